Context: an optimization exercise on an open-source flow, tuned for small area and a short achievable clock period. The choices shown serve that exercise and are no tape-out recipe. The RTL was checked by simulation tests, not by an equivalence proof against the original design. Order is by start time. A run may have started before the one above it ended, and the first run may already hold edits. Some runs may be left out. An edit can pass the tests and still lose a function that they never use. No activity file was given, so power comes from the tool's default toggle rates.

<file path="flow/design.v">
`default_nettype none
module alu_op_cell(
	input i_clk,
	input i_rst,
	input i_data_valid,
	input [31:0] i_data,
	input i_result_empty,
	output o_result_valid,
	output [31:0] o_result,
	output [31:0] o_op_a,
	output [31:0] o_op_b,
	input [31:0] i_op_result
);
	reg [32:0] op_cell;
	wire op_cell_empty = !op_cell[32];
	wire [31:0] op_cell_value = op_cell[31:0];
	assign o_result_valid = !op_cell_empty;
	assign o_result = op_cell_value;
	assign o_op_a = i_data;
	assign o_op_b = op_cell_value;
	always @(posedge i_clk) begin
		if (i_rst) begin
			op_cell <= {1'b0, 32'b0};
		end else if (i_data_valid) begin
			if (op_cell_empty) begin
				op_cell <= {1'b1, i_data};
			end else begin
				op_cell <= {1'b1, i_op_result};
			end
		end else if (i_result_empty && o_result_valid) begin
			op_cell <= {1'b0, 32'b0};
		end
	end
endmodule
module alu_op_cell_plus(
	input i_clk,
	input i_rst,
	input i_data_valid,
	input [31:0] i_data,
	input i_result_empty,
	output o_result_valid,
	output [31:0] o_result
);
	wire [31:0] op_a;
	wire [31:0] op_b;
	wire [31:0] op_result = op_a + op_b;
	alu_op_cell op_cell (
		.i_clk(i_clk),
		.i_rst(i_rst),
		.i_data_valid(i_data_valid),
		.i_data(i_data),
		.i_result_empty(i_result_empty),
		.o_result_valid(o_result_valid),
		.o_result(o_result),
		.o_op_a(op_a),
		.o_op_b(op_b),
		.i_op_result(op_result)
	);
endmodule
module alu_op_cell_and(
	input i_clk,
	input i_rst,
	input i_data_valid,
	input [31:0] i_data,
	input i_result_empty,
	output o_result_valid,
	output [31:0] o_result
);
	wire [31:0] op_a;
	wire [31:0] op_b;
	wire [31:0] op_result = op_a & op_b;
	alu_op_cell op_cell (
		.i_clk(i_clk),
		.i_rst(i_rst),
		.i_data_valid(i_data_valid),
		.i_data(i_data),
		.i_result_empty(i_result_empty),
		.o_result_valid(o_result_valid),
		.o_result(o_result),
		.o_op_a(op_a),
		.o_op_b(op_b),
		.i_op_result(op_result)
	);
endmodule
module alu_op_cell_or(
	input i_clk,
	input i_rst,
	input i_data_valid,
	input [31:0] i_data,
	input i_result_empty,
	output o_result_valid,
	output [31:0] o_result
);
	wire [31:0] op_a;
	wire [31:0] op_b;
	wire [31:0] op_result = op_a | op_b;
	alu_op_cell op_cell (
		.i_clk(i_clk),
		.i_rst(i_rst),
		.i_data_valid(i_data_valid),
		.i_data(i_data),
		.i_result_empty(i_result_empty),
		.o_result_valid(o_result_valid),
		.o_result(o_result),
		.o_op_a(op_a),
		.o_op_b(op_b),
		.i_op_result(op_result)
	);
endmodule
module alu_op_cell_xor(
	input i_clk,
	input i_rst,
	input i_data_valid,
	input [31:0] i_data,
	input i_result_empty,
	output o_result_valid,
	output [31:0] o_result
);
	wire [31:0] op_a;
	wire [31:0] op_b;
	wire [31:0] op_result = op_a ^ op_b;
	alu_op_cell op_cell (
		.i_clk(i_clk),
		.i_rst(i_rst),
		.i_data_valid(i_data_valid),
		.i_data(i_data),
		.i_result_empty(i_result_empty),
		.o_result_valid(o_result_valid),
		.o_result(o_result),
		.o_op_a(op_a),
		.o_op_b(op_b),
		.i_op_result(op_result)
	);
endmodule
module alu(
	input i_clk,
	input i_rst,
	input [1:0] i_input_op,
	input i_data_valid,
	input [31:0] i_data,
	input [1:0] i_output_op,
	input i_result_empty,
	output reg o_result_valid,
	output reg [31:0] o_result,
	output [4:0] o_result_flags
);
	parameter OP_PLUS = 2'b00;
	parameter OP_AND = 2'b01;
	parameter OP_OR = 2'b10;
	parameter OP_XOR = 2'b11;
	reg data_valid_plus;
	reg result_empty_plus;
	wire result_valid_plus;
	wire [31:0] result_plus;
	alu_op_cell_plus op_cell_plus (
		.i_clk(i_clk),
		.i_rst(i_rst),
		.i_data_valid(data_valid_plus),
		.i_data(i_data),
		.i_result_empty(result_empty_plus),
		.o_result_valid(result_valid_plus),
		.o_result(result_plus)
	);
	reg data_valid_and;
	reg result_empty_and;
	wire result_valid_and;
	wire [31:0] result_and;
	alu_op_cell_and op_cell_and (
		.i_clk(i_clk),
		.i_rst(i_rst),
		.i_data_valid(data_valid_and),
		.i_data(i_data),
		.i_result_empty(result_empty_and),
		.o_result_valid(result_valid_and),
		.o_result(result_and)
	);
	reg data_valid_or;
	reg result_empty_or;
	wire result_valid_or;
	wire [31:0] result_or;
	alu_op_cell_or op_cell_or (
		.i_clk(i_clk),
		.i_rst(i_rst),
		.i_data_valid(data_valid_or),
		.i_data(i_data),
		.i_result_empty(result_empty_or),
		.o_result_valid(result_valid_or),
		.o_result(result_or)
	);
	reg data_valid_xor;
	reg result_empty_xor;
	wire result_valid_xor;
	wire [31:0] result_xor;
	alu_op_cell_xor op_cell_xor (
		.i_clk(i_clk),
		.i_rst(i_rst),
		.i_data_valid(data_valid_xor),
		.i_data(i_data),
		.i_result_empty(result_empty_xor),
		.o_result_valid(result_valid_xor),
		.o_result(result_xor)
	);
	always @(*) begin
		data_valid_plus = i_data_valid && i_input_op == OP_PLUS;
		data_valid_and = i_data_valid && i_input_op == OP_AND;
		data_valid_or = i_data_valid && i_input_op == OP_OR;
		data_valid_xor = i_data_valid && i_input_op == OP_XOR;
	end
	always @(*) begin
		result_empty_plus = i_result_empty && i_output_op == OP_PLUS;
		result_empty_and = i_result_empty && i_output_op == OP_AND;
		result_empty_or = i_result_empty && i_output_op == OP_OR;
		result_empty_xor = i_result_empty && i_output_op == OP_XOR;
		case (i_output_op)
			OP_PLUS: begin
				o_result_valid = result_valid_plus;
				o_result = result_plus;
			end
			OP_AND: begin
				o_result_valid = result_valid_and;
				o_result = result_and;
			end
			OP_OR: begin
				o_result_valid = result_valid_or;
				o_result = result_or;
			end
			OP_XOR: begin
				o_result_valid = result_valid_xor;
				o_result = result_xor;
			end
		endcase
	end
	assign o_result_flags = {
		^o_result,  
		~|o_result,  
		1'b0,  
		o_result[31],  
		1'b0  
	};
endmodule
`default_nettype none
module cpu(
	input i_clk,
	input i_rst,
	output [31:0] o_pc,
	input [39:0] i_instr,
	output [7:0] o_gpio
);
	reg [31:0] datamem [0:(2**6-1)];
	reg [1:0] alu_input_op;
	reg alu_data_valid;
	reg [31:0] alu_data;
	reg [1:0] alu_output_op;
	reg alu_result_empty;
	wire alu_result_valid;
	wire [31:0] alu_result;
	wire [4:0] alu_result_flags;
	alu ALU (
		.i_clk(i_clk),
		.i_rst(i_rst),
		.i_input_op(alu_input_op),
		.i_data_valid(alu_data_valid),
		.i_data(alu_data),
		.i_output_op(alu_output_op),
		.i_result_empty(alu_result_empty),
		.o_result_valid(alu_result_valid),
		.o_result(alu_result),
		.o_result_flags(alu_result_flags)
	);
	parameter SPR_PC = 0;
	parameter SPR_STATUS = 1;
	parameter SPR_RNG = 3;
	parameter SPR_ALU_OPS_XMASK = 4'b1xx;
	parameter SPR_SIZ = 8;
	parameter SPR_SINZ = 9;
	parameter SPR_REF = 10;
	parameter SPR_DEF = 11;
	parameter SPR_NULL = 12;
	parameter SPR_GPIO = 13;
	reg [31:0] reg_pc;
	reg [4:0] reg_status;
	reg [31:0] reg_rng;
	reg [5:0] reg_ref;
	wire [31:0] reg_def = datamem[reg_ref];
	reg [7:0] reg_gpio;
	assign o_gpio = reg_gpio;
	assign o_pc = reg_pc;
	reg [31:0] reg_gprs [0:31];
	wire [39:0] instr = i_instr;
	wire instr_transfer = instr[39];
	wire [31:0] instr_source = instr[37:6];
	wire [5:0] instr_dest = instr[5:0];
	wire instr_dest_reg_is_spr = !instr_dest[5];
	wire [4:0] instr_dest_reg = instr_dest[4:0];
	wire [31:0] instr_source_literal = instr_source;
	wire instr_source_reg_is_spr = !instr_source[5];
	wire [4:0] instr_source_reg = instr_source[4:0];
	reg rng_next;
	reg [31:0] source_value;
	always @(*) begin
		rng_next = 1'b0;
		alu_output_op = 2'b0;
		alu_result_empty = 1'b0;
		if (!instr_transfer) begin
			source_value = instr_source_literal;
		end else begin
			if (instr_source_reg_is_spr) begin
				casex (instr_source_reg)
					SPR_PC: source_value = reg_pc;
					SPR_STATUS: source_value = reg_status;
					SPR_RNG: begin
						source_value = reg_rng;
						rng_next = 1'b1;
					end
					SPR_ALU_OPS_XMASK: begin
						alu_output_op = instr_source_reg[1:0];
						alu_result_empty = 1'b1;
						source_value = alu_result;
					end
					SPR_REF: source_value = reg_ref;
					SPR_DEF: source_value = reg_def;
					SPR_NULL: source_value = 0;
					SPR_GPIO: source_value = reg_gpio;
					default: source_value = 0;
				endcase
			end else begin
				source_value = reg_gprs[instr_source_reg];
			end
		end
	end
	wire [31:0] next_pc_no_skip = reg_pc + 1;
	wire [31:0] next_pc_skip = reg_pc + 2;
	reg [31:0] next_pc;
	always @(*) begin
		alu_input_op = 2'b0;
		alu_data_valid = 1'b0;
		alu_data = 32'b0;
		next_pc = reg_pc + 1;
		if (instr_dest_reg_is_spr) begin
			casex (instr_dest_reg)
				SPR_PC: next_pc = source_value;
				SPR_ALU_OPS_XMASK: begin
					alu_input_op = instr_dest_reg[1:0];
					alu_data_valid = 1'b1;
					alu_data = source_value;
				end
				SPR_SIZ: next_pc = source_value == 32'b0
					? next_pc_skip : next_pc_no_skip;
				SPR_SINZ: next_pc = source_value != 32'b0
					? next_pc_skip : next_pc_no_skip;
			endcase
		end
	end
	wire rng_next_bit = ^(reg_rng & 32'h800007D8);
	always @(posedge i_clk) begin
		if (!i_rst) begin
			if (instr_dest_reg_is_spr) begin
				if (instr_dest_reg == SPR_DEF)
					datamem[reg_ref] <= source_value;
			end else begin
				reg_gprs[instr_dest_reg] <= source_value;
			end
		end
	end
	always @(posedge i_clk) begin
		if (i_rst) begin
			reg_pc <= 32'b0;
			reg_status <= 5'b0;
			reg_rng <= 32'b0;
			reg_ref <= 6'b0;
			reg_gpio <= 8'b0;
		end else begin
			if (instr_dest_reg_is_spr) begin
				case (instr_dest_reg)
					SPR_RNG: reg_rng <= source_value;
					SPR_REF: reg_ref <= source_value;
					SPR_GPIO: reg_gpio <= source_value;
				endcase
			end
			reg_pc <= next_pc;
			if (alu_result_valid) begin
				reg_status <= {27'b0, alu_result_flags};
			end
			if (rng_next) begin
				reg_rng <= {rng_next_bit, reg_rng[31:1]};
			end
		end
	end
endmodule
</file>
<file path="flow/run.sh">
#!/bin/bash
# synth_recipe.tcl (not shown) runs the flow's synth.tcl, then flattens the netlist and writes it again
# the make line also repeats each setting of config.mk as NAME=value (left out here)
make -C /OpenROAD-flow-scripts/flow DESIGN_CONFIG=/design/flow/config.mk WORK_HOME=/design/flow/orfs CLKGATE_MAP_FILE= SYNTH_SCRIPT=/design/flow/synth_recipe.tcl finish
</file>
<file path="flow/config.mk">
export PLATFORM = sky130hd
export DESIGN_NAME = cpu
export DESIGN_NICKNAME = cpu
export VERILOG_FILES = /design/flow/design.v
export SDC_FILE = /design/flow/constraint.sdc
export NUM_CORES = 4
export LEC_CHECK = 0
export CAP_MARGIN = 20
export CORE_MARGIN = 2
export CORE_UTILIZATION = 40
export SETUP_SLACK_MARGIN = 0.2
export SLEW_MARGIN = 20
</file>
<file path="flow/constraint.sdc">
create_clock -name core_clock -period 7.5 [get_ports {i_clk}]
set_input_delay 1.5000 -clock core_clock [delete_from_list [all_inputs] [get_ports {i_clk}]]
set_output_delay 1.5000 -clock core_clock [all_outputs]
set_load 0.01 [all_outputs]
</file>
==> results_dict.tcl, run 1 <==
set metrics [dict create \
    max_stage_delay_ns 0.83 \
    postRouteAntennaNets 0 \
    layout_commonest_cell "edfxtp_1" \
    finalSetupTns_ns 0 \
    p_leak_nw 48.4 \
    setup_slack_ns 0.454 \
    hold_path_class "reg2reg" \
    outcome "no timing/DRC/antenna violations" \
    ys.flop_type "edfxtp_1" \
    cts.clk_slew.worst_paths_ns 0.06 \
    yosys_register_bits 3291 \
    die_h_um 581 \
    max_freq_ghz 0.142 \
    clock_latency_ns 0.91 \
    synth-edff-count 3072 \
    drive_above_1_share_pct 26.0 \
    core_mm2 0.331 \
    peakVddDrop_mv 0.210 \
    ios 82 \
    synth_area_mm2 0.133 \
    finalSetupViolCount 0 \
    cts_hold_buffers 0 \
    fin_nets 7937 \
    seq_area_frac_synth_pct 72.7 \
    yosysWarnings 3 \
    cts_sinks 3291 \
    final-hold-violation-count 0 \
    cts_tree "built" \
    cts_buffers 334 \
    wirelength_um 456000 \
    synthCells 7216 \
    rows 211 \
    gr-total-overflow 0 \
    syn_avg_cell_area_um2 18.4 \
    drt_first_pass_iters 8 \
    grt.total_usage_pct 26.5 \
    syn2layout_area_growth_pct 16.0 \
    grt_pass1_vias 75300 \
    synthArstFlopShare_pct 0 \
    grt_pass1_wl_um 622000 \
    whs_ns 0.484 \
    initial_core_util_pct 40.2 \
    cp_top_family "compound AO/OA/AOI/OAI gates" \
    grt_max_degree 101 \
    die_width_um 581 \
    cpMaxStageDelayCell "a2111oi_1" \
    dieArea_mm2 0.337 \
    endpoint_kind "flip-flop" \
    hpwl_um 292000 \
    startpoint_type "primary input" \
    cts-root-buf "clkbuf_16" \
    clk_path_buf_depth 4 \
    fin_crit_ns 7.05 \
    tightest_slew_ns 1.21 \
    required_ns 8.28 \
    path_common_cell "buf_4" \
    antenna_found_initial 32 \
    maxSlewViolCount 0 \
    fin_worst_skew_ns 0.0536 \
    ys_types 103 \
    critPathKind "in2reg" \
    rsz0062_at_grt "no" \
    port_buffers 80 \
    fin_area_mm2 0.154 \
    place_congestion 0.984 \
    vias 78500 \
    via_per_inst 6.29 \
    total_power_mw 38.6 \
    slew_headroom_pct 19.6 \
    dpl_worst_slack_ns -0.257 \
    drc 0 \
    final.period_utilization_pct 93.9 \
    post_drt_wl_per_cell_um 36.6 \
    path_buf_inv 6 \
    cp_data_arrival_time_ns 7.82 \
    final_cell_mix "3072 x edfxtp_1, 707 x mux4_2, 579 x buf_4, 349 x nor2_1, 341 x clkbuf_16" \
    drt_iter0_drc 12000 \
    fill_cells 27700 \
    htree_levels 5 \
    syn-num-nets 7310 \
    p_per_area_mw_per_mm2 250 \
    cp_max_fo 12 \
    maxCapViolCount 0 \
    dpl_cell_area_mm2 0.144 \
]
## layer usage
layer,track usage (%),routed length (um),vias up
met5,0,77,-
met1,35.4,172000,41600
li1,-,-,30900
met2,41.2,209000,4979
met4,12.1,24400,14
met3,6.17,50400,934
## cells in the mapped netlist, drive strengths merged, types with 37 or more instances
cell type / count / area (um2)
nand3: 104 / 526
nor2: 457 / 1730
clkbuf: 212 / 797
o21ai: 102 / 514
o22ai: 103 / 644
ha: 51 / 638
mux4: 707 / 15900
a211oi: 53 / 398
a22oi: 211 / 1580
nand2: 264 / 993
nor2b: 37 / 231
and2: 48 / 300
edfxtp: 3072 / 92200
dfxtp: 219 / 4380
nand2b: 37 / 231
mux2i: 240 / 2400
nor4: 42 / 293
nor3: 100 / 510
a221oi: 43 / 377
xnor2: 45 / 394
mux2: 67 / 754
a21oi: 196 / 988
buf: 239 / 1660
## worst register-to-register path, cell delays in order, from the launching register on
cell,delay (ns)
dfxtp_4,0.97
buf_4,0.64
mux4_2,0.65
a2111oi_1,0.74
buf_4,0.29
nor4_1,0.09
buf_4,0.20
or3_4,0.38
and2_1,0.19
ha_1,0.29
a21oi_1,0.18
nor2b_1,0.07
o21ai_0,0.18
nand2b_1,0.11
a21o_1,0.18
a21o_1,0.19
o211ai_1,0.29
a311oi_2,0.18
a211oi_2,0.27
nor4_1,0.07
or4_1,0.53
o211a_1,0.14
## metrics by stage
step / cells / util (%)
after global routing: 12500 / 46.7
final: 12500 / 46.7
after floorplan: 7216 / -
after detailed placement: 11900 / 43.6
after global placement: 11900 / 43.6
after CTS: 12500 / 46.7
## area by class of cell
class | instances | area, um2 | area share, %
well taps | 4366 | 5460 | 3.54
inverters | 36 | 141 | 0.0916
multi-input cells | 3438 | 35000 | 22.7
flip-flops and latches | 3291 | 96700 | 62.6
clock inverters | 141 | 1270 | 0.821
diodes | 14 | 35.0 | 0.0227
clock buffers | 442 | 8970 | 5.81
repair buffers | 742 | 6810 | 4.41
## kinds of logic (layout without fill, tap and decap cells)
kind of cell	after synthesis	in the layout	synth area share, %
mux	1014	1014	14.3
flops	3291	3291	72.7
buf+inv	487	1361	1.95
other cells	0	14	0
fa+ha+maj	52	52	0.495
xor+xnor	70	70	0.461
simple gates	1256	1256	4.54
compound gates	1046	1046	5.56
## registers in the layout, summed over array words and instances, names as in the netlist, named ones only
name,cells
datamem,2048
reg_status,3
reg_gpio,8
reg_pc,32
ALU.op_cell_xor.op_cell.op_cell,33
ALU.op_cell_and.op_cell.op_cell,33
ALU.op_cell_or.op_cell.op_cell,33
reg_gprs,1024
reg_rng,32
ALU.op_cell_plus.op_cell.op_cell,33
reg_ref,6
## final timing paths
kind                                                          start                                   end  slack (ns)  cells past startpoint
worst max-delay path                                     i_instr[8]  ALU.op_cell_plus.op_cell.op_cell[31]        0.45                     26
worst max register to register                            flip-flop  ALU.op_cell_plus.op_cell.op_cell[31]        0.59                     21
worst min register to register  ALU.op_cell_and.op_cell.op_cell[11]   ALU.op_cell_and.op_cell.op_cell[11]        0.48                      2
worst min-delay path            ALU.op_cell_and.op_cell.op_cell[11]   ALU.op_cell_and.op_cell.op_cell[11]        0.48                      2
## power breakdown
part	switching, mW	internal (mW)
combinational	1.53	0.512
sequential	0.0263	20.4
clock	7.03	9.07
## repair_timing
| item | in CTS | in global routing |
|---|---|---|
| setup endpoints to repair | 0 | 1 |
| hold endpoints to repair | 0 | 0 |
| gates resized for setup | 0 | 1 |
| setup buffers | 0 | 0 |
==> run 2: changes to the inputs <==
==> flow/design.v (replaced) <==
`default_nettype none
module alu(
	input i_clk,
	input i_rst,
	input [1:0] i_input_op,
	input i_data_valid,
	input [31:0] i_data,
	input [1:0] i_output_op,
	input i_result_empty,
	output o_result_valid,
	output [31:0] o_result,
	output [4:0] o_result_flags
);
	reg [31:0] plus_s;
	reg [31:1] plus_c;
	reg [31:0] and_m;
	reg [31:0] or_v;
	reg [31:0] xor_v;
	reg [3:0] full;
	wire [31:0] plus_c32 = {plus_c, 1'b0};
	wire [31:0] plus_val = plus_s + plus_c32;
	wire [31:0] and_val = full[1] ? and_m : 32'b0;
	wire [3:0] wr = {4{i_data_valid}} & (4'b0001 << i_input_op);
	wire [3:0] rd = {4{i_result_empty}} & (4'b0001 << i_output_op);
	wire [31:0] csa_s = plus_s ^ plus_c32 ^ i_data;
	wire [31:0] csa_c = (plus_s & plus_c32) | (plus_s & i_data) | (plus_c32 & i_data);
	always @(posedge i_clk) begin
		if (i_rst) begin
			plus_s <= 32'b0;
			plus_c <= 31'b0;
			and_m <= 32'hFFFFFFFF;
			or_v <= 32'b0;
			xor_v <= 32'b0;
			full <= 4'b0;
		end else begin
			if (wr[0]) begin
				plus_s <= csa_s;
				plus_c <= csa_c[30:0];
			end else if (rd[0]) begin
				plus_s <= 32'b0;
				plus_c <= 31'b0;
			end
			if (wr[1])
				and_m <= and_m & i_data;
			else if (rd[1])
				and_m <= 32'hFFFFFFFF;
			if (wr[2])
				or_v <= or_v | i_data;
			else if (rd[2])
				or_v <= 32'b0;
			if (wr[3])
				xor_v <= xor_v ^ i_data;
			else if (rd[3])
				xor_v <= 32'b0;
			full <= (full | wr) & ~(rd & ~wr);
		end
	end
	reg [31:0] result;
	always @(*) begin
		case (i_output_op)
			2'd0: result = plus_val;
			2'd1: result = and_val;
			2'd2: result = or_v;
			default: result = xor_v;
		endcase
	end
	assign o_result = result;
	assign o_result_valid = full[i_output_op];
	assign o_result_flags = {^result, ~|result, 1'b0, result[31], 1'b0};
endmodule
`default_nettype none
module cpu(
	input i_clk,
	input i_rst,
	output [31:0] o_pc,
	input [39:0] i_instr,
	output [7:0] o_gpio
);
	reg [31:0] datamem [0:63];
	reg [31:0] gprs [0:31];
	reg [31:0] reg_pc;
	reg [2:0] reg_status;  
	reg [31:0] reg_rng;
	reg [5:0] reg_ref;
	reg [7:0] reg_gpio;
	assign o_pc = reg_pc;
	assign o_gpio = reg_gpio;
	wire t = i_instr[39];
	wire [31:0] lit = i_instr[37:6];
	wire [5:0] src = i_instr[11:6];
	wire [5:0] dst = i_instr[5:0];
	wire src_alu = t && src[5:2] == 4'b0001;
	wire src_rng = t && src == 6'd3;
	wire alu_valid;
	wire [31:0] alu_result;
	wire [4:0] alu_flags;
	wire [31:0] def_val = datamem[reg_ref];
	wire [31:0] status_val = {27'b0, reg_status[2:1], 1'b0, reg_status[0], 1'b0};
	reg [31:0] spr_val;
	always @(*) begin
		case (src[4:0])
			5'd0: spr_val = reg_pc;
			5'd1: spr_val = status_val;
			5'd3: spr_val = reg_rng;
			5'd4, 5'd5, 5'd6, 5'd7: spr_val = alu_result;
			5'd10: spr_val = {26'b0, reg_ref};
			5'd11: spr_val = def_val;
			5'd13: spr_val = {24'b0, reg_gpio};
			default: spr_val = 32'b0;
		endcase
	end
	wire [31:0] reg_val = src[5] ? gprs[src[4:0]] : spr_val;
	wire [31:0] source_value = t ? reg_val : lit;
	alu ALU (
		.i_clk(i_clk),
		.i_rst(i_rst),
		.i_input_op(dst[1:0]),
		.i_data_valid(dst[5:2] == 4'b0001),
		.i_data(source_value),
		.i_output_op(src_alu ? src[1:0] : 2'b00),
		.i_result_empty(src_alu),
		.o_result_valid(alu_valid),
		.o_result(alu_result),
		.o_result_flags(alu_flags)
	);
	wire zero = source_value == 32'b0;
	wire [31:0] pc1 = reg_pc + 32'd1;
	wire [31:0] pc2 = reg_pc + 32'd2;
	reg [31:0] next_pc;
	always @(*) begin
		case (dst)
			6'd0: next_pc = source_value;
			6'd8: next_pc = zero ? pc2 : pc1;
			6'd9: next_pc = zero ? pc1 : pc2;
			default: next_pc = pc1;
		endcase
	end
	wire rng_bit = ^(reg_rng & 32'h800007D8);
	always @(posedge i_clk) begin
		if (!i_rst) begin
			if (dst == 6'd11)
				datamem[reg_ref] <= source_value;
			if (dst[5])
				gprs[dst[4:0]] <= source_value;
		end
	end
	always @(posedge i_clk) begin
		if (i_rst) begin
			reg_pc <= 32'b0;
			reg_status <= 3'b0;
			reg_rng <= 32'b0;
			reg_ref <= 6'b0;
			reg_gpio <= 8'b0;
		end else begin
			reg_pc <= next_pc;
			if (alu_valid)
				reg_status <= {alu_flags[4:3], alu_flags[1]};
			if (src_rng)
				reg_rng <= {rng_bit, reg_rng[31:1]};
			else if (dst == 6'd3)
				reg_rng <= source_value;
			if (dst == 6'd10)
				reg_ref <= source_value[5:0];
			if (dst == 6'd13)
				reg_gpio <= source_value[7:0];
		end
	end
endmodule
==> results_dict.tcl, run 2 <==
set metrics [dict create \
    finalSetupTns_ns 0 \
    synth-xor-area-share_pct 0.647 \
    synth-edff-count 3072 \
    clock_latency_ns 0.96 \
    fin_nets 7921 \
    syn2layout_area_growth_pct 15.5 \
    dp_cells 11800 \
    synth_top_family_by_area "multiplexers" \
    cts_tree "built" \
    rows 212 \
    largest_register "datamem" \
    endpoint_kind "flip-flop" \
    fin_crit_ns 6.60 \
    cp_data_arrival_time_ns 7.44 \
    synth_compound_gate_area_share_pct 4.98 \
    drt_first_pass_iters 9 \
    cts-root-buf "clkbuf_16" \
    yosys.area_share.simple_pct 4.39 \
    seq_area_frac_synth_pct 72.6 \
    syn_avg_cell_area_um2 18.3 \
    setup_slack_ns 0.903 \
    grt_max_degree 103 \
    total_power_mw 39.8 \
    yosys_register_bits 3322 \
    dpl_worst_slack_ns 0.309 \
    die_h_um 583 \
    maxCapViolCount 0 \
    cts.clk_slew.worst_paths_ns 0.06 \
    antenna_found_initial 30 \
    largest_register_ffs 2048 \
    clk_path_buf_depth 4 \
    ys.flop_type "edfxtp_1" \
    grt_pass1_vias 74900 \
    synthMuxAreaShare_pct 14.4 \
    ff_latch_area_mm2 0.0973 \
    via_per_inst 6.11 \
    required_ns 8.34 \
    postRouteAntennaNets 0 \
    startpoint_type "flip-flop" \
    core_mm2 0.333 \
    synth_largest_area_cell "edfxtp_1" \
    synth_most_common_cell "edfxtp_1" \
    hpwl_um 275000 \
    cts_setup_buffers 0 \
    cts.repair.resized 0 \
    wirelength_um 433000 \
    maxSlewViolCount 0 \
    tightest_slew_ns 1.20 \
    synthArstFlopShare_pct 0 \
    cts_hold_buffers 0 \
    outcome "no timing/DRC/antenna violations" \
    dieArea_mm2 0.340 \
    p_leak_nw 48.3 \
    slew_headroom_pct 19.2 \
    fill_cells 27900 \
    synth_commonest_cells "3072 x edfxtp_1, 717 x mux4_2, 490 x nor2_1" \
    ios 82 \
    final-hold-violation-count 0 \
    peakVddDrop_mv 0.197 \
    drive_above_1_share_pct 23.9 \
    drt_iter0_drc 11500 \
    hold_path_class "reg2reg" \
    fin_worst_skew_ns 0.0991 \
    critPathKind "reg2reg" \
    htree_levels 5 \
    max_freq_ghz 0.152 \
    synth_area_mm2 0.134 \
    yosysWarnings 2 \
    yosys.area_share.adder_pct 0.920 \
    netlist.area_leader.share_pct 68.8 \
    initial_core_util_pct 40.2 \
    grt_pass1_wl_um 597000 \
    port_buffers 80 \
    cts_sinks 3322 \
    p_per_area_mw_per_mm2 257 \
    drc 0 \
    vias 76400 \
    ys_types 99 \
    final.period_utilization_pct 88.0 \
    die_width_um 583 \
    multi_input_area_mm2 0.0351 \
    rsz0062_at_grt "no" \
    grt.total_usage_pct 25.1 \
    gr-total-overflow 0 \
    syn-num-nets 7435 \
    cts_buffers 348 \
    finalSetupViolCount 0 \
    fin_cells 12500 \
    cp_max_fo 46 \
    place_congestion 0.977 \
    final_cell_mix "3072 x edfxtp_1, 717 x mux4_2, 427 x buf_4, 389 x nor2_1, 351 x clkbuf_16" \
    post_drt_wl_per_cell_um 34.6 \
    synth_area_leaders "edfxtp_1 69%, mux4_2 12%, dfxtp_1 3.7%" \
    synthCells 7313 \
    layout_commonest_cell "edfxtp_1" \
]
[run 2: changes by cell type after synthesis, sizes merged, moves of 22 or more]
cell	previous run	this run
nor3	100	73
a22oi	211	150
inv	28	106
fa	1	31
dfxtp	219	250
nand2	264	351
a21oi	196	241
nor2	457	493
and2	48	26
xor2	25	49
o22ai	103	80
[run 2: power by group]
group	leakage [nW]	total (mW)	internal [mW]	switching, mW
sequential	29.7	20.6	20.5	0.0348
combinational	13.0	1.83	0.461	1.37
clock	5.56	17.4	10.0	7.36
[run 2: routing by layer]
metal	vias to the layer above	track usage (%)	part of all wire [%]
met5	-	0	0.0095
met4	6	11.7	5.3
met3	803	4.95	10
met2	4214	38.2	45
met1	40600	34.8	39
li1	30700	-	-
[run 2: worst max-delay path, cell delays in order (launching register included)]
cell and delay [ns]:
dfxtp_4 0.89, buf_12 0.34, buf_12 0.31, mux4_2 0.35, mux2i_1 0.71, o221ai_1 0.25, o21ai_0 0.24, a21o_1 0.43
nor3b_1 0.37, a31oi_1 0.15, a2111o_1 0.32, or4_1 0.54, nor3_4 0.24, mux2i_1 0.26, nor2_1 0.12, buf_4 0.17
or4_1 0.47, a31oi_1 0.19
[run 2: per-stage QoR]
| stage | cell area, um2 | util (%) | hold slack, ns |
|---|---|---|---|
| 2_1_floorplan | 134000 | - | 0.439 |
| 6_report | 155000 | 46.4 | 0.462 |
| 4_1_cts | 155000 | 46.4 | 0.464 |
| 5_1_grt | 155000 | 46.4 | 0.488 |
| 3_3_place_gp | 143000 | 43.0 | 0.448 |
| 3_5_place_dp | 143000 | 43.0 | 0.453 |
[run 2: cells by family after synthesis]
logic type / Yosys count
fa+ha+maj: 80
simple gates: 1284
flops: 3322
mux: 1016
xor+xnor: 99
buf+inv: 536
compound gates: 976
[run 2: final cells by class]
cell class,instances,share of cell area (%)
clock buffer,418,5.88
multi-input combinational,3455,22.7
sequential,3322,62.8
clock inverter,225,1.48
tap,4387,3.54
inverter,110,0.273
antenna,9,0.0145
timing repair buffer,562,3.33
[run 2: worst paths after layout]
kind / from / to / slack, ns / depth (start not counted)
min reg2reg: ALU.and_m[5] / ALU.and_m[5] / 0.46 / 2
max: flip-flop / reg_pc[29] / 0.90 / 17
max reg2reg: flip-flop / reg_pc[29] / 0.90 / 17
min: ALU.and_m[5] / ALU.and_m[5] / 0.46 / 2
==> run 3: changes to the inputs <==
--- a/flow/design.v
+++ b/flow/design.v
@@ -1,2 +1,27 @@
 `default_nettype none
+module add32(
+	input [31:0] i_a,
+	input [31:0] i_b,
+	output [31:0] o_sum
+);
+	wire [31:0] g [0:5];
+	wire [31:0] p [0:5];
+	assign g[0] = i_a & i_b;
+	assign p[0] = i_a ^ i_b;
+	genvar l, i;
+	generate
+		for (l = 0; l < 5; l = l + 1) begin : lvl
+			for (i = 0; i < 32; i = i + 1) begin : bt
+				if (i >= (1 << l)) begin : comb
+					assign g[l + 1][i] = g[l][i] | (p[l][i] & g[l][i - (1 << l)]);
+					assign p[l + 1][i] = p[l][i] & p[l][i - (1 << l)];
+				end else begin : pass
+					assign g[l + 1][i] = g[l][i];
+					assign p[l + 1][i] = p[l][i];
+				end
+			end
+		end
+	endgenerate
+	assign o_sum = p[0] ^ {g[5][30:0], 1'b0};
+endmodule
 module alu(
@@ -11,3 +36,4 @@
 	output [31:0] o_result,
-	output [4:0] o_result_flags
+	output [4:0] o_result_flags,
+	output [3:0] o_zero
 );
@@ -20,3 +46,4 @@
 	wire [31:0] plus_c32 = {plus_c, 1'b0};
-	wire [31:0] plus_val = plus_s + plus_c32;
+	wire [31:0] plus_val;
+	add32 plus_add (.i_a(plus_s), .i_b(plus_c32), .o_sum(plus_val));
 	wire [31:0] and_val = full[1] ? and_m : 32'b0;
@@ -69,2 +96,6 @@
 	assign o_result_flags = {^result, ~|result, 1'b0, result[31], 1'b0};
+	wire [31:0] plus_p = plus_s ^ plus_c32;
+	wire [31:0] plus_o = plus_s | plus_c32;
+	wire plus_zero = ~|(plus_p ^ {plus_o[30:0], 1'b0});
+	assign o_zero = {~|xor_v, ~|or_v, ~|and_val, plus_zero};
 endmodule
@@ -78,4 +109,2 @@
 );
-	reg [31:0] datamem [0:63];
-	reg [31:0] gprs [0:31];
 	reg [31:0] reg_pc;
@@ -84,2 +113,3 @@
 	reg [5:0] reg_ref;
+	reg [63:0] ref_sel;  
 	reg [7:0] reg_gpio;
@@ -93,2 +123,46 @@
 	wire src_rng = t && src == 6'd3;
+	wire [31:0] source_value;
+	wire [31:0] gpr_sel = {32{src[5]}} & (32'd1 << src[4:0]);
+	wire [31:0] gpr_we = {32{!i_rst && dst[5]}} & (32'd1 << dst[4:0]);
+	wire [63:0] dm_we = {64{!i_rst && dst == 6'd11}} & ref_sel;
+	wire [32*32-1:0] gpr_q;
+	wire [31:0] gpr_z;  
+	wire [32*64-1:0] dm_q;
+	genvar w;
+	generate
+		for (w = 0; w < 32; w = w + 1) begin : gpr
+			reg [31:0] q;
+			reg z;
+			always @(posedge i_clk)
+				if (gpr_we[w]) begin
+					q <= source_value;
+					z <= zero;
+				end
+			assign gpr_q[32*w +: 32] = q;
+			assign gpr_z[w] = z;
+		end
+		for (w = 0; w < 64; w = w + 1) begin : dm
+			reg [31:0] q;
+			always @(posedge i_clk)
+				if (dm_we[w])
+					q <= source_value;
+			assign dm_q[32*w +: 32] = q;
+		end
+	endgenerate
+	wire zero;
+	reg [31:0] gpr_val;
+	reg gpr_zero;
+	reg [31:0] def_val;
+	integer i;
+	always @(*) begin
+		gpr_val = 32'b0;
+		gpr_zero = 1'b0;
+		for (i = 0; i < 32; i = i + 1) begin
+			gpr_val = gpr_val | ({32{gpr_sel[i]}} & gpr_q[32*i +: 32]);
+			gpr_zero = gpr_zero | (gpr_sel[i] & gpr_z[i]);
+		end
+		def_val = 32'b0;
+		for (i = 0; i < 64; i = i + 1)
+			def_val = def_val | ({32{ref_sel[i]}} & dm_q[32*i +: 32]);
+	end
 	wire alu_valid;
@@ -96,19 +170,3 @@
 	wire [4:0] alu_flags;
-	wire [31:0] def_val = datamem[reg_ref];
-	wire [31:0] status_val = {27'b0, reg_status[2:1], 1'b0, reg_status[0], 1'b0};
-	reg [31:0] spr_val;
-	always @(*) begin
-		case (src[4:0])
-			5'd0: spr_val = reg_pc;
-			5'd1: spr_val = status_val;
-			5'd3: spr_val = reg_rng;
-			5'd4, 5'd5, 5'd6, 5'd7: spr_val = alu_result;
-			5'd10: spr_val = {26'b0, reg_ref};
-			5'd11: spr_val = def_val;
-			5'd13: spr_val = {24'b0, reg_gpio};
-			default: spr_val = 32'b0;
-		endcase
-	end
-	wire [31:0] reg_val = src[5] ? gprs[src[4:0]] : spr_val;
-	wire [31:0] source_value = t ? reg_val : lit;
+	wire [3:0] alu_zero;
 	alu ALU (
@@ -123,25 +181,49 @@
 		.o_result(alu_result),
-		.o_result_flags(alu_flags)
+		.o_result_flags(alu_flags),
+		.o_zero(alu_zero)
 	);
-	wire zero = source_value == 32'b0;
-	wire [31:0] pc1 = reg_pc + 32'd1;
-	wire [31:0] pc2 = reg_pc + 32'd2;
-	reg [31:0] next_pc;
+	wire [31:0] status_val = {27'b0, reg_status[2:1], 1'b0, reg_status[0], 1'b0};
+	reg [31:0] spr_val;
+	reg spr_zero;
 	always @(*) begin
-		case (dst)
-			6'd0: next_pc = source_value;
-			6'd8: next_pc = zero ? pc2 : pc1;
-			6'd9: next_pc = zero ? pc1 : pc2;
-			default: next_pc = pc1;
+		case (src[4:0])
+			5'd0: begin spr_val = reg_pc; spr_zero = ~|reg_pc; end
+			5'd1: begin spr_val = status_val; spr_zero = ~|reg_status; end
+			5'd3: begin spr_val = reg_rng; spr_zero = ~|reg_rng; end
+			5'd4: begin spr_val = alu_result; spr_zero = alu_zero[0]; end
+			5'd5: begin spr_val = alu_result; spr_zero = alu_zero[1]; end
+			5'd6: begin spr_val = alu_result; spr_zero = alu_zero[2]; end
+			5'd7: begin spr_val = alu_result; spr_zero = alu_zero[3]; end
+			5'd10: begin spr_val = {26'b0, reg_ref}; spr_zero = ~|reg_ref; end
+			5'd11: begin spr_val = def_val; spr_zero = ~|def_val; end
+			5'd13: begin spr_val = {24'b0, reg_gpio}; spr_zero = ~|reg_gpio; end
+			default: begin spr_val = 32'b0; spr_zero = 1'b1; end
 		endcase
 	end
+	wire [31:0] reg_val = gpr_val | (src[5] ? 32'b0 : spr_val);
+	wire reg_zero = src[5] ? gpr_zero : spr_zero;
+	assign source_value = t ? reg_val : lit;
+	assign zero = t ? reg_zero : ~|lit;
+	wire [31:0] pc_carry;
+	assign pc_carry[0] = 1'b1;
+	genvar b;
+	generate
+		for (b = 1; b < 32; b = b + 1) begin : inc
+			assign pc_carry[b] = &reg_pc[b-1:0];
+		end
+	endgenerate
+	wire [31:0] pc1 = reg_pc ^ pc_carry;
+	wire [31:1] hi_carry;
+	assign hi_carry[1] = 1'b1;
+	generate
+		for (b = 2; b < 32; b = b + 1) begin : inc2
+			assign hi_carry[b] = &reg_pc[b-1:1];
+		end
+	endgenerate
+	wire [31:0] pc2 = {reg_pc[31:1] ^ hi_carry[31:1], reg_pc[0]};
+	wire jmp = dst == 6'd0;
+	wire [31:0] next_pc_z = jmp ? source_value : dst == 6'd8 ? pc2 : pc1;
+	wire [31:0] next_pc_nz = jmp ? source_value : dst == 6'd9 ? pc2 : pc1;
+	wire [31:0] next_pc = zero ? next_pc_z : next_pc_nz;
 	wire rng_bit = ^(reg_rng & 32'h800007D8);
-	always @(posedge i_clk) begin
-		if (!i_rst) begin
-			if (dst == 6'd11)
-				datamem[reg_ref] <= source_value;
-			if (dst[5])
-				gprs[dst[4:0]] <= source_value;
-		end
-	end
 	always @(posedge i_clk) begin
@@ -152,2 +234,3 @@
 			reg_ref <= 6'b0;
+			ref_sel <= 64'd1;
 			reg_gpio <= 8'b0;
@@ -161,4 +244,6 @@
 				reg_rng <= source_value;
-			if (dst == 6'd10)
+			if (dst == 6'd10) begin
 				reg_ref <= source_value[5:0];
+				ref_sel <= 64'd1 << source_value[5:0];
+			end
 			if (dst == 6'd13)
--- a/flow/config.mk
+++ b/flow/config.mk
@@ -7,6 +7,8 @@
 export LEC_CHECK = 0
+export ABC_CLOCK_PERIOD_IN_PS = 3500
 export CAP_MARGIN = 20
 export CORE_MARGIN = 2
-export CORE_UTILIZATION = 40
-export SETUP_SLACK_MARGIN = 0.2
+export CORE_UTILIZATION = 55
+export SETUP_SLACK_MARGIN = 3.6
 export SLEW_MARGIN = 20
+export TNS_END_PERCENT = 5
==> results_dict.tcl, run 3 <==
set metrics [dict create \
    postRouteAntennaNets 0 \
    total_power_mw 40.4 \
    grt_pass1_vias 83500 \
    synth_top_family_by_area "compound AO/OA/AOI/OAI gates" \
    cts_buffers 362 \
    clock_latency_ns 0.99 \
    maxSlewViolCount 0 \
    min_from "ALU.and_m[23]" \
    drt_iter0_drc 19500 \
    netlist.area_leader.share_pct 72.0 \
    synth-xor-area-share_pct 0.609 \
    peakVddDrop_mv 0.209 \
    maxCapViolCount 0 \
    rows 178 \
    cts.clk_slew.worst_paths_ns 0.06 \
    p_leak_nw 52.1 \
    antenna_found_initial 49 \
    grt.total_usage_pct 47.1 \
    largest_register_ffs 2048 \
    post_drt_wl_per_cell_um 47.4 \
    die_h_um 489 \
    yosysWarnings 3 \
    tightest_slew_ns 1.33 \
    synthMuxAreaShare_pct 0.260 \
    syn-num-nets 8072 \
    finalSetupTns_ns 0 \
    fin_crit_ns 4.89 \
    fin_worst_skew_ns 0.0775 \
    synth_commonest_cells "3104 x edfxtp_1, 522 x a221oi_1, 516 x a22o_1" \
    via_per_inst 7.65 \
    required_ns 8.40 \
    port_buffers 80 \
    startpoint_type "flip-flop" \
    syn_avg_cell_area_um2 16.4 \
    synth_largest_area_cell "edfxtp_1" \
    die_width_um 489 \
    endpoint_kind "flip-flop" \
    synth_most_common_cell "edfxtp_1" \
    gr-total-overflow 0 \
    fin_cells 12200 \
    clk_path_buf_depth 4 \
    cp_max_fo 12 \
    grt_pass1_wl_um 748000 \
    initial_core_util_pct 55.2 \
    ys.flop_type "edfxtp_1" \
    yosys_register_bits 3412 \
    finish.utilization_pct 67.6 \
    cp_data_arrival_time_ns 5.79 \
    synth_area_leaders "edfxtp_1 72%, dfxtp_1 4.8%, a221oi_1 3.5%" \
    hold_path_class "reg2reg" \
    synth-edff-count 3104 \
    routed-wl-met2_um 244000 \
    place_congestion 0.977 \
    synth_area_mm2 0.129 \
    drc 0 \
    seq_area_frac_synth_pct 76.8 \
    min_to "ALU.and_m[23]" \
    ys_types 93 \
    top_layer "met5" \
    met1_length_um 186000 \
    synthArstFlopShare_pct 0 \
    hpwl_um 306000 \
    final.period_utilization_pct 65.1 \
    cts_sinks 3412 \
    cts_tree "built" \
    r2r-end "ALU.plus_s[8]" \
    ios 82 \
    grt_max_degree 102 \
    cts_hold_buffers 0 \
    r2r_slack_ns 2.61 \
    rsz0062_at_grt "yes" \
    hold_path_depth 2 \
    max_freq_ghz 0.205 \
    timing.rr.start "ref_sel[54]" \
    cts-root-buf "clkbuf_16" \
    wirelength_um 579000 \
    synth_compound_gate_area_share_pct 13.4 \
    slew_headroom_pct 11.1 \
    largest_register "dm.q" \
    synthCells 7909 \
    htree_levels 5 \
    final-hold-violation-count 0 \
    fin_nets 8931 \
    wl_met3_um 95300 \
    drt_first_pass_iters 10 \
    dieArea_mm2 0.239 \
    yosys.area_share.simple_pct 5.44 \
    final_cell_mix "3104 x edfxtp_1, 528 x buf_4, 515 x a22o_1, 510 x a22oi_1, 395 x a221oi_1" \
    outcome "no timing/DRC/antenna violations" \
    yosys.area_share.adder_pct 1.35 \
    critPathKind "reg2reg" \
    core_mm2 0.235 \
    layout_commonest_cell "edfxtp_1" \
    reg2regPathDepth 15 \
    dp_cells 11000 \
    finalSetupViolCount 0 \
    p_per_area_mw_per_mm2 255 \
    drive_above_1_share_pct 22.8 \
    syn2layout_area_growth_pct 22.6 \
    vias 93500 \
]
==> run 3: cell types whose count changed in the layout (fill, tap and decap cells not counted), sizes merged, moves of 65 or more <==
cell,delta
a21oi,-91
a221oi,+475
a22o,+497
a22oi,+361
buf,+432
clkbuf,+65
mux2i,-217
mux4,-727
nand4,+204
nor2,-76
nor4,+75
o22ai,-65
==> run 3: where the power goes <==
group	leakage, nW	switching [mW]	internal, mW
sequential	30.5	0.0390	21.1
clock	5.43	7.43	9.89
combinational	16.1	1.42	0.599
total	52.1	8.89	31.5
==> run 3: metrics by stage <==
stage | worst slack (ns) | cell area [um2] | hold slack (ns)
finish | 2.61 | 159000 | 0.485
global route | 2.64 | 158000 | 0.500
CTS | 2.97 | 156000 | 0.480
detailed placement | 0.682 | 137000 | 0.469
global placement | 0.746 | 137000 | 0.457
floorplan | 1.45 | 130000 | 0.440
==> run 3: worst max path at each step <==
stage / startpoint / end / depth (start not counted)
floorplan: i_instr[8] / ALU.plus_s[18] / 16
global placement: i_instr[9] / reg_pc[31] / 15
detailed placement: i_instr[9] / reg_pc[31] / 15
CTS: ref_sel[52] / reg_pc[29] / 16
global route: ref_sel[47] / reg_pc[29] / 17
finish: ref_sel[54] / ALU.plus_s[8] / 15
==> run 3: cell families (layout without fill, tap and decap cells) <==
logic type                 after synthesis  after routing
and+or+nand+nor                       1403           1405
other                                    0             42
adders and majority gates              121            121
buffers and inverters                  681           1798
muxes                                   31             32
AOI/OAI and AO/OA                     2171           2173
DFF                                   3412           3412
xor gates and xnor gates                90             90
==> run 3: area by class of cell <==
| cell class | instances | area, um2 |
|---|---|---|
| multi-input combinational | 3821 | 30200 |
| antenna | 42 | 105 |
| tap | 3150 | 3940 |
| timing repair buffer | 1034 | 13000 |
| fill | 15800 | 76000 |
| timing repair inverter | 2 | 28.8 |
| clock inverter | 161 | 1400 |
| clock buffer | 466 | 9690 |
| sequential | 3412 | 99600 |
| inverter | 135 | 581 |
==> run 3: worst max-delay path, stage by stage (launching register included) <==
cell      delay (ns)
dfxtp_4         0.45
buf_12          0.22
a22o_1          0.22
a221oi_2        0.18
nand4_1         0.37
or4_4           0.74
buf_6           0.16
a222oi_1        1.06
o31ai_1         0.24
nand2_1         0.21
a31oi_4         0.16
inv_1           0.12
fa_1            0.41
nor2_1          0.11
a21oi_1         0.06
nor2_1          0.10
==> run 3: timing repair <==
action,in CTS,in global routing
resized for setup,629,256
pin swaps,143,98
gates cloned,57,23
setup buffers,349,100
endpoints found under the setup margin,5725,5243
==> run 3: layer usage <==
metal  up-vias  track usage, %
li1      34400               -
met2      9643            68.1
met5         -           0.805
met1     46800            59.3
met4        39            32.6
met3      2579            17.1
==> run 4: changes to the inputs <==
--- a/flow/design.v
+++ b/flow/design.v
@@ -37,3 +37,4 @@
 	output [4:0] o_result_flags,
-	output [3:0] o_zero
+	output [3:0] o_zero,
+	output [127:0] o_vals
 );
@@ -99,2 +100,3 @@
 	wire plus_zero = ~|(plus_p ^ {plus_o[30:0], 1'b0});
+	assign o_vals = {xor_v, or_v, and_val, plus_val};
 	assign o_zero = {~|xor_v, ~|or_v, ~|and_val, plus_zero};
@@ -112,4 +114,15 @@
 	reg [31:0] reg_rng;
-	reg [5:0] reg_ref;
-	reg [63:0] ref_sel;  
+	reg [3:0] ref_a;
+	reg [3:0] ref_b;
+	reg [3:0] ref_c;
+	wire [5:0] reg_ref = {ref_c[2] | ref_c[3], ref_c[1] | ref_c[3],
+		ref_b[2] | ref_b[3], ref_b[1] | ref_b[3],
+		ref_a[2] | ref_a[3], ref_a[1] | ref_a[3]};
+	wire [63:0] ref_sel;  
+	genvar r;
+	generate
+		for (r = 0; r < 64; r = r + 1) begin : rsel
+			assign ref_sel[r] = ref_a[r % 4] & ref_b[(r / 4) % 4] & ref_c[r / 16];
+		end
+	endgenerate
 	reg [7:0] reg_gpio;
@@ -124,5 +137,21 @@
 	wire [31:0] source_value;
-	wire [31:0] gpr_sel = {32{src[5]}} & (32'd1 << src[4:0]);
-	wire [31:0] gpr_we = {32{!i_rst && dst[5]}} & (32'd1 << dst[4:0]);
-	wire [63:0] dm_we = {64{!i_rst && dst == 6'd11}} & ref_sel;
+	wire [63:0] src_oh = {64{t}} & (64'd1 << src);
+	reg [31:0] pend_val;
+	reg pend_z;
+	reg pend_g;         
+	reg [4:0] pend_gi;  
+	reg pend_d;         
+	wire zero;
+	always @(posedge i_clk) begin
+		pend_val <= source_value;
+		pend_z <= zero;
+		pend_g <= !i_rst && dst[5];
+		pend_gi <= dst[4:0];
+		pend_d <= !i_rst && dst == 6'd11;
+	end
+	wire [31:0] pend_goh = {32{pend_g}} & (32'd1 << pend_gi);
+	wire gpr_hit = t && src[5] && pend_g && src[4:0] == pend_gi;
+	wire [31:0] gpr_sel = src_oh[63:32] & ~pend_goh;
+	wire [31:0] gpr_we = pend_goh;
+	wire [63:0] dm_we = {64{pend_d}} & ref_sel;
 	wire [32*32-1:0] gpr_q;
@@ -130,2 +159,3 @@
 	wire [32*64-1:0] dm_q;
+	wire [63:0] dm_z;  
 	genvar w;
@@ -137,4 +167,4 @@
 				if (gpr_we[w]) begin
-					q <= source_value;
-					z <= zero;
+					q <= pend_val;
+					z <= pend_z;
 				end
@@ -145,9 +175,12 @@
 			reg [31:0] q;
+			reg z;
 			always @(posedge i_clk)
-				if (dm_we[w])
-					q <= source_value;
+				if (dm_we[w]) begin
+					q <= pend_val;
+					z <= pend_z;
+				end
 			assign dm_q[32*w +: 32] = q;
-		end
-	endgenerate
-	wire zero;
+			assign dm_z[w] = z;
+		end
+	endgenerate
 	reg [31:0] gpr_val;
@@ -155,6 +188,7 @@
 	reg [31:0] def_val;
+	reg def_zero;
 	integer i;
 	always @(*) begin
-		gpr_val = 32'b0;
-		gpr_zero = 1'b0;
+		gpr_val = {32{gpr_hit}} & pend_val;
+		gpr_zero = gpr_hit & pend_z;
 		for (i = 0; i < 32; i = i + 1) begin
@@ -164,4 +198,11 @@
 		def_val = 32'b0;
-		for (i = 0; i < 64; i = i + 1)
+		def_zero = 1'b0;
+		for (i = 0; i < 64; i = i + 1) begin
 			def_val = def_val | ({32{ref_sel[i]}} & dm_q[32*i +: 32]);
+			def_zero = def_zero | (ref_sel[i] & dm_z[i]);
+		end
+		if (pend_d) begin
+			def_val = pend_val;
+			def_zero = pend_z;
+		end
 	end
@@ -171,2 +212,3 @@
 	wire [3:0] alu_zero;
+	wire [127:0] alu_vals;
 	alu ALU (
@@ -182,26 +224,31 @@
 		.o_result_flags(alu_flags),
-		.o_zero(alu_zero)
+		.o_zero(alu_zero),
+		.o_vals(alu_vals)
 	);
 	wire [31:0] status_val = {27'b0, reg_status[2:1], 1'b0, reg_status[0], 1'b0};
-	reg [31:0] spr_val;
-	reg spr_zero;
-	always @(*) begin
-		case (src[4:0])
-			5'd0: begin spr_val = reg_pc; spr_zero = ~|reg_pc; end
-			5'd1: begin spr_val = status_val; spr_zero = ~|reg_status; end
-			5'd3: begin spr_val = reg_rng; spr_zero = ~|reg_rng; end
-			5'd4: begin spr_val = alu_result; spr_zero = alu_zero[0]; end
-			5'd5: begin spr_val = alu_result; spr_zero = alu_zero[1]; end
-			5'd6: begin spr_val = alu_result; spr_zero = alu_zero[2]; end
-			5'd7: begin spr_val = alu_result; spr_zero = alu_zero[3]; end
-			5'd10: begin spr_val = {26'b0, reg_ref}; spr_zero = ~|reg_ref; end
-			5'd11: begin spr_val = def_val; spr_zero = ~|def_val; end
-			5'd13: begin spr_val = {24'b0, reg_gpio}; spr_zero = ~|reg_gpio; end
-			default: begin spr_val = 32'b0; spr_zero = 1'b1; end
-		endcase
-	end
-	wire [31:0] reg_val = gpr_val | (src[5] ? 32'b0 : spr_val);
-	wire reg_zero = src[5] ? gpr_zero : spr_zero;
-	assign source_value = t ? reg_val : lit;
-	assign zero = t ? reg_zero : ~|lit;
+	wire [31:0] spr_val =
+		({32{src_oh[0]}} & reg_pc) |
+		({32{src_oh[1]}} & status_val) |
+		({32{src_oh[3]}} & reg_rng) |
+		({32{src_oh[4]}} & alu_vals[31:0]) |
+		({32{src_oh[5]}} & alu_vals[63:32]) |
+		({32{src_oh[6]}} & alu_vals[95:64]) |
+		({32{src_oh[7]}} & alu_vals[127:96]) |
+		({32{src_oh[10]}} & {26'b0, reg_ref}) |
+		({32{src_oh[11]}} & def_val) |
+		({32{src_oh[13]}} & {24'b0, reg_gpio});
+	wire spr_zero =
+		(src_oh[0] & ~|reg_pc) |
+		(src_oh[1] & ~|reg_status) |
+		(src_oh[3] & ~|reg_rng) |
+		(src_oh[4] & alu_zero[0]) |
+		(src_oh[5] & alu_zero[1]) |
+		(src_oh[6] & alu_zero[2]) |
+		(src_oh[7] & alu_zero[3]) |
+		(src_oh[10] & ref_a[0] & ref_b[0] & ref_c[0]) |
+		(src_oh[11] & def_zero) |
+		(src_oh[13] & ~|reg_gpio) |
+		src_oh[2] | src_oh[8] | src_oh[9] | src_oh[12] | (|src_oh[31:14]);
+	assign source_value = gpr_val | spr_val | ({32{!t}} & lit);
+	assign zero = gpr_zero | spr_zero | (!t & ~|lit);
 	wire [31:0] pc_carry;
@@ -233,4 +280,5 @@
 			reg_rng <= 32'b0;
-			reg_ref <= 6'b0;
-			ref_sel <= 64'd1;
+			ref_a <= 4'd1;
+			ref_b <= 4'd1;
+			ref_c <= 4'd1;
 			reg_gpio <= 8'b0;
@@ -245,4 +293,5 @@
 			if (dst == 6'd10) begin
-				reg_ref <= source_value[5:0];
-				ref_sel <= 64'd1 << source_value[5:0];
+				ref_a <= 4'd1 << source_value[1:0];
+				ref_b <= 4'd1 << source_value[3:2];
+				ref_c <= 4'd1 << source_value[5:4];
 			end
--- a/flow/config.mk
+++ b/flow/config.mk
@@ -11,4 +11,6 @@
 export CORE_UTILIZATION = 55
-export SETUP_SLACK_MARGIN = 3.6
+export CTS_CLUSTER_DIAMETER = 100
+export CTS_CLUSTER_SIZE = 22
+export SETUP_SLACK_MARGIN = 4.0
 export SLEW_MARGIN = 20
-export TNS_END_PERCENT = 5
+export TNS_END_PERCENT = 0
==> results_dict.tcl, run 4 <==
set metrics [dict create \
    outcome "no timing/DRC/antenna violations" \
    startpoint_type "flip-flop" \
    hpwl_um 336000 \
    fin_area_mm2 0.150 \
    cts.clk_slew.worst_paths_ns 0.09 \
    final_cell_mix "3168 x edfxtp_1, 832 x a22oi_1, 620 x buf_4, 340 x a22o_1, 312 x nor2_1" \
    cpMaxStageDelayCell "and3_4" \
    synth_largest_area_cell "edfxtp_1" \
    grt_pass1_vias 81800 \
    fin_nets 8744 \
    die_h_um 493 \
    min_to "ALU.full[0]" \
    largest_register "dm.q" \
    port_buffers 80 \
    largest_register_ffs 2048 \
    p_per_area_mw_per_mm2 224 \
    cts_buffers 178 \
    rows 179 \
    grt_pass1_wl_um 748000 \
    timing.rr.start "ref_c[3]" \
    yosys.area_share.adder_pct 1.33 \
    maxCapViolCount 0 \
    drt_iter0_drc 18500 \
    synthMuxAreaShare_pct 0.144 \
    yosys.area_share.simple_pct 5.91 \
    drt_first_pass_iters 9 \
    die_width_um 493 \
    drive_above_1_share_pct 17.5 \
    startpoint "ref_c[3]" \
    synth_area_mm2 0.131 \
    fill_cells 17000 \
    ys.flop_type "edfxtp_1" \
    drc 0 \
    setup_slack_ns 3.05 \
    antenna_found_initial 44 \
    rsz0062_at_grt "yes" \
    cp_max_fo 23 \
    gr-total-overflow 0 \
    p_leak_nw 47.9 \
    layout_commonest_cell "edfxtp_1" \
    fin_crit_ns 4.45 \
    initial_core_util_pct 55.3 \
    endpoint_kind "flip-flop" \
    cts_tree "built" \
    final.period_utilization_pct 59.3 \
    required_ns 8.24 \
    seq_area_frac_synth_pct 76.8 \
    synth_compound_gate_area_share_pct 13.1 \
    peakVddDrop_mv 0.199 \
    synth_most_common_cell "edfxtp_1" \
    syn-num-nets 8232 \
    maxSlewViolCount 0 \
    syn2layout_area_growth_pct 14.0 \
    synth-xor-area-share_pct 0.753 \
    hold_path_class "reg2reg" \
    ios 82 \
    ff_latch_area_mm2 0.101 \
    total_power_mw 33.6 \
    multi_input_area_mm2 0.0306 \
    tightest_slew_ns 1.28 \
    min_from "ALU.full[0]" \
    synth_area_leaders "edfxtp_1 72%, a22oi_1 4.8%, dfxtp_1 4.4%" \
    netlist.area_leader.share_pct 72.4 \
    syn_avg_cell_area_um2 16.3 \
    grt_max_degree 97 \
    critPathKind "reg2reg" \
    via_per_inst 7.72 \
    r2r_slack_ns 3.05 \
    max_stage_delay_ns 0.70 \
    synth_top_family_by_area "compound AO/OA/AOI/OAI gates" \
    dieArea_mm2 0.243 \
    synthArstFlopShare_pct 0 \
    place_congestion 0.982 \
    crit_chain "buf_4 > and3_4 > buf_12 > a22o_1 > a221oi_2 > nand4_1 > nor3_1 > a221oi_2 > nor4_2 > buf_4 > o21ai_1 > inv_1 > fa_1 > nor2_1 > a21oi_1 > nor2_1" \
    core_mm2 0.238 \
    wirelength_um 572000 \
    cts_hold_buffers 0 \
    yosys_register_bits 3458 \
    vias 91300 \
    dpl_worst_slack_ns 0.931 \
    cp_data_arrival_time_ns 5.19 \
    postRouteAntennaNets 0 \
    reg2regPathDepth 16 \
    grt.total_usage_pct 46.3 \
    htree_levels 4 \
    dpl_cell_area_mm2 0.139 \
    cts_sinks 3458 \
    clk_path_buf_depth 3 \
    cts-root-buf "clkbuf_16" \
    synth_commonest_cells "3168 x edfxtp_1, 839 x a22oi_1, 455 x clkbuf_1" \
    synthCells 8069 \
    slew_headroom_pct 14.9 \
    finalSetupTns_ns 0 \
    fin_worst_skew_ns 0.0480 \
    max_freq_ghz 0.225 \
    post_drt_wl_per_cell_um 48.4 \
    clock_latency_ns 0.90 \
    final-hold-violation-count 0 \
    yosysWarnings 3 \
    ys_types 91 \
    finalSetupViolCount 0 \
    synth-edff-count 3168 \
    r2r-end "ALU.plus_s[8]" \
    finish.utilization_pct 63.1 \
    hold_path_depth 2 \
]
[run 4: changes by cell type in the layout (fill, tap and decap cells not counted), sizes merged, moves of 85 or more]
cell,change
a22oi,+328
clkbuf,-280
a221oi,-185
a22o,-176
buf,-128
clkinv,-114
nand3,+112
nand2,-108
a21oi,+85
[run 4: report_power, final]
group          switching, mW  total (mW)  leakage [nW]  internal (mW)
Sequential             0.235        21.6          31.1           21.4
Clock                   6.15        10.6          2.41           4.43
Combinational           1.07        1.39          14.4          0.319
[run 4: worst max-delay path by stage]
stage | endpoint | slack, ns
final | ALU.plus_s[8] | 3.05
after global routing | reg_status[2] | 3.12
after CTS | ALU.plus_s[26] | 3.30
after detailed placement | ALU.plus_s[17] | 0.93
after global placement | ALU.plus_s[26] | 0.74
after floorplan | reg_pc[28] | 3.01
[run 4: worst max-delay path, delay by kind of cell (launching register included)]
| family | cells | cell delay, ns |
|---|---|---|
| simple gates | 6 | 1.24 |
| compound gates | 5 | 1.15 |
| buf+inv | 4 | 1.03 |
| fa+ha+maj | 1 | 0.49 |
| flops | 1 | 0.33 |
[run 4: stage by stage]
| stage | hold WS [ns] | instances |
|---|---|---|
| finish | 0.472 | 11800 |
| global route | 0.500 | 11800 |
| CTS | 0.471 | 11800 |
| detailed placement | 0.459 | 11300 |
| global placement | 0.442 | 11300 |
| floorplan | 0.436 | 8069 |
[run 4: metal layers]
layer	vias to the layer above	track usage, %	part of all wire (%)
li1	34000	-	-
met5	-	0	0.021
met1	45800	59.3	32
met4	18	32.9	9.3
met2	9331	67.9	43
met3	2129	13.8	16
[run 4: cell type report]
class	count	area share, %
multi-input cells	3937	20.4
repair buffers	878	5.77
diodes	31	0.0518
well taps	3167	2.64
clock buffers	202	3.08
clock inverters	21	0.221
inverters	128	0.327
flip-flops and latches	3458	67.5
[run 4: cell families after synthesis]
logic type	after synthesis
flops	3458
compound gates	2221
simple gates	1462
buf+inv	676
fa+ha+maj	121
xor+xnor	113
mux	18
[run 4: what timing repair did]
action                      CTS  global route
setup buffers               230            26
resized for setup           521            51
gates cloned                 25             0
setup endpoints to repair  1640           365
pin swaps                   164            42
==> run 5: changes to the inputs <==
--- a/flow/design.v
+++ b/flow/design.v
@@ -35,3 +35,2 @@
 	output o_result_valid,
-	output [31:0] o_result,
 	output [4:0] o_result_flags,
@@ -40,4 +39,3 @@
 );
-	reg [31:0] plus_s;
-	reg [31:1] plus_c;
+	reg [31:0] plus_r;
 	reg [31:0] and_m;
@@ -46,5 +44,6 @@
 	reg [3:0] full;
-	wire [31:0] plus_c32 = {plus_c, 1'b0};
+	reg [31:0] plus_w;  
+	wire [31:0] pend = plus_w;
 	wire [31:0] plus_val;
-	add32 plus_add (.i_a(plus_s), .i_b(plus_c32), .o_sum(plus_val));
+	add32 plus_add (.i_a(plus_r), .i_b(pend), .o_sum(plus_val));
 	wire [31:0] and_val = full[1] ? and_m : 32'b0;
@@ -52,8 +51,5 @@
 	wire [3:0] rd = {4{i_result_empty}} & (4'b0001 << i_output_op);
-	wire [31:0] csa_s = plus_s ^ plus_c32 ^ i_data;
-	wire [31:0] csa_c = (plus_s & plus_c32) | (plus_s & i_data) | (plus_c32 & i_data);
 	always @(posedge i_clk) begin
 		if (i_rst) begin
-			plus_s <= 32'b0;
-			plus_c <= 31'b0;
+			plus_r <= 32'b0;
 			and_m <= 32'hFFFFFFFF;
@@ -62,10 +58,9 @@
 			full <= 4'b0;
+			plus_w <= 32'b0;
 		end else begin
-			if (wr[0]) begin
-				plus_s <= csa_s;
-				plus_c <= csa_c[30:0];
-			end else if (rd[0]) begin
-				plus_s <= 32'b0;
-				plus_c <= 31'b0;
-			end
+			plus_w <= {32{wr[0]}} & i_data;
+			if (rd[0] && !wr[0])
+				plus_r <= 32'b0;
+			else
+				plus_r <= plus_val;
 			if (wr[1])
@@ -85,19 +80,25 @@
 	end
-	reg [31:0] result;
+	wire [31:0] plus_x = plus_r ^ pend;
+	wire [31:0] plus_o = plus_r | pend;
+	wire plus_zero = ~|(plus_x ^ {plus_o[30:0], 1'b0});
+	wire and_zero = ~|and_val;
+	wire or_zero = ~|or_v;
+	wire xor_zero = ~|xor_v;
+	wire [2:0] plus_flags = {^plus_val, plus_zero, plus_val[31]};
+	wire [2:0] and_flags = {^and_val, and_zero, and_val[31]};
+	wire [2:0] or_flags = {^or_v, or_zero, or_v[31]};
+	wire [2:0] xor_flags = {^xor_v, xor_zero, xor_v[31]};
+	reg [2:0] flags;
 	always @(*) begin
 		case (i_output_op)
-			2'd0: result = plus_val;
-			2'd1: result = and_val;
-			2'd2: result = or_v;
-			default: result = xor_v;
+			2'd0: flags = plus_flags;
+			2'd1: flags = and_flags;
+			2'd2: flags = or_flags;
+			default: flags = xor_flags;
 		endcase
 	end
-	assign o_result = result;
 	assign o_result_valid = full[i_output_op];
-	assign o_result_flags = {^result, ~|result, 1'b0, result[31], 1'b0};
-	wire [31:0] plus_p = plus_s ^ plus_c32;
-	wire [31:0] plus_o = plus_s | plus_c32;
-	wire plus_zero = ~|(plus_p ^ {plus_o[30:0], 1'b0});
+	assign o_result_flags = {flags[2:1], 1'b0, flags[0], 1'b0};
 	assign o_vals = {xor_v, or_v, and_val, plus_val};
-	assign o_zero = {~|xor_v, ~|or_v, ~|and_val, plus_zero};
+	assign o_zero = {xor_zero, or_zero, and_zero, plus_zero};
 endmodule
@@ -209,3 +210,2 @@
 	wire alu_valid;
-	wire [31:0] alu_result;
 	wire [4:0] alu_flags;
@@ -222,3 +222,2 @@
 		.o_result_valid(alu_valid),
-		.o_result(alu_result),
 		.o_result_flags(alu_flags),
==> results_dict.tcl, run 5 <==
set metrics [dict create \
    ios 82 \
    fin_nets 8272 \
    final.period_utilization_pct 63.1 \
    outcome "no timing/DRC/antenna violations" \
    finalSetupTns_ns 0 \
    ff_latch_area_mm2 0.101 \
    synth-edff-count 3168 \
    dpl_worst_slack_ns 0.802 \
    multi_input_area_mm2 0.0284 \
    drt_first_pass_iters 8 \
    ys_types 76 \
    yosysWarnings 3 \
    peakVddDrop_mv 0.227 \
    initial_core_util_pct 55.4 \
    tightest_slew_ns 1.25 \
    final-hold-violation-count 0 \
    final_cell_mix "3168 x edfxtp_1, 848 x a22oi_1, 425 x buf_4, 359 x a221oi_1, 344 x a22o_1" \
    drt_iter0_drc 18000 \
    cts_sinks 3459 \
    hpwl_um 316000 \
    largest_register_ffs 2048 \
    layout_commonest_cell "edfxtp_1" \
    fill_cells 17300 \
    cpMaxStageDelayCell "nand4_1" \
    required_ns 8.24 \
    synth_most_common_cell "edfxtp_1" \
    port_buffers 80 \
    largest_register "dm.q" \
    post_drt_wl_per_cell_um 48.5 \
    postRouteAntennaNets 0 \
    synth_area_mm2 0.130 \
    seq_area_frac_synth_pct 77.6 \
    maxCapViolCount 0 \
    syn2layout_area_growth_pct 10.6 \
    synth_largest_area_cell "edfxtp_1" \
    htree_levels 4 \
    clk_path_buf_depth 3 \
    ys.flop_type "edfxtp_1" \
    rows 178 \
    r2r_slack_ns 2.77 \
    finalSetupViolCount 0 \
    die_width_um 491 \
    cp_top_family "simple AND/OR/NAND/NOR gates" \
    wirelength_um 550000 \
    critPathKind "reg2reg" \
    drive_above_1_share_pct 13.0 \
    endpoint_kind "flip-flop" \
    drc 0 \
    cp_data_arrival_time_ns 5.47 \
    min_from "ALU.full[0]" \
    crit_chain "buf_4 > and3_2 > buf_4 > buf_4 > a22oi_1 > nand4_1 > nor4_1 > nand4_1 > o221ai_2 > o211a_4 > clkinvlp_4 > a22oi_1 > nor2_1" \
    dieArea_mm2 0.241 \
    synthCells 7896 \
    cp_max_fo 22 \
    cts-root-buf "clkbuf_16" \
    p_per_area_mw_per_mm2 232 \
    gr-total-overflow 0 \
    cts_tree "built" \
    synth_commonest_cells "3168 x edfxtp_1, 849 x a22oi_1, 475 x clkbuf_1" \
    netlist.area_leader.share_pct 73.1 \
    grt_pass1_vias 78600 \
    max_stage_delay_ns 0.58 \
    via_per_inst 7.70 \
    yosys_register_bits 3459 \
    rsz0062_at_grt "yes" \
    setup_slack_ns 2.77 \
    grt_pass1_wl_um 721000 \
    timing.rr.start "ref_c[0]" \
    clock_latency_ns 0.91 \
    place_congestion 0.946 \
    path_common_cell "buf_4" \
    synth_area_leaders "edfxtp_1 73%, a22oi_1 4.9%, dfxtp_1 4.5%" \
    antenna_found_initial 41 \
    startpoint_type "flip-flop" \
    max_freq_ghz 0.211 \
    startpoint "ref_c[0]" \
    grt_max_degree 99 \
    cts_hold_buffers 0 \
    cts_buffers 175 \
    fin_crit_ns 4.73 \
    slew_headroom_pct 16.7 \
    syn-num-nets 8062 \
    cts.clk_slew.worst_paths_ns 0.09 \
    maxSlewViolCount 0 \
    grt.total_usage_pct 45.0 \
    vias 87400 \
    path_buf_inv 4 \
    fin_worst_skew_ns 0.0609 \
    syn_avg_cell_area_um2 16.5 \
    p_leak_nw 45.2 \
    hold_path_class "reg2reg" \
    core_mm2 0.235 \
    die_h_um 491 \
    synthArstFlopShare_pct 0 \
]
## run 5: logic make-up (layout without fill, tap and decap cells)
| group | after synthesis | count (layout) | synth area share, % |
|---|---|---|---|
| flip-flops | 3459 | 3459 | 77.6 |
| AO/OA/AOI/OAI | 2080 | 2080 | 12.5 |
| AND/OR/NAND/NOR | 1347 | 1348 | 5.36 |
| buffers and inverters | 693 | 960 | 2.01 |
| XOR/XNOR | 184 | 184 | 1.31 |
| adder cells (fa/ha/maj) | 124 | 124 | 1.20 |
| multiplexers | 9 | 9 | 0.0702 |
| other | 0 | 26 | 0 |
## run 5: layout make-up
class,instances,area share [%]
antenna,26,0.0452
multi-input combinational,3745,19.7
tap,3150,2.74
clock inverter,15,0.203
sequential,3459,70.2
inverter,168,0.446
clock buffer,220,3.22
timing repair buffer,557,3.45
## run 5: where the power goes
part	total [mW]	switching, mW	internal [mW]
Clock	10.5	6.08	4.43
Sequential	21.6	0.202	21.4
Combinational	1.31	1.05	0.258
## run 5: worst paths after layout
check | to | cells after the start
setup / recovery | ALU.or_v[13] | 13
hold / removal | ALU.full[0] | 2
setup reg to reg | ALU.or_v[13] | 13
hold reg to reg | ALU.full[0] | 2
## run 5: layer usage
layer  part of all wire, %  vias up  GRT usage, %
met2                    43     8403          66.3
met4                   9.6       34          33.5
met3                    15     2137          12.7
met5                 0.062        -             0
li1                      -    32600             -
met1                    32    44200          57.0
## run 5: metrics by stage
step	power, mW	util (%)	hold slack [ns]	cell area [um2]	instances
2_1_floorplan	22.4	-	0.434	130000	7896
3_3_place_gp	23.2	58.5	0.470	137000	11000
3_5_place_dp	23.2	58.5	0.472	138000	11000
4_1_cts	33.3	61.1	0.485	144000	11300
5_1_grt	34.0	61.2	0.513	144000	11300
6_report	33.4	61.2	0.486	144000	11300
## run 5: repair_timing
item / CTS / global route
gates cloned: 3 / 0
gates resized for setup: 213 / 23
endpoints found under the setup margin: 993 / 636
pin swaps: 54 / 15
buffers inserted: 44 / 0
## run 5: tightest hold or removal path: cells and delay by family, from the launching register on
kind             cells  cell delay, ns
flip-flops           1            0.34
AND/OR/NAND/NOR      2            0.12
==> run 6: changes to the inputs <==
--- a/flow/design.v
+++ b/flow/design.v
@@ -115,15 +115,4 @@
 	reg [31:0] reg_rng;
-	reg [3:0] ref_a;
-	reg [3:0] ref_b;
-	reg [3:0] ref_c;
-	wire [5:0] reg_ref = {ref_c[2] | ref_c[3], ref_c[1] | ref_c[3],
-		ref_b[2] | ref_b[3], ref_b[1] | ref_b[3],
-		ref_a[2] | ref_a[3], ref_a[1] | ref_a[3]};
-	wire [63:0] ref_sel;  
-	genvar r;
-	generate
-		for (r = 0; r < 64; r = r + 1) begin : rsel
-			assign ref_sel[r] = ref_a[r % 4] & ref_b[(r / 4) % 4] & ref_c[r / 16];
-		end
-	endgenerate
+	reg [5:0] reg_ref;
+	reg [63:0] ref_sel;  
 	reg [7:0] reg_gpio;
@@ -246,3 +235,3 @@
 		(src_oh[7] & alu_zero[3]) |
-		(src_oh[10] & ref_a[0] & ref_b[0] & ref_c[0]) |
+		(src_oh[10] & ~|reg_ref) |
 		(src_oh[11] & def_zero) |
@@ -279,5 +268,4 @@
 			reg_rng <= 32'b0;
-			ref_a <= 4'd1;
-			ref_b <= 4'd1;
-			ref_c <= 4'd1;
+			reg_ref <= 6'b0;
+			ref_sel <= 64'd1;
 			reg_gpio <= 8'b0;
@@ -292,5 +280,4 @@
 			if (dst == 6'd10) begin
-				ref_a <= 4'd1 << source_value[1:0];
-				ref_b <= 4'd1 << source_value[3:2];
-				ref_c <= 4'd1 << source_value[5:4];
+				reg_ref <= source_value[5:0];
+				ref_sel <= 64'd1 << source_value[5:0];
 			end
==> results_dict.tcl, run 6 <==
set metrics [dict create \
    critPathKind "reg2reg" \
    max_stage_delay_ns 0.61 \
    postRouteAntennaNets 0 \
    synth_area_mm2 0.132 \
    place_congestion 0.984 \
    antenna_found_initial 50 \
    die_h_um 494 \
    cp_top_family "simple AND/OR/NAND/NOR gates" \
    r2r_slack_ns 2.97 \
    ff_latch_area_mm2 0.102 \
    drc 0 \
    max_freq_ghz 0.221 \
    final.period_utilization_pct 60.4 \
    fin_worst_skew_ns 0.0493 \
    cts-root-buf "clkbuf_16" \
    seq_area_frac_synth_pct 77.4 \
    fill_cells 17900 \
    setup_slack_ns 2.97 \
    synthArstFlopShare_pct 0 \
    hpwl_um 327000 \
    fin_crit_ns 4.53 \
    synth-edff-count 3168 \
    total_power_mw 34.1 \
    outcome "no timing/DRC/antenna violations" \
    clk_path_buf_depth 3 \
    startpoint_type "flip-flop" \
    via_per_inst 7.85 \
    final_cell_mix "3168 x edfxtp_1, 927 x a22oi_1, 430 x buf_4, 356 x a221oi_1, 330 x a22o_1" \
    synth_commonest_cells "3168 x edfxtp_1, 927 x a22oi_1, 441 x clkbuf_1" \
    cts.clk_slew.worst_paths_ns 0.10 \
    ios 82 \
    dpl_worst_slack_ns 0.944 \
    cp_max_fo 12 \
    htree_levels 4 \
    drt_first_pass_iters 7 \
    vias 90700 \
    yosysWarnings 3 \
    hold_path_class "reg2reg" \
    syn_avg_cell_area_um2 16.4 \
    final-hold-violation-count 0 \
    port_buffers 80 \
    post_drt_wl_per_cell_um 49.5 \
    cpMaxStageDelayCell "dfxtp_2" \
    fin_nets 8449 \
    slew_headroom_pct 13.3 \
    syn-num-nets 8224 \
    rsz0062_at_grt "yes" \
    die_width_um 494 \
    maxSlewViolCount 0 \
    endpoint_kind "flip-flop" \
    finalSetupTns_ns 0 \
    finalSetupViolCount 0 \
    drt_iter0_drc 20700 \
    cts_tree "built" \
    synthCells 8058 \
    rows 179 \
    wirelength_um 572000 \
    cp_data_arrival_time_ns 5.33 \
    p_per_area_mw_per_mm2 233 \
    drive_above_1_share_pct 13.2 \
    syn2layout_area_growth_pct 10.6 \
    ys.flop_type "edfxtp_1" \
    synth_largest_area_cell "edfxtp_1" \
    peakVddDrop_mv 0.216 \
    cts_sinks 3517 \
    ys_types 79 \
    path_buf_inv 2 \
    required_ns 8.30 \
    layout_commonest_cell "edfxtp_1" \
    grt_pass1_vias 80600 \
    core_mm2 0.238 \
    synth_area_leaders "edfxtp_1 72%, dfxtp_1 5.3%, a22oi_1 5.3%" \
    finish.utilization_pct 61.2 \
    cts_buffers 179 \
    p_leak_nw 45.9 \
    yosys_register_bits 3517 \
    largest_register "dm.q" \
    multi_input_area_mm2 0.0286 \
    largest_register_ffs 2048 \
    crit_chain "buf_4 > a22oi_1 > nand3_1 > nor4_2 > nand4_1 > o221ai_2 > nand4_1 > nor4_1 > o21ai_1 > buf_4 > o22ai_1 > nand2b_1" \
    tightest_slew_ns 1.30 \
    initial_core_util_pct 55.4 \
    gr-total-overflow 0 \
    synth_most_common_cell "edfxtp_1" \
    grt.total_usage_pct 46.3 \
    clock_latency_ns 0.92 \
    maxCapViolCount 0 \
    dieArea_mm2 0.244 \
    grt_max_degree 99 \
    grt_pass1_wl_um 746000 \
    netlist.area_leader.share_pct 72.1 \
]
-- run 6: cell types whose count changed in the layout (fill, tap and decap cells not counted), sizes merged, moves of 22 or more --
| cell | previous run | this run |
|---|---|---|
| nor2 | 306 | 375 |
| buf | 482 | 509 |
| clkbuf | 220 | 252 |
| nand3 | 173 | 136 |
| nand2b | 11 | 42 |
| dfxtp | 291 | 349 |
| and3 | 83 | 17 |
| a22oi | 849 | 927 |
| nand2 | 193 | 215 |
-- run 6: per-layer routing --
| layer | vias to the layer above | GRT usage, % | part of all wire, % |
|---|---|---|---|
| li1 | 33100 | - | - |
| met3 | 1744 | 17.2 | 18 |
| met1 | 46400 | 66.0 | 35 |
| met4 | 20 | 22.0 | 6.3 |
| met2 | 9379 | 63.1 | 40 |
| met5 | - | 0.196 | 0.041 |
-- run 6: worst register-to-register path, stage by stage, from the launching register on --
cell,delay [ns]
dfxtp_2,0.61
buf_4,0.43
a22oi_1,0.23
nand3_1,0.17
nor4_2,0.49
nand4_1,0.39
o221ai_2,0.50
nand4_1,0.26
nor4_1,0.38
o21ai_1,0.36
buf_4,0.32
o22ai_1,0.18
nand2b_1,0.08
-- run 6: logic make-up (layout without fill, tap and decap cells) --
logic type | after synthesis | count (layout) | synth area share, %
compound gates | 2116 | 2116 | 12.5
fa+ha+maj | 124 | 124 | 1.18
other cells | 0 | 16 | 0
mux | 11 | 11 | 0.0844
xor+xnor | 180 | 180 | 1.31
simple gates | 1404 | 1404 | 5.45
flops | 3517 | 3517 | 77.4
buf+inv | 706 | 1020 | 2.03
-- run 6: area by class of cell --
type,count,share of cell area (%)
multi-input cells,3835,19.6
well taps,3167,2.72
inverters,174,0.449
clock inverters,18,0.191
flip-flops and latches,3517,70.1
clock buffers,252,3.32
repair buffers,576,3.57
diodes,16,0.0274
-- run 6: path summary, 6_finish.rpt --
kind | cells past startpoint | from | to
worst max-delay path | 12 | ref_sel[34] | ALU.and_m[7]
worst min-delay path | 2 | ALU.full[0] | ALU.full[0]
worst max register to register | 12 | ref_sel[34] | ALU.and_m[7]
worst min register to register | 2 | ALU.full[0] | ALU.full[0]
-- run 6: power breakdown --
group          internal (mW)  switching [mW]
registers               21.7           0.243
logic                  0.261           0.971
clock network           4.56            6.33
-- run 6: repair_timing --
action,CTS,global route
setup buffers,65,12
resized for setup,268,15
endpoints found under the setup margin,370,341
cloned,4,0
pin swaps,69,19
hold endpoints to repair,0,0
hold buffers,0,0
-- run 6: metrics by stage --
stage | instances | area (um2) | hold WS, ns
2_1_floorplan | 8058 | 132000 | 0.422
3_3_place_gp | 11200 | 139000 | 0.436
3_5_place_dp | 11200 | 139000 | 0.439
4_1_cts | 11500 | 146000 | 0.455
5_1_grt | 11500 | 146000 | 0.475
6_report | 11600 | 146000 | 0.461

-- separate check: timing with driven ports --
Ports are ideal in the flow. The routed layouts listed here were re-timed in OpenROAD. Step 1: set_driving_cell puts a clkbuf_16 on i_clk and a buf_2 on each other input, an assumption about the parent block. Step 2 adds t to the input delays and takes it off the output delays; t is the mean of the earliest and latest rising clock arrival at the registers after step 1. Input paths then give back, and output paths get back, about the clock's delay inside the block. a / b / c = no drivers / after step 1 / after step 2; a / b = the first two.
| run | t, ns | slack for setup (ns) | hold WS [ns] | slew at the worst register clock pin (ns) | worst data-port slew with drivers (ns) |
|---|---|---|---|---|---|
| run 1 | 0.988 | 0.454 / 0.530 / -0.458 | 0.484 / 0.484 / 0.484 | 0.07 / 0.07 | 0.24 |
| run 2 | 1.018 | 0.903 / 0.903 / 0.290 | 0.462 / 0.462 / 0.462 | 0.07 / 0.07 | 0.11 |
| run 3 | 1.051 | 2.615 / 2.615 / 1.723 | 0.485 / 0.485 / 0.485 | 0.07 / 0.07 | 0.13 |
| run 4 | 0.974 | 3.055 / 3.055 / 2.161 | 0.472 / 0.472 / 0.472 | 0.10 / 0.10 | 0.07 |
| run 5 | 0.972 | 2.767 / 2.767 / 1.880 | 0.486 / 0.486 / 0.486 | 0.10 / 0.10 | 0.05 |
| run 6 | 1.010 | 2.970 / 2.970 / 2.071 | 0.461 / 0.461 / 0.461 | 0.11 / 0.11 | 0.08 |
With both steps, setup timing fails in run 1, where it was met with ideal ports. For run 1, which loses most, drivers alone change the setup slack by +0.076 ns; drivers and shift together by -0.912 ns.
